From an optimization exercise on the open Yosys and OpenROAD flow, aimed at small area and few clock cycles; shortcuts taken in it are not production practice.
Only simulation tests tie the RTL to the original design; equivalence was not proved.
Runs are listed by start time; runs that overlapped did not see each other's results, and the first one shown may already differ from the original design.
The series may have gaps, and a smaller design here may also do less where the tests do not look.
Power figures rest on the tool's default switching activity, not on a simulated workload.

==> design.v <==
function integer clogb2;
input [31:0] value;
begin
   for (clogb2 = 0; value > 0; clogb2 = clogb2 + 1)
        value = value >> 1;
end
endfunction 
function integer clogb2_v1;
input [31:0] value;
reg   [31:0] i;
reg   [31:0] temp;
begin
   temp = 0;
   i    = 0;
   for (i = 0; temp < value; i = i + 1)  
	temp = 1<<i;
   clogb2_v1 = i-1;
end
endfunction
module lm32_adder (
    adder_op_x,
    adder_op_x_n,
    operand_0_x,
    operand_1_x,
    adder_result_x,
    adder_carry_n_x,
    adder_overflow_x
    );
input adder_op_x;                                        
input adder_op_x_n;                                      
input [(32-1):0] operand_0_x;                      
input [(32-1):0] operand_1_x;                      
output [(32-1):0] adder_result_x;                  
wire   [(32-1):0] adder_result_x;
output adder_carry_n_x;                                  
wire   adder_carry_n_x;
output adder_overflow_x;                                 
reg    adder_overflow_x;
wire a_sign;                                             
wire b_sign;                                             
wire result_sign;                                        
lm32_addsub addsub (
    .DataA          (operand_0_x), 
    .DataB          (operand_1_x), 
    .Cin            (adder_op_x), 
    .Add_Sub        (adder_op_x_n), 
    .Result         (adder_result_x), 
    .Cout           (adder_carry_n_x)
    );
assign a_sign = operand_0_x[32-1];
assign b_sign = operand_1_x[32-1];
assign result_sign = adder_result_x[32-1];
always @(*)
begin    
    if  (   (!a_sign & b_sign & result_sign)
         || (a_sign & !b_sign & !result_sign)
        )
        adder_overflow_x = 1'b1;
    else
        adder_overflow_x = 1'b0;
end
endmodule
module lm32_addsub (
    DataA, 
    DataB, 
    Cin, 
    Add_Sub, 
    Result, 
    Cout
    );
input [31:0] DataA;
input [31:0] DataB;
input Cin;
input Add_Sub;
output [31:0] Result;
wire   [31:0] Result;
output Cout;
wire   Cout;
	     wire [32:0] tmp_addResult = DataA + DataB + Cin;
	     wire [32:0] tmp_subResult = DataA - DataB - !Cin;   
	     assign  Result = (Add_Sub == 1) ? tmp_addResult[31:0] : tmp_subResult[31:0];
	     assign  Cout = (Add_Sub == 1) ? tmp_addResult[32] : !tmp_subResult[32];
endmodule
module lm32_logic_op (
    logic_op_x,
    operand_0_x,
    operand_1_x,
    logic_result_x
    );
input [3:0] logic_op_x;
input [(32-1):0] operand_0_x;
input [(32-1):0] operand_1_x;
output [(32-1):0] logic_result_x;
reg    [(32-1):0] logic_result_x;
integer logic_idx;
always @(*)
begin
    for(logic_idx = 0; logic_idx < 32; logic_idx = logic_idx + 1)
        logic_result_x[logic_idx] = logic_op_x[{operand_1_x[logic_idx], operand_0_x[logic_idx]}];
end
endmodule
module lm32_decoder (
    instruction,
    d_result_sel_0,
    d_result_sel_1,        
    x_result_sel_csr,
    x_result_sel_shift,
    x_result_sel_logic,
    x_result_sel_add,
    m_result_sel_compare,
    w_result_sel_load,
    x_bypass_enable,
    m_bypass_enable,
    read_enable_0,
    read_idx_0,
    read_enable_1,
    read_idx_1,
    write_enable,
    write_idx,
    immediate,
    branch_offset,
    load,
    store,
    size,
    sign_extend,
    adder_op,
    logic_op,
    branch,
    branch_reg,
    condition,
    bi_conditional,
    bi_unconditional,
    scall,
    eret,
    csr_write_enable
    );
input [(32-1):0] instruction;        
output [0:0] d_result_sel_0;
reg    [0:0] d_result_sel_0;
output [1:0] d_result_sel_1;
reg    [1:0] d_result_sel_1;
output x_result_sel_csr;
reg    x_result_sel_csr;
output x_result_sel_shift;
reg    x_result_sel_shift;
output x_result_sel_logic;
reg    x_result_sel_logic;
output x_result_sel_add;
reg    x_result_sel_add;
output m_result_sel_compare;
reg    m_result_sel_compare;
output w_result_sel_load;
reg    w_result_sel_load;
output x_bypass_enable;
wire   x_bypass_enable;
output m_bypass_enable;
wire   m_bypass_enable;
output read_enable_0;
wire   read_enable_0;
output [(5-1):0] read_idx_0;
wire   [(5-1):0] read_idx_0;
output read_enable_1;
wire   read_enable_1;
output [(5-1):0] read_idx_1;
wire   [(5-1):0] read_idx_1;
output write_enable;
wire   write_enable;
output [(5-1):0] write_idx;
wire   [(5-1):0] write_idx;
output [(32-1):0] immediate;
wire   [(32-1):0] immediate;
output [((32-2)+2-1):2] branch_offset;
wire   [((32-2)+2-1):2] branch_offset;
output load;
wire   load;
output store;
wire   store;
output [1:0] size;
wire   [1:0] size;
output sign_extend;
wire   sign_extend;
output adder_op;
wire   adder_op;
output [3:0] logic_op;
wire   [3:0] logic_op;
output branch;
wire   branch;
output branch_reg;
wire   branch_reg;
output [(3-1):0] condition;
wire   [(3-1):0] condition;
output bi_conditional;
wire bi_conditional;
output bi_unconditional;
wire bi_unconditional;
output scall;
wire   scall;
output eret;
wire   eret;
output csr_write_enable;
wire   csr_write_enable;
wire [(32-1):0] extended_immediate;        
wire [(32-1):0] high_immediate;            
wire [(32-1):0] call_immediate;            
wire [(32-1):0] branch_immediate;          
wire sign_extend_immediate;                      
wire select_high_immediate;                      
wire select_call_immediate;                      
function integer clogb2;
input [31:0] value;
begin
   for (clogb2 = 0; value > 0; clogb2 = clogb2 + 1)
        value = value >> 1;
end
endfunction 
function integer clogb2_v1;
input [31:0] value;
reg   [31:0] i;
reg   [31:0] temp;
begin
   temp = 0;
   i    = 0;
   for (i = 0; temp < value; i = i + 1)  
	temp = 1<<i;
   clogb2_v1 = i-1;
end
endfunction
assign op_add    = instruction[30:26] == 5'b01101;
assign op_and    = instruction[30:26] == 5'b01000;
assign op_andhi  = instruction[31:26] == 6'b011000;
assign op_b      = instruction[31:26] == 6'b110000;
assign op_bi     = instruction[31:26] == 6'b111000;
assign op_be     = instruction[31:26] == 6'b010001;
assign op_bg     = instruction[31:26] == 6'b010010;
assign op_bge    = instruction[31:26] == 6'b010011;
assign op_bgeu   = instruction[31:26] == 6'b010100;
assign op_bgu    = instruction[31:26] == 6'b010101;
assign op_bne    = instruction[31:26] == 6'b010111;
assign op_call   = instruction[31:26] == 6'b110110;
assign op_calli  = instruction[31:26] == 6'b111110;
assign op_cmpe   = instruction[30:26] == 5'b11001;
assign op_cmpg   = instruction[30:26] == 5'b11010;
assign op_cmpge  = instruction[30:26] == 5'b11011;
assign op_cmpgeu = instruction[30:26] == 5'b11100;
assign op_cmpgu  = instruction[30:26] == 5'b11101;
assign op_cmpne  = instruction[30:26] == 5'b11111;
assign op_lb     = instruction[31:26] == 6'b000100;
assign op_lbu    = instruction[31:26] == 6'b010000;
assign op_lh     = instruction[31:26] == 6'b000111;
assign op_lhu    = instruction[31:26] == 6'b001011;
assign op_lw     = instruction[31:26] == 6'b001010;
assign op_nor    = instruction[30:26] == 5'b00001;
assign op_or     = instruction[30:26] == 5'b01110;
assign op_orhi   = instruction[31:26] == 6'b011110;
assign op_raise  = instruction[31:26] == 6'b101011;
assign op_rcsr   = instruction[31:26] == 6'b100100;
assign op_sb     = instruction[31:26] == 6'b001100;
assign op_sh     = instruction[31:26] == 6'b000011;
assign op_sr     = instruction[30:26] == 5'b00101;
assign op_sru    = instruction[30:26] == 5'b00000;
assign op_sub    = instruction[31:26] == 6'b110010;
assign op_sw     = instruction[31:26] == 6'b010110;
assign op_user   = instruction[31:26] == 6'b110011;
assign op_wcsr   = instruction[31:26] == 6'b110100;
assign op_xnor   = instruction[30:26] == 5'b01001;
assign op_xor    = instruction[30:26] == 5'b00110;
assign arith = op_add | op_sub;
assign logical = op_and | op_andhi | op_nor | op_or | op_orhi | op_xor | op_xnor;
assign cmp = op_cmpe | op_cmpg | op_cmpge | op_cmpgeu | op_cmpgu | op_cmpne;
assign bi_conditional = op_be | op_bg | op_bge | op_bgeu  | op_bgu | op_bne;
assign bi_unconditional = op_bi;
assign bra = op_b | bi_unconditional | bi_conditional;
assign call = op_call | op_calli;
assign shift = op_sr | op_sru;
assign load = op_lb | op_lbu | op_lh | op_lhu | op_lw;
assign store = op_sb | op_sh | op_sw;
always @(*)
begin
    if (call) 
        d_result_sel_0 = 1'b1;
    else 
        d_result_sel_0 = 1'b0;
    if (call) 
        d_result_sel_1 = 2'b00;         
    else if ((instruction[31] == 1'b0) && !bra) 
        d_result_sel_1 = 2'b10;
    else
        d_result_sel_1 = 2'b01; 
    x_result_sel_csr = 1'b0;
    x_result_sel_shift = 1'b0;
    x_result_sel_logic = 1'b0;
    x_result_sel_add = 1'b0;
    if (op_rcsr)
        x_result_sel_csr = 1'b1;
    else if (shift)
        x_result_sel_shift = 1'b1;        
    else if (logical) 
        x_result_sel_logic = 1'b1;
    else 
        x_result_sel_add = 1'b1;        
    m_result_sel_compare = cmp;
    w_result_sel_load = load;
end
assign x_bypass_enable =  arith 
                        | logical
                        | shift
                        | op_rcsr
                        ;
assign m_bypass_enable = x_bypass_enable 
                        | cmp
                        ;
assign read_enable_0 = ~(op_bi | op_calli);
assign read_idx_0 = instruction[25:21];
assign read_enable_1 = ~(op_bi | op_calli | load);
assign read_idx_1 = instruction[20:16];
assign write_enable = ~(bra | op_raise | store | op_wcsr);
assign write_idx = call
                    ? 5'd29
                    : instruction[31] == 1'b0 
                        ? instruction[20:16] 
                        : instruction[15:11];
assign size = instruction[27:26];
assign sign_extend = instruction[28];                      
assign adder_op = op_sub | op_cmpe | op_cmpg | op_cmpge | op_cmpgeu | op_cmpgu | op_cmpne | bra;
assign logic_op = instruction[29:26];
assign branch = bra | call;
assign branch_reg = op_call | op_b;
assign condition = instruction[28:26];      
assign scall = op_raise & instruction[2];
assign eret = op_b & (instruction[25:21] == 5'd30);
assign csr_write_enable = op_wcsr;
assign sign_extend_immediate = ~(op_and | op_cmpgeu | op_cmpgu | op_nor | op_or | op_xnor | op_xor);
assign select_high_immediate = op_andhi | op_orhi;
assign select_call_immediate = instruction[31];
assign high_immediate = {instruction[15:0], 16'h0000};
assign extended_immediate = {{16{sign_extend_immediate & instruction[15]}}, instruction[15:0]};
assign call_immediate = {{6{instruction[25]}}, instruction[25:0]};
assign branch_immediate = {{16{instruction[15]}}, instruction[15:0]};
assign immediate = select_high_immediate == 1'b1 
                        ? high_immediate 
                        : extended_immediate;
assign branch_offset = select_call_immediate == 1'b1   
                        ? call_immediate
                        : branch_immediate;
endmodule 
module lm32_interrupt (
    clk_i, 
    rst_i,
    interrupt,
    stall_x,
    exception,
    eret_q_x,
    csr,
    csr_write_data,
    csr_write_enable,
    interrupt_exception,
    csr_read_data
    );
parameter interrupts = 32;          
input clk_i;                                     
input rst_i;                                     
input [interrupts-1:0] interrupt;                
input stall_x;                                   
input exception;                                 
input eret_q_x;                                  
input [(3-1):0] csr;                       
input [(32-1):0] csr_write_data;           
input csr_write_enable;                          
output interrupt_exception;                      
wire   interrupt_exception;
output [(32-1):0] csr_read_data;           
reg    [(32-1):0] csr_read_data;
wire [interrupts-1:0] asserted;                  
wire [interrupts-1:0] interrupt_n_exception;
reg ie;                                          
reg eie;                                         
reg [interrupts-1:0] ip;                         
reg [interrupts-1:0] im;                         
assign interrupt_n_exception = ip & im;
assign interrupt_exception = (|interrupt_n_exception) & ie;
assign asserted = ip | interrupt;
assign ie_csr_read_data = {{32-3{1'b0}}, 
                           1'b0,
                           eie, 
                           ie
                          };
assign ip_csr_read_data = ip;
assign im_csr_read_data = im;
generate
    if (interrupts > 1) 
    begin
always @(*)
begin
    case (csr)
    3'h0:  csr_read_data = {{32-3{1'b0}}, 
                                    1'b0,                                     
                                    eie, 
                                    ie
                                   };
    3'h2:  csr_read_data = ip;
    3'h1:  csr_read_data = im;
    default:       csr_read_data = {32{1'bx}};
    endcase
end
    end
    else
    begin
always @(*)
begin
    case (csr)
    3'h0:  csr_read_data = {{32-3{1'b0}}, 
                                    1'b0,                                    
                                    eie, 
                                    ie
                                   };
    3'h2:  csr_read_data = ip;
    default:       csr_read_data = {32{1'bx}};
    endcase
end
    end
endgenerate
generate
    if (interrupts > 1)
    begin
always @(posedge clk_i )
begin
    if (rst_i == 1'b1)
    begin
        ie <= 1'b0;
        eie <= 1'b0;
        im <= {interrupts{1'b0}};
        ip <= {interrupts{1'b0}};
    end
    else
    begin
        ip <= asserted;
        if (exception == 1'b1)
        begin
            eie <= ie;
            ie <= 1'b0;
        end
        else if (stall_x == 1'b0)
        begin
            if (eret_q_x == 1'b1)
                ie <= eie;          
            else if (csr_write_enable == 1'b1)
            begin
                if (csr == 3'h0)
                begin
                    ie <= csr_write_data[0];
                    eie <= csr_write_data[1];
                end
                if (csr == 3'h1)
                    im <= csr_write_data[interrupts-1:0];
                if (csr == 3'h2)
                    ip <= asserted & ~csr_write_data[interrupts-1:0];
            end
        end
    end
end
    end
else
    begin
always @(posedge clk_i )
begin
    if (rst_i == 1'b1)
    begin
        ie <= 1'b0;
        eie <= 1'b0;
        ip <= {interrupts{1'b0}};
    end
    else
    begin
        ip <= asserted;
        if (exception == 1'b1)
        begin
            eie <= ie;
            ie <= 1'b0;
        end
        else if (stall_x == 1'b0)
        begin
            if (eret_q_x == 1'b1)
                ie <= eie;          
            else if (csr_write_enable == 1'b1)
            begin
                if (csr == 3'h0)
                begin
                    ie <= csr_write_data[0];
                    eie <= csr_write_data[1];
                end
                if (csr == 3'h2)
                    ip <= asserted & ~csr_write_data[interrupts-1:0];
            end
        end
    end
end
    end
endgenerate
endmodule
module lm32_load_store_unit (
    clk_i,
    rst_i,
    stall_a,
    stall_x,
    stall_m,
    kill_x,
    kill_m,
    exception_m,
    store_operand_x,
    load_store_address_x,
    load_store_address_m,
    load_store_address_w,
    load_x,
    store_x,
    load_q_x,
    store_q_x,
    load_q_m,
    store_q_m,
    sign_extend_x,
    size_x,
    d_dat_i,
    d_ack_i,
    d_err_i,
    d_rty_i,
    load_data_w,
    stall_wb_load,
    d_dat_o,
    d_adr_o,
    d_cyc_o,
    d_sel_o,
    d_stb_o,
    d_we_o,
    d_cti_o,
    d_lock_o,
    d_bte_o
    );
parameter associativity = 1;                             
parameter sets = 512;                                    
parameter bytes_per_line = 16;                           
parameter base_address = 0;                              
parameter limit = 0;                                     
localparam addr_offset_width = bytes_per_line == 4 ? 1 : clogb2(bytes_per_line)-1-2;
localparam addr_offset_lsb = 2;
localparam addr_offset_msb = (addr_offset_lsb+addr_offset_width-1);
input clk_i;                                             
input rst_i;                                             
input stall_a;                                           
input stall_x;                                           
input stall_m;                                           
input kill_x;                                            
input kill_m;                                            
input exception_m;                                       
input [(32-1):0] store_operand_x;                  
input [(32-1):0] load_store_address_x;             
input [(32-1):0] load_store_address_m;             
input [1:0] load_store_address_w;                        
input load_x;                                            
input store_x;                                           
input load_q_x;                                          
input store_q_x;                                         
input load_q_m;                                          
input store_q_m;                                         
input sign_extend_x;                                     
input [1:0] size_x;                           
input [(32-1):0] d_dat_i;                          
input d_ack_i;                                           
input d_err_i;                                           
input d_rty_i;                                           
output [(32-1):0] load_data_w;                     
reg    [(32-1):0] load_data_w;
output stall_wb_load;                                    
reg    stall_wb_load;
output [(32-1):0] d_dat_o;                         
reg    [(32-1):0] d_dat_o;
output [(32-1):0] d_adr_o;                         
reg    [(32-1):0] d_adr_o;
output d_cyc_o;                                          
reg    d_cyc_o;
output [(4-1):0] d_sel_o;                  
reg    [(4-1):0] d_sel_o;
output d_stb_o;                                          
reg    d_stb_o; 
output d_we_o;                                           
reg    d_we_o;
output [(3-1):0] d_cti_o;                        
reg    [(3-1):0] d_cti_o;
output d_lock_o;                                         
reg    d_lock_o;
output [(2-1):0] d_bte_o;                        
wire   [(2-1):0] d_bte_o;
reg [1:0] size_m;
reg [1:0] size_w;
reg sign_extend_m;
reg sign_extend_w;
reg [(32-1):0] store_data_x;       
reg [(32-1):0] store_data_m;       
reg [(4-1):0] byte_enable_x;
reg [(4-1):0] byte_enable_m;
wire [(32-1):0] data_m;
reg [(32-1):0] data_w;
wire wb_select_x;                                        
reg wb_select_m;
reg [(32-1):0] wb_data_m;                          
reg wb_load_complete;                                    
function integer clogb2;
input [31:0] value;
begin
   for (clogb2 = 0; value > 0; clogb2 = clogb2 + 1)
        value = value >> 1;
end
endfunction 
function integer clogb2_v1;
input [31:0] value;
reg   [31:0] i;
reg   [31:0] temp;
begin
   temp = 0;
   i    = 0;
   for (i = 0; temp < value; i = i + 1)  
	temp = 1<<i;
   clogb2_v1 = i-1;
end
endfunction
   assign wb_select_x =    1'b1
                     ;
always @(*)
begin
    case (size_x)
    2'b00:  store_data_x = {4{store_operand_x[7:0]}};
    2'b11: store_data_x = {2{store_operand_x[15:0]}};
    2'b10:  store_data_x = store_operand_x;    
    default:          store_data_x = {32{1'bx}};
    endcase
end
always @(*)
begin
    casez ({size_x, load_store_address_x[1:0]})
    {2'b00, 2'b11}:  byte_enable_x = 4'b0001;
    {2'b00, 2'b10}:  byte_enable_x = 4'b0010;
    {2'b00, 2'b01}:  byte_enable_x = 4'b0100;
    {2'b00, 2'b00}:  byte_enable_x = 4'b1000;
    {2'b11, 2'b1?}: byte_enable_x = 4'b0011;
    {2'b11, 2'b0?}: byte_enable_x = 4'b1100;
    {2'b10, 2'b??}:  byte_enable_x = 4'b1111;
    default:                   byte_enable_x = 4'bxxxx;
    endcase
end
   assign data_m = wb_data_m;
always @(*)
begin
    casez ({size_w, load_store_address_w[1:0]})
    {2'b00, 2'b11}:  load_data_w = {{24{sign_extend_w & data_w[7]}}, data_w[7:0]};
    {2'b00, 2'b10}:  load_data_w = {{24{sign_extend_w & data_w[15]}}, data_w[15:8]};
    {2'b00, 2'b01}:  load_data_w = {{24{sign_extend_w & data_w[23]}}, data_w[23:16]};
    {2'b00, 2'b00}:  load_data_w = {{24{sign_extend_w & data_w[31]}}, data_w[31:24]};
    {2'b11, 2'b1?}: load_data_w = {{16{sign_extend_w & data_w[15]}}, data_w[15:0]};
    {2'b11, 2'b0?}: load_data_w = {{16{sign_extend_w & data_w[31]}}, data_w[31:16]};
    {2'b10, 2'b??}:  load_data_w = data_w;
    default:                   load_data_w = {32{1'bx}};
    endcase
end
assign d_bte_o = 2'b00;
always @(posedge clk_i )
begin
    if (rst_i == 1'b1)
    begin
        d_cyc_o <= 1'b0;
        d_stb_o <= 1'b0;
        d_dat_o <= {32{1'b0}};
        d_adr_o <= {32{1'b0}};
        d_sel_o <= {4{1'b0}};
        d_we_o <= 1'b0;
        d_cti_o <= 3'b111;
        d_lock_o <= 1'b0;
        wb_data_m <= {32{1'b0}};
        wb_load_complete <= 1'b0;
        stall_wb_load <= 1'b0;
    end
    else
    begin
        if (d_cyc_o == 1'b1)
        begin
            if ((d_ack_i == 1'b1) || (d_err_i == 1'b1))
            begin
                begin
                    d_cyc_o <= 1'b0;
                    d_stb_o <= 1'b0;
                    d_lock_o <= 1'b0;
                end
                wb_data_m <= d_dat_i;
                wb_load_complete <= !d_we_o;
            end
            if (d_err_i == 1'b1)
                $display ("Data bus error. Address: %x", d_adr_o);
        end
        else
        begin
                 if (   (store_q_m == 1'b1)
                     && (stall_m == 1'b0)
                    )
            begin
                d_dat_o <= store_data_m;
                d_adr_o <= load_store_address_m;
                d_cyc_o <= 1'b1;
                d_sel_o <= byte_enable_m;
                d_stb_o <= 1'b1;
                d_we_o <= 1'b1;
                d_cti_o <= 3'b111;
            end        
            else if (   (load_q_m == 1'b1) 
                     && (wb_select_m == 1'b1) 
                     && (wb_load_complete == 1'b0)
                    )
            begin
                stall_wb_load <= 1'b0;
                d_adr_o <= load_store_address_m;
                d_cyc_o <= 1'b1;
                d_sel_o <= byte_enable_m;
                d_stb_o <= 1'b1;
                d_we_o <= 1'b0;
                d_cti_o <= 3'b111;
            end
        end
        if (stall_m == 1'b0)
            wb_load_complete <= 1'b0;
        if ((load_q_x == 1'b1) && (wb_select_x == 1'b1) && (stall_x == 1'b0))
            stall_wb_load <= 1'b1;
        if ((kill_m == 1'b1) || (exception_m == 1'b1))
            stall_wb_load <= 1'b0;
    end
end
always @(posedge clk_i )
begin
    if (rst_i == 1'b1)
    begin
        sign_extend_m <= 1'b0;
        size_m <= 2'b00;
        byte_enable_m <= 1'b0;
        store_data_m <= {32{1'b0}};
        wb_select_m <= 1'b0;        
    end
    else
    begin
        if (stall_m == 1'b0)
        begin
            sign_extend_m <= sign_extend_x;
            size_m <= size_x;
            byte_enable_m <= byte_enable_x;    
            store_data_m <= store_data_x;
            wb_select_m <= wb_select_x;
        end
    end
end
always @(posedge clk_i )
begin
    if (rst_i == 1'b1)
    begin
        size_w <= 2'b00;
        data_w <= {32{1'b0}};
        sign_extend_w <= 1'b0;
    end
    else
    begin
        size_w <= size_m;
        data_w <= data_m;
        sign_extend_w <= sign_extend_m;
    end
end
always @(posedge clk_i)
begin
    if (((load_q_m == 1'b1) || (store_q_m == 1'b1)) && (stall_m == 1'b0)) 
    begin
        if ((size_m === 2'b11) && (load_store_address_m[0] !== 1'b0))
            $display ("Warning: Non-aligned halfword access. Address: 0x%0x Time: %0t.", load_store_address_m, $time);
        if ((size_m === 2'b10) && (load_store_address_m[1:0] !== 2'b00))
            $display ("Warning: Non-aligned word access. Address: 0x%0x Time: %0t.", load_store_address_m, $time);
    end
end
endmodule
module lm32_instruction_unit (
    clk_i,
    rst_i,
    stall_a,
    stall_f,
    stall_d,
    stall_x,
    stall_m,
    valid_f,
    valid_d,
    kill_f,
    branch_predict_taken_d,
    branch_predict_address_d,
    exception_m,
    branch_taken_m,
    branch_mispredict_taken_m,
    branch_target_m,
    i_dat_i,
    i_ack_i,
    i_err_i,
    i_rty_i,
    pc_f,
    pc_d,
    pc_x,
    pc_m,
    pc_w,
    i_dat_o,
    i_adr_o,
    i_cyc_o,
    i_sel_o,
    i_stb_o,
    i_we_o,
    i_cti_o,
    i_lock_o,
    i_bte_o,
    bus_error_d,
    instruction_d
    );
parameter associativity = 1;                             
parameter sets = 512;                                    
parameter bytes_per_line = 16;                           
parameter base_address = 0;                              
parameter limit = 0;                                     
localparam addr_offset_width = bytes_per_line == 4 ? 1 : clogb2(bytes_per_line)-1-2;
localparam addr_offset_lsb = 2;
localparam addr_offset_msb = (addr_offset_lsb+addr_offset_width-1);
input clk_i;                                             
input rst_i;                                             
input stall_a;                                           
input stall_f;                                           
input stall_d;                                           
input stall_x;                                           
input stall_m;                                           
input valid_f;                                           
input valid_d;                                           
input kill_f;                                            
input branch_predict_taken_d;                            
input [((32-2)+2-1):2] branch_predict_address_d;           
input exception_m;
input branch_taken_m;                                    
input branch_mispredict_taken_m;                         
input [((32-2)+2-1):2] branch_target_m;                    
input [(32-1):0] i_dat_i;                          
input i_ack_i;                                           
input i_err_i;                                           
input i_rty_i;                                           
output [((32-2)+2-1):2] pc_f;                              
reg    [((32-2)+2-1):2] pc_f;
output [((32-2)+2-1):2] pc_d;                              
reg    [((32-2)+2-1):2] pc_d;
output [((32-2)+2-1):2] pc_x;                              
reg    [((32-2)+2-1):2] pc_x;
output [((32-2)+2-1):2] pc_m;                              
reg    [((32-2)+2-1):2] pc_m;
output [((32-2)+2-1):2] pc_w;                              
reg    [((32-2)+2-1):2] pc_w;
output [(32-1):0] i_dat_o;                         
wire   [(32-1):0] i_dat_o;
output [(32-1):0] i_adr_o;                         
reg    [(32-1):0] i_adr_o;
output i_cyc_o;                                          
reg    i_cyc_o; 
output [(4-1):0] i_sel_o;                  
wire   [(4-1):0] i_sel_o;
output i_stb_o;                                          
reg    i_stb_o;
output i_we_o;                                           
wire   i_we_o;
output [(3-1):0] i_cti_o;                        
reg    [(3-1):0] i_cti_o;
output i_lock_o;                                         
reg    i_lock_o;
output [(2-1):0] i_bte_o;                        
wire   [(2-1):0] i_bte_o;
output bus_error_d;                                      
reg    bus_error_d;
output [(32-1):0] instruction_d;            
reg    [(32-1):0] instruction_d;
reg [((32-2)+2-1):2] pc_a;                                 
reg [(32-1):0] wb_data_f;                   
wire [(32-1):0] instruction_f;              
reg bus_error_f;                                         
function integer clogb2;
input [31:0] value;
begin
   for (clogb2 = 0; value > 0; clogb2 = clogb2 + 1)
        value = value >> 1;
end
endfunction 
function integer clogb2_v1;
input [31:0] value;
reg   [31:0] i;
reg   [31:0] temp;
begin
   temp = 0;
   i    = 0;
   for (i = 0; temp < value; i = i + 1)  
	temp = 1<<i;
   clogb2_v1 = i-1;
end
endfunction
always @(*)
begin
      if (branch_taken_m == 1'b1)
	if ((branch_mispredict_taken_m == 1'b1) && (exception_m == 1'b0))
	  pc_a = pc_x;
	else
          pc_a = branch_target_m;
      else
	if ( (valid_d == 1'b1) && (branch_predict_taken_d == 1'b1) )
	  pc_a = branch_predict_address_d;
	else
            pc_a = pc_f + 1'b1;
end
assign instruction_f = wb_data_f;
assign i_dat_o = 32'd0;
assign i_we_o = 1'b0;
assign i_sel_o = 4'b1111;
assign i_bte_o = 2'b00;
always @(posedge clk_i )
begin
    if (rst_i == 1'b1)
    begin
        pc_f <= (32'h0-4)/4;
        pc_d <= {(32-2){1'b0}};
        pc_x <= {(32-2){1'b0}};
        pc_m <= {(32-2){1'b0}};
        pc_w <= {(32-2){1'b0}};
    end
    else
    begin
        if (stall_f == 1'b0)
            pc_f <= pc_a;
        if (stall_d == 1'b0)
            pc_d <= pc_f;
        if (stall_x == 1'b0)
            pc_x <= pc_d;
        if (stall_m == 1'b0)
            pc_m <= pc_x;
        pc_w <= pc_m;
    end
end
always @(posedge clk_i )
begin
    if (rst_i == 1'b1)
    begin
        i_cyc_o <= 1'b0;
        i_stb_o <= 1'b0;
        i_adr_o <= {32{1'b0}};
        i_cti_o <= 3'b111;
        i_lock_o <= 1'b0;
        wb_data_f <= {32{1'b0}};
        bus_error_f <= 1'b0;
    end
    else
    begin   
        if (i_cyc_o == 1'b1)
        begin
            if((i_ack_i == 1'b1) || (i_err_i == 1'b1))
            begin
                i_cyc_o <= 1'b0;
                i_stb_o <= 1'b0;
                wb_data_f <= i_dat_i;
            end
            if (i_err_i == 1'b1)
            begin
                bus_error_f <= 1'b1;
                $display ("Instruction bus error. Address: %x", i_adr_o);
            end
        end
        else
        begin
            if (   (stall_a == 1'b0) 
               )
            begin
                i_adr_o <= {pc_a, 2'b00};
                i_cyc_o <= 1'b1;
                i_stb_o <= 1'b1;
                bus_error_f <= 1'b0;
            end
	    else
	    begin
	        if (   (stall_a == 1'b0) 
	           )
		begin
		    bus_error_f <= 1'b0;
		end
	    end
        end
    end
end
always @(posedge clk_i )
begin
    if (rst_i == 1'b1)
    begin
        instruction_d <= {32{1'b0}};
        bus_error_d <= 1'b0;
    end
    else
    begin
        if (stall_d == 1'b0)
        begin
            instruction_d <= instruction_f;
            bus_error_d <= bus_error_f;
        end
    end
end  
endmodule
module lm32_cpu (
    clk_i,
    rst_i,
    interrupt,
    I_DAT_I,
    I_ACK_I,
    I_ERR_I,
    I_RTY_I,
    D_DAT_I,
    D_ACK_I,
    D_ERR_I,
    D_RTY_I,
    I_DAT_O,
    I_ADR_O,
    I_CYC_O,
    I_SEL_O,
    I_STB_O,
    I_WE_O,
    I_CTI_O,
    I_LOCK_O,
    I_BTE_O,
    D_DAT_O,
    D_ADR_O,
    D_CYC_O,
    D_SEL_O,
    D_STB_O,
    D_WE_O,
    D_CTI_O,
    D_LOCK_O,
    D_BTE_O
    );
parameter eba_reset = 32'h0;                            
parameter icache_associativity = 1;    
parameter icache_sets = 512;                      
parameter icache_bytes_per_line = 16;  
parameter icache_base_address = 0;      
parameter icache_limit = 0;                    
parameter dcache_associativity = 1;    
parameter dcache_sets = 512;                      
parameter dcache_bytes_per_line = 16;  
parameter dcache_base_address = 0;      
parameter dcache_limit = 0;                    
parameter watchpoints = 0;
parameter breakpoints = 0;
parameter interrupts = 32;                          
input clk_i;                                     
input rst_i;                                     
input [(32-1):0] interrupt;           
input [(32-1):0] I_DAT_I;                  
input I_ACK_I;                                   
input I_ERR_I;                                   
input I_RTY_I;                                   
input [(32-1):0] D_DAT_I;                  
input D_ACK_I;                                   
input D_ERR_I;                                   
input D_RTY_I;                                   
output [(32-1):0] I_DAT_O;                 
wire   [(32-1):0] I_DAT_O;
output [(32-1):0] I_ADR_O;                 
wire   [(32-1):0] I_ADR_O;
output I_CYC_O;                                  
wire   I_CYC_O;
output [(4-1):0] I_SEL_O;          
wire   [(4-1):0] I_SEL_O;
output I_STB_O;                                  
wire   I_STB_O;
output I_WE_O;                                   
wire   I_WE_O;
output [(3-1):0] I_CTI_O;                
wire   [(3-1):0] I_CTI_O;
output I_LOCK_O;                                 
wire   I_LOCK_O;
output [(2-1):0] I_BTE_O;                
wire   [(2-1):0] I_BTE_O;
output [(32-1):0] D_DAT_O;                 
wire   [(32-1):0] D_DAT_O;
output [(32-1):0] D_ADR_O;                 
wire   [(32-1):0] D_ADR_O;
output D_CYC_O;                                  
wire   D_CYC_O;
output [(4-1):0] D_SEL_O;          
wire   [(4-1):0] D_SEL_O;
output D_STB_O;                                  
wire   D_STB_O;
output D_WE_O;                                   
wire   D_WE_O;
output [(3-1):0] D_CTI_O;                
wire   [(3-1):0] D_CTI_O;
output D_LOCK_O;                                 
wire   D_LOCK_O;
output [(2-1):0] D_BTE_O;                
wire   [(2-1):0] D_BTE_O;
reg valid_f;                                     
reg valid_d;                                     
reg valid_x;                                     
reg valid_m;                                     
reg valid_w;                                     
wire q_x;
wire [(32-1):0] immediate_d;               
wire load_d;                                     
reg load_x;                                     
reg load_m;
wire load_q_x;
wire store_q_x;
wire store_d;                                    
reg store_x;
reg store_m;
wire [1:0] size_d;                    
reg [1:0] size_x;
wire branch_d;                                   
wire branch_predict_d;                           
wire branch_predict_taken_d;                     
wire [((32-2)+2-1):2] branch_predict_address_d;    
wire [((32-2)+2-1):2] branch_target_d;
wire bi_unconditional;
wire bi_conditional;
reg branch_x;                                   
reg branch_predict_x;
reg branch_predict_taken_x;
reg branch_m;
reg branch_predict_m;
reg branch_predict_taken_m;
wire branch_mispredict_taken_m;                  
wire branch_flushX_m;                            
wire branch_reg_d;                               
wire [((32-2)+2-1):2] branch_offset_d;             
reg [((32-2)+2-1):2] branch_target_x;              
reg [((32-2)+2-1):2] branch_target_m;
wire [0:0] d_result_sel_0_d;  
wire [1:0] d_result_sel_1_d;  
wire x_result_sel_csr_d;                         
reg x_result_sel_csr_x;
wire x_result_sel_shift_d;                       
reg x_result_sel_shift_x;
wire x_result_sel_logic_d;                       
reg x_result_sel_logic_x;
wire x_result_sel_add_d;                         
reg x_result_sel_add_x;
wire m_result_sel_compare_d;                     
reg m_result_sel_compare_x;
reg m_result_sel_compare_m;
wire w_result_sel_load_d;                        
reg w_result_sel_load_x;
reg w_result_sel_load_m;
reg w_result_sel_load_w;
wire x_bypass_enable_d;                          
reg x_bypass_enable_x;                          
wire m_bypass_enable_d;                          
reg m_bypass_enable_x;                          
reg m_bypass_enable_m;
wire sign_extend_d;                              
reg sign_extend_x;
wire write_enable_d;                             
reg write_enable_x;
wire write_enable_q_x;
reg write_enable_m;
wire write_enable_q_m;
reg write_enable_w;
wire write_enable_q_w;
wire read_enable_0_d;                            
wire [(5-1):0] read_idx_0_d;           
wire read_enable_1_d;                            
wire [(5-1):0] read_idx_1_d;           
wire [(5-1):0] write_idx_d;            
reg [(5-1):0] write_idx_x;            
reg [(5-1):0] write_idx_m;
reg [(5-1):0] write_idx_w;
wire [(3-1):0] csr_d;                      
reg  [(3-1):0] csr_x;                  
wire [(3-1):0] condition_d;          
reg [(3-1):0] condition_x;          
wire scall_d;                                    
reg scall_x;    
wire eret_d;                                     
reg eret_x;
wire eret_q_x;
reg eret_m;
wire csr_write_enable_d;                         
reg csr_write_enable_x;
wire csr_write_enable_q_x;
wire bus_error_d;                                
reg bus_error_x;
reg data_bus_error_exception_m;
reg [((32-2)+2-1):2] memop_pc_w;
reg [(32-1):0] d_result_0;                 
reg [(32-1):0] d_result_1;                 
reg [(32-1):0] x_result;                   
reg [(32-1):0] m_result;                   
reg [(32-1):0] w_result;                   
reg [(32-1):0] operand_0_x;                
reg [(32-1):0] operand_1_x;                
reg [(32-1):0] store_operand_x;            
reg [(32-1):0] operand_m;                  
reg [(32-1):0] operand_w;                  
reg [(32-1):0] registers[0:(1<<5)-1];    
wire [(32-1):0] reg_data_0;                
wire [(32-1):0] reg_data_1;                
reg [(32-1):0] bypass_data_0;              
reg [(32-1):0] bypass_data_1;              
wire reg_write_enable_q_w;
reg interlock;                                   
wire stall_a;                                    
wire stall_f;                                    
wire stall_d;                                    
wire stall_x;                                    
wire stall_m;                                    
wire adder_op_d;                                 
reg adder_op_x;                                 
reg adder_op_x_n;                                
wire [(32-1):0] adder_result_x;            
wire adder_overflow_x;                           
wire adder_carry_n_x;                            
wire [3:0] logic_op_d;            
reg [3:0] logic_op_x;            
wire [(32-1):0] logic_result_x;            
wire [(32-1):0] shifter_result_x;          
wire [(32-1):0] interrupt_csr_read_data_x; 
wire [(32-1):0] cfg;                       
wire [(32-1):0] cfg2;                      
reg [(32-1):0] csr_read_data_x;            
wire [((32-2)+2-1):2] pc_f;                        
wire [((32-2)+2-1):2] pc_d;                        
wire [((32-2)+2-1):2] pc_x;                        
wire [((32-2)+2-1):2] pc_m;                        
wire [((32-2)+2-1):2] pc_w;                        
wire [(32-1):0] instruction_d;      
wire [(32-1):0] load_data_w;               
wire stall_wb_load;                              
wire raw_x_0;                                    
wire raw_x_1;                                    
wire raw_m_0;                                    
wire raw_m_1;                                    
wire raw_w_0;                                    
wire raw_w_1;                                    
wire cmp_zero;                                   
wire cmp_negative;                               
wire cmp_overflow;                               
wire cmp_carry_n;                                
reg condition_met_x;                             
reg condition_met_m;
wire branch_taken_m;                             
wire kill_f;                                     
wire kill_d;                                     
wire kill_x;                                     
wire kill_m;                                     
wire kill_w;                                     
reg [(32-2)+2-1:8] eba;                  
reg [(3-1):0] eid_x;                       
wire exception_x;                                
reg exception_m;
reg exception_w;
wire exception_q_w;
wire interrupt_exception;                        
wire instruction_bus_error_exception;            
wire data_bus_error_exception;                   
wire system_call_exception;                      
reg data_bus_error_seen;                         
function integer clogb2;
input [31:0] value;
begin
   for (clogb2 = 0; value > 0; clogb2 = clogb2 + 1)
        value = value >> 1;
end
endfunction 
function integer clogb2_v1;
input [31:0] value;
reg   [31:0] i;
reg   [31:0] temp;
begin
   temp = 0;
   i    = 0;
   for (i = 0; temp < value; i = i + 1)  
	temp = 1<<i;
   clogb2_v1 = i-1;
end
endfunction
lm32_instruction_unit #(
    .associativity          (icache_associativity),
    .sets                   (icache_sets),
    .bytes_per_line         (icache_bytes_per_line),
    .base_address           (icache_base_address),
    .limit                  (icache_limit)
  ) instruction_unit (
    .clk_i                  (clk_i),
    .rst_i                  (rst_i),
    .stall_a                (stall_a),
    .stall_f                (stall_f),
    .stall_d                (stall_d),
    .stall_x                (stall_x),
    .stall_m                (stall_m),
    .valid_f                (valid_f),
    .valid_d                (valid_d),
    .kill_f                 (kill_f),
    .branch_predict_taken_d (branch_predict_taken_d),
    .branch_predict_address_d (branch_predict_address_d),
    .exception_m            (exception_m),
    .branch_taken_m         (branch_taken_m),
    .branch_mispredict_taken_m (branch_mispredict_taken_m),
    .branch_target_m        (branch_target_m),
    .i_dat_i                (I_DAT_I),
    .i_ack_i                (I_ACK_I),
    .i_err_i                (I_ERR_I),
    .i_rty_i                (I_RTY_I),
    .pc_f                   (pc_f),
    .pc_d                   (pc_d),
    .pc_x                   (pc_x),
    .pc_m                   (pc_m),
    .pc_w                   (pc_w),
    .i_dat_o                (I_DAT_O),
    .i_adr_o                (I_ADR_O),
    .i_cyc_o                (I_CYC_O),
    .i_sel_o                (I_SEL_O),
    .i_stb_o                (I_STB_O),
    .i_we_o                 (I_WE_O),
    .i_cti_o                (I_CTI_O),
    .i_lock_o               (I_LOCK_O),
    .i_bte_o                (I_BTE_O),
    .bus_error_d            (bus_error_d),
    .instruction_d          (instruction_d)
    );
lm32_decoder decoder (
    .instruction            (instruction_d),
    .d_result_sel_0         (d_result_sel_0_d),
    .d_result_sel_1         (d_result_sel_1_d),
    .x_result_sel_csr       (x_result_sel_csr_d),
    .x_result_sel_shift     (x_result_sel_shift_d),
    .x_result_sel_logic     (x_result_sel_logic_d),
    .x_result_sel_add       (x_result_sel_add_d),
    .m_result_sel_compare   (m_result_sel_compare_d),
    .w_result_sel_load      (w_result_sel_load_d),
    .x_bypass_enable        (x_bypass_enable_d),
    .m_bypass_enable        (m_bypass_enable_d),
    .read_enable_0          (read_enable_0_d),
    .read_idx_0             (read_idx_0_d),
    .read_enable_1          (read_enable_1_d),
    .read_idx_1             (read_idx_1_d),
    .write_enable           (write_enable_d),
    .write_idx              (write_idx_d),
    .immediate              (immediate_d),
    .branch_offset          (branch_offset_d),
    .load                   (load_d),
    .store                  (store_d),
    .size                   (size_d),
    .sign_extend            (sign_extend_d),
    .adder_op               (adder_op_d),
    .logic_op               (logic_op_d),
    .branch                 (branch_d),
    .bi_unconditional       (bi_unconditional),
    .bi_conditional         (bi_conditional),
    .branch_reg             (branch_reg_d),
    .condition              (condition_d),
    .scall                  (scall_d),
    .eret                   (eret_d),
    .csr_write_enable       (csr_write_enable_d)
    ); 
lm32_load_store_unit #(
    .associativity          (dcache_associativity),
    .sets                   (dcache_sets),
    .bytes_per_line         (dcache_bytes_per_line),
    .base_address           (dcache_base_address),
    .limit                  (dcache_limit)
  ) load_store_unit (
    .clk_i                  (clk_i),
    .rst_i                  (rst_i),
    .stall_a                (stall_a),
    .stall_x                (stall_x),
    .stall_m                (stall_m),
    .kill_x                 (kill_x),
    .kill_m                 (kill_m),
    .exception_m            (exception_m),
    .store_operand_x        (store_operand_x),
    .load_store_address_x   (adder_result_x),
    .load_store_address_m   (operand_m),
    .load_store_address_w   (operand_w[1:0]),
    .load_x                 (load_x),
    .store_x                (store_x),
    .load_q_x               (load_q_x),
    .store_q_x              (store_q_x),
    .load_q_m               (load_q_m),
    .store_q_m              (store_q_m),
    .sign_extend_x          (sign_extend_x),
    .size_x                 (size_x),
    .d_dat_i                (D_DAT_I),
    .d_ack_i                (D_ACK_I),
    .d_err_i                (D_ERR_I),
    .d_rty_i                (D_RTY_I),
    .load_data_w            (load_data_w),
    .stall_wb_load          (stall_wb_load),
    .d_dat_o                (D_DAT_O),
    .d_adr_o                (D_ADR_O),
    .d_cyc_o                (D_CYC_O),
    .d_sel_o                (D_SEL_O),
    .d_stb_o                (D_STB_O),
    .d_we_o                 (D_WE_O),
    .d_cti_o                (D_CTI_O),
    .d_lock_o               (D_LOCK_O),
    .d_bte_o                (D_BTE_O)
    );      
lm32_adder adder (
    .adder_op_x             (adder_op_x),
    .adder_op_x_n           (adder_op_x_n),
    .operand_0_x            (operand_0_x),
    .operand_1_x            (operand_1_x),
    .adder_result_x         (adder_result_x),
    .adder_carry_n_x        (adder_carry_n_x),
    .adder_overflow_x       (adder_overflow_x)
    );
lm32_logic_op logic_op (
    .logic_op_x             (logic_op_x),
    .operand_0_x            (operand_0_x),
    .operand_1_x            (operand_1_x),
    .logic_result_x         (logic_result_x)
    );
lm32_interrupt interrupt_unit (
    .clk_i                  (clk_i), 
    .rst_i                  (rst_i),
    .interrupt              (interrupt),
    .stall_x                (stall_x),
    .exception              (exception_q_w), 
    .eret_q_x               (eret_q_x),
    .csr                    (csr_x),
    .csr_write_data         (operand_1_x),
    .csr_write_enable       (csr_write_enable_q_x),
    .interrupt_exception    (interrupt_exception),
    .csr_read_data          (interrupt_csr_read_data_x)
    );
assign reg_data_0 = registers[read_idx_0_d];
assign reg_data_1 = registers[read_idx_1_d];
assign raw_x_0 = (write_idx_x == read_idx_0_d) && (write_enable_q_x == 1'b1);
assign raw_m_0 = (write_idx_m == read_idx_0_d) && (write_enable_q_m == 1'b1);
assign raw_w_0 = (write_idx_w == read_idx_0_d) && (write_enable_q_w == 1'b1);
assign raw_x_1 = (write_idx_x == read_idx_1_d) && (write_enable_q_x == 1'b1);
assign raw_m_1 = (write_idx_m == read_idx_1_d) && (write_enable_q_m == 1'b1);
assign raw_w_1 = (write_idx_w == read_idx_1_d) && (write_enable_q_w == 1'b1);
always @(*)
begin
    if (   (   (x_bypass_enable_x == 1'b0)
            && (   ((read_enable_0_d == 1'b1) && (raw_x_0 == 1'b1))
                || ((read_enable_1_d == 1'b1) && (raw_x_1 == 1'b1))
               )
           )
        || (   (m_bypass_enable_m == 1'b0)
            && (   ((read_enable_0_d == 1'b1) && (raw_m_0 == 1'b1))
                || ((read_enable_1_d == 1'b1) && (raw_m_1 == 1'b1))
               )
           )
       )
        interlock = 1'b1;
    else
        interlock = 1'b0;
end
always @(*)
begin
    if (raw_x_0 == 1'b1)        
        bypass_data_0 = x_result;
    else if (raw_m_0 == 1'b1)
        bypass_data_0 = m_result;
    else if (raw_w_0 == 1'b1)
        bypass_data_0 = w_result;
    else
        bypass_data_0 = reg_data_0;
end
always @(*)
begin
    if (raw_x_1 == 1'b1)
        bypass_data_1 = x_result;
    else if (raw_m_1 == 1'b1)
        bypass_data_1 = m_result;
    else if (raw_w_1 == 1'b1)
        bypass_data_1 = w_result;
    else
        bypass_data_1 = reg_data_1;
end
   assign branch_predict_d = bi_unconditional | bi_conditional;
   assign branch_predict_taken_d = bi_unconditional ? 1'b1 : (bi_conditional ? instruction_d[15] : 1'b0);
   assign branch_target_d = pc_d + branch_offset_d;
   assign branch_predict_address_d = branch_predict_taken_d ? branch_target_d : pc_f;
always @(*)
begin
    d_result_0 = d_result_sel_0_d[0] ? {pc_f, 2'b00} : bypass_data_0; 
    case (d_result_sel_1_d)
    2'b00:      d_result_1 = {32{1'b0}};
    2'b01:     d_result_1 = bypass_data_1;
    2'b10: d_result_1 = immediate_d;
    default:                        d_result_1 = {32{1'bx}};
    endcase
end
assign shifter_result_x = {operand_0_x[32-1] & sign_extend_x, operand_0_x[32-1:1]};
assign cmp_zero = operand_0_x == operand_1_x;
assign cmp_negative = adder_result_x[32-1];
assign cmp_overflow = adder_overflow_x;
assign cmp_carry_n = adder_carry_n_x;
always @(*)
begin
    case (condition_x)
    3'b000:   condition_met_x = 1'b1;
    3'b110:   condition_met_x = 1'b1;
    3'b001:    condition_met_x = cmp_zero;
    3'b111:   condition_met_x = !cmp_zero;
    3'b010:    condition_met_x = !cmp_zero && (cmp_negative == cmp_overflow);
    3'b101:   condition_met_x = cmp_carry_n && !cmp_zero;
    3'b011:   condition_met_x = cmp_negative == cmp_overflow;
    3'b100:  condition_met_x = cmp_carry_n;
    default:              condition_met_x = 1'bx;
    endcase 
end
always @(*)
begin
    x_result =   x_result_sel_add_x ? adder_result_x 
               : x_result_sel_csr_x ? csr_read_data_x
               : x_result_sel_shift_x ? shifter_result_x
               : logic_result_x;
end
always @(*)
begin
    m_result =   m_result_sel_compare_m ? {{32-1{1'b0}}, condition_met_m}
               : operand_m; 
end
always @(*)
begin
    w_result =    w_result_sel_load_w ? load_data_w
                : operand_w;
end
assign branch_taken_m =      (stall_m == 1'b0) 
                          && (   (   (branch_m == 1'b1) 
                                  && (valid_m == 1'b1)
                                  && (   (   (condition_met_m == 1'b1)
					  && (branch_predict_taken_m == 1'b0)
					 )
				      || (   (condition_met_m == 1'b0)
					  && (branch_predict_m == 1'b1)
					  && (branch_predict_taken_m == 1'b1)
					 )
				     )
                                 ) 
                              || (exception_m == 1'b1)
                             );
assign branch_mispredict_taken_m =    (condition_met_m == 1'b0)
                                   && (branch_predict_m == 1'b1)
	   			   && (branch_predict_taken_m == 1'b1);
assign branch_flushX_m =    (stall_m == 1'b0)
                         && (   (   (branch_m == 1'b1) 
                                 && (valid_m == 1'b1)
			         && (   (condition_met_m == 1'b1)
				     || (   (condition_met_m == 1'b0)
					 && (branch_predict_m == 1'b1)
					 && (branch_predict_taken_m == 1'b1)
					)
				    )
			        )
			     || (exception_m == 1'b1)
			    );
assign kill_f =    (   (valid_d == 1'b1)
                    && (branch_predict_taken_d == 1'b1)
		   )
                || (branch_taken_m == 1'b1) 
                ;
assign kill_d =    (branch_taken_m == 1'b1) 
                ;
assign kill_x =    (branch_flushX_m == 1'b1) 
                ;
assign kill_m =    1'b0
                ;                
assign kill_w =    1'b0
                ;
assign instruction_bus_error_exception = (   (bus_error_x == 1'b1)
                                          && (valid_x == 1'b1)
                                         );
assign data_bus_error_exception = data_bus_error_seen == 1'b1;
assign system_call_exception = (   (scall_x == 1'b1)
                                && (valid_x == 1'b1)
			       );
assign exception_x =           (system_call_exception == 1'b1)
                            || (instruction_bus_error_exception == 1'b1)
                            || (data_bus_error_exception == 1'b1)
                            || (   (interrupt_exception == 1'b1)
 				&& (store_q_m == 1'b0)
				&& (D_CYC_O == 1'b0)
                               )
                            ;
always @(*)
begin
         if (data_bus_error_exception == 1'b1)
        eid_x = 3'h4;
    else
         if (instruction_bus_error_exception == 1'b1)
        eid_x = 3'h2;
    else
         if (   (interrupt_exception == 1'b1)
            )
        eid_x = 3'h6;
    else
        eid_x = 3'h7;
end
assign stall_a = (stall_f == 1'b1);
assign stall_f = (stall_d == 1'b1);
assign stall_d =   (stall_x == 1'b1) 
                || (   (interlock == 1'b1)
                    && (kill_d == 1'b0)
                   ) 
		|| (   (   (eret_d == 1'b1)
			|| (scall_d == 1'b1)
			|| (bus_error_d == 1'b1)
		       )
		    && (   (load_q_x == 1'b1)
			|| (load_q_m == 1'b1)
			|| (store_q_x == 1'b1)
			|| (store_q_m == 1'b1)
			|| (D_CYC_O == 1'b1)
		       )
                    && (kill_d == 1'b0)
		   )
                || (   (csr_write_enable_d == 1'b1)
                    && (load_q_x == 1'b1)
                   )                      
                ;
assign stall_x =    (stall_m == 1'b1)
                 ;
assign stall_m =    (stall_wb_load == 1'b1)
                 || (   (D_CYC_O == 1'b1)
                     && (   (store_m == 1'b1)
		         || ((store_x == 1'b1) && (interrupt_exception == 1'b1))
                         || (load_m == 1'b1)
                         || (load_x == 1'b1)
                        ) 
                    ) 
                 || (I_CYC_O == 1'b1)            
                 ;      
assign q_x = (valid_x == 1'b1) && (kill_x == 1'b0);
assign csr_write_enable_q_x = (csr_write_enable_x == 1'b1) && (q_x == 1'b1);
assign eret_q_x = (eret_x == 1'b1) && (q_x == 1'b1);
assign load_q_x = (load_x == 1'b1) 
               && (q_x == 1'b1)
                  ;
assign store_q_x = (store_x == 1'b1) 
               && (q_x == 1'b1)
                  ;
assign q_m = (valid_m == 1'b1) && (kill_m == 1'b0) && (exception_m == 1'b0);
assign load_q_m = (load_m == 1'b1) && (q_m == 1'b1);
assign store_q_m = (store_m == 1'b1) && (q_m == 1'b1);
assign exception_q_w = ((exception_w == 1'b1) && (valid_w == 1'b1));        
assign write_enable_q_x = (write_enable_x == 1'b1) && (valid_x == 1'b1) && (branch_flushX_m == 1'b0);
assign write_enable_q_m = (write_enable_m == 1'b1) && (valid_m == 1'b1);
assign write_enable_q_w = (write_enable_w == 1'b1) && (valid_w == 1'b1);
assign reg_write_enable_q_w = (write_enable_w == 1'b1) && (kill_w == 1'b0) && (valid_w == 1'b1);
assign cfg = {
              6'h02,
              watchpoints[3:0],
              breakpoints[3:0],
              interrupts[5:0],
              1'b0,
              1'b0,
              1'b0,
              1'b0,
              1'b0,
              1'b0,
              1'b0,
              1'b0,
              1'b0,
              1'b0,
              1'b0,
              1'b0
              };
assign cfg2 = {
		     30'b0,
		     1'b0,
		     1'b0
		     };
assign csr_d = read_idx_0_d[(3-1):0];
always @(*)
begin
    case (csr_x)
    3'h0,
    3'h1,
    3'h2:   csr_read_data_x = interrupt_csr_read_data_x;  
    3'h6:  csr_read_data_x = cfg;
    3'h7:  csr_read_data_x = {eba, 8'h00};
    3'ha: csr_read_data_x = cfg2;
    default:        csr_read_data_x = {32{1'bx}};
    endcase
end
always @(posedge clk_i )
begin
    if (rst_i == 1'b1)
        eba <= eba_reset[(32-2)+2-1:8];
    else
    begin
        if ((csr_write_enable_q_x == 1'b1) && (csr_x == 3'h7) && (stall_x == 1'b0))
            eba <= operand_1_x[(32-2)+2-1:8];
    end
end
always @(posedge clk_i )
begin
    if (rst_i == 1'b1)
        data_bus_error_seen <= 1'b0;
    else
    begin
        if ((D_ERR_I == 1'b1) && (D_CYC_O == 1'b1))
            data_bus_error_seen <= 1'b1;
        if ((exception_m == 1'b1) && (kill_m == 1'b0))
            data_bus_error_seen <= 1'b0;
    end
end
always @(posedge clk_i )
begin
    if (rst_i == 1'b1)
    begin
        valid_f <= 1'b0;
        valid_d <= 1'b0;
        valid_x <= 1'b0;
        valid_m <= 1'b0;
        valid_w <= 1'b0;
    end
    else
    begin    
        if ((kill_f == 1'b1) || (stall_a == 1'b0))
            valid_f <= 1'b1;
        else if (stall_f == 1'b0)
            valid_f <= 1'b0;            
        if (kill_d == 1'b1)
            valid_d <= 1'b0;
        else if (stall_f == 1'b0)
            valid_d <= valid_f & !kill_f;
        else if (stall_d == 1'b0)
            valid_d <= 1'b0;
        if (stall_d == 1'b0)
            valid_x <= valid_d & !kill_d;
        else if (kill_x == 1'b1)
            valid_x <= 1'b0;
        else if (stall_x == 1'b0)
            valid_x <= 1'b0;
        if (kill_m == 1'b1)
            valid_m <= 1'b0;
        else if (stall_x == 1'b0)
            valid_m <= valid_x & !kill_x;
        else if (stall_m == 1'b0)
            valid_m <= 1'b0;
        if (stall_m == 1'b0)
            valid_w <= valid_m & !kill_m;
        else 
            valid_w <= 1'b0;        
    end
end
always @(posedge clk_i )
begin
    if (rst_i == 1'b1)
    begin
        operand_0_x <= {32{1'b0}};
        operand_1_x <= {32{1'b0}};
        store_operand_x <= {32{1'b0}};
        branch_target_x <= {32{1'b0}};        
        x_result_sel_csr_x <= 1'b0;
        x_result_sel_shift_x <= 1'b0;
        x_result_sel_logic_x <= 1'b0;
        x_result_sel_add_x <= 1'b0;
        m_result_sel_compare_x <= 1'b0;
        w_result_sel_load_x <= 1'b0;
        x_bypass_enable_x <= 1'b0;
        m_bypass_enable_x <= 1'b0;
        write_enable_x <= 1'b0;
        write_idx_x <= {5{1'b0}};
        csr_x <= {3{1'b0}};
        load_x <= 1'b0;
        store_x <= 1'b0;
        size_x <= {2{1'b0}};
        sign_extend_x <= 1'b0;
        adder_op_x <= 1'b0;
        adder_op_x_n <= 1'b0;
        logic_op_x <= 4'h0;
        branch_x <= 1'b0;
        branch_predict_x <= 1'b0;
        branch_predict_taken_x <= 1'b0;
        condition_x <= 3'b000;
        scall_x <= 1'b0;
        eret_x <= 1'b0;
        bus_error_x <= 1'b0;
        data_bus_error_exception_m <= 1'b0;
        csr_write_enable_x <= 1'b0;
        operand_m <= {32{1'b0}};
        branch_target_m <= {32{1'b0}};
        m_result_sel_compare_m <= 1'b0;
        w_result_sel_load_m <= 1'b0;
        m_bypass_enable_m <= 1'b0;
        branch_m <= 1'b0;
        branch_predict_m <= 1'b0;
	branch_predict_taken_m <= 1'b0;
        exception_m <= 1'b0;
        load_m <= 1'b0;
        store_m <= 1'b0;
        write_enable_m <= 1'b0;            
        write_idx_m <= {5{1'b0}};
        condition_met_m <= 1'b0;
        operand_w <= {32{1'b0}};        
        w_result_sel_load_w <= 1'b0;
        write_idx_w <= {5{1'b0}};        
        write_enable_w <= 1'b0;
        exception_w <= 1'b0;
        memop_pc_w <= {(32-2){1'b0}};
    end
    else
    begin
        if (stall_x == 1'b0)
        begin
            operand_0_x <= d_result_0;
            operand_1_x <= d_result_1;
            store_operand_x <= bypass_data_1;
            branch_target_x <= branch_reg_d == 1'b1 ? bypass_data_0[((32-2)+2-1):2] : branch_target_d;            
            x_result_sel_csr_x <= x_result_sel_csr_d;
            x_result_sel_shift_x <= x_result_sel_shift_d;
            x_result_sel_logic_x <= x_result_sel_logic_d;
            x_result_sel_add_x <= x_result_sel_add_d;
            m_result_sel_compare_x <= m_result_sel_compare_d;
            w_result_sel_load_x <= w_result_sel_load_d;
            x_bypass_enable_x <= x_bypass_enable_d;
            m_bypass_enable_x <= m_bypass_enable_d;
            load_x <= load_d;
            store_x <= store_d;
            branch_x <= branch_d;
	    branch_predict_x <= branch_predict_d;
	    branch_predict_taken_x <= branch_predict_taken_d;
	    write_idx_x <= write_idx_d;
            csr_x <= csr_d;
            size_x <= size_d;
            sign_extend_x <= sign_extend_d;
            adder_op_x <= adder_op_d;
            adder_op_x_n <= ~adder_op_d;
            logic_op_x <= logic_op_d;
            condition_x <= condition_d;
            csr_write_enable_x <= csr_write_enable_d;
            scall_x <= scall_d;
            bus_error_x <= bus_error_d;
            eret_x <= eret_d;
            write_enable_x <= write_enable_d;
        end
        if (stall_m == 1'b0)
        begin
            operand_m <= x_result;
            m_result_sel_compare_m <= m_result_sel_compare_x;
            if (exception_x == 1'b1)
            begin
                w_result_sel_load_m <= 1'b0;
            end
            else
            begin
                w_result_sel_load_m <= w_result_sel_load_x;
            end
            m_bypass_enable_m <= m_bypass_enable_x;
            load_m <= load_x;
            store_m <= store_x;
            branch_m <= branch_x;
	    branch_predict_m <= branch_predict_x;
	    branch_predict_taken_m <= branch_predict_taken_x;
            if (exception_x == 1'b1)
                write_idx_m <= 5'd30;
            else 
                write_idx_m <= write_idx_x;
            condition_met_m <= condition_met_x;
            branch_target_m <= exception_x == 1'b1 ? {eba, eid_x, {3{1'b0}}} : branch_target_x;
            eret_m <= eret_q_x;
            write_enable_m <= exception_x == 1'b1 ? 1'b1 : write_enable_x;            
        end
        if (stall_m == 1'b0)
        begin
            if ((exception_x == 1'b1) && (q_x == 1'b1) && (stall_x == 1'b0))
                exception_m <= 1'b1;
            else 
                exception_m <= 1'b0;
	   data_bus_error_exception_m <=    (data_bus_error_exception == 1'b1) 
					 ;
	end
        operand_w <= exception_m == 1'b1 ? (data_bus_error_exception_m ? {memop_pc_w, 2'b00} : {pc_m, 2'b00}) : m_result;
        w_result_sel_load_w <= w_result_sel_load_m;
        write_idx_w <= write_idx_m;
        write_enable_w <= write_enable_m;
        exception_w <= exception_m;
        if (   (stall_m == 1'b0)
            && (   (load_q_m == 1'b1) 
                || (store_q_m == 1'b1)
               )
	   )
          memop_pc_w <= pc_m;
    end
end
always @(posedge clk_i )
begin
    if (rst_i == 1'b1) begin
        registers[0] <= {32{1'b0}};
        registers[1] <= {32{1'b0}};
        registers[2] <= {32{1'b0}};
        registers[3] <= {32{1'b0}};
        registers[4] <= {32{1'b0}};
        registers[5] <= {32{1'b0}};
        registers[6] <= {32{1'b0}};
        registers[7] <= {32{1'b0}};
        registers[8] <= {32{1'b0}};
        registers[9] <= {32{1'b0}};
        registers[10] <= {32{1'b0}};
        registers[11] <= {32{1'b0}};
        registers[12] <= {32{1'b0}};
        registers[13] <= {32{1'b0}};
        registers[14] <= {32{1'b0}};
        registers[15] <= {32{1'b0}};
        registers[16] <= {32{1'b0}};
        registers[17] <= {32{1'b0}};
        registers[18] <= {32{1'b0}};
        registers[19] <= {32{1'b0}};
        registers[20] <= {32{1'b0}};
        registers[21] <= {32{1'b0}};
        registers[22] <= {32{1'b0}};
        registers[23] <= {32{1'b0}};
        registers[24] <= {32{1'b0}};
        registers[25] <= {32{1'b0}};
        registers[26] <= {32{1'b0}};
        registers[27] <= {32{1'b0}};
        registers[28] <= {32{1'b0}};
        registers[29] <= {32{1'b0}};
        registers[30] <= {32{1'b0}};
        registers[31] <= {32{1'b0}}; 
        end
    else begin
        if (reg_write_enable_q_w == 1'b1)
          registers[write_idx_w] <= w_result;
        end
end
endmodule 
module lm32_wb (
    input         clk_i,
    input         rst_i,
    input  [31:0] interrupt,
    input  [31:0] I_DAT_I,
    input         I_ACK_I,
    output [31:0] I_ADR_O,
    output        I_CYC_O,
    output        I_STB_O,
    input  [31:0] D_DAT_I,
    input         D_ACK_I,
    output [31:0] D_DAT_O,
    output [31:0] D_ADR_O,
    output        D_CYC_O,
    output [3:0]  D_SEL_O,
    output        D_STB_O,
    output        D_WE_O
);
wire [31:0] i_dat_o_unused;
wire [3:0]  i_sel_o_unused;
wire        i_we_o_unused;
wire [2:0]  i_cti_o_unused;
wire        i_lock_o_unused;
wire [1:0]  i_bte_o_unused;
wire [2:0]  d_cti_o_unused;
wire        d_lock_o_unused;
wire [1:0]  d_bte_o_unused;
lm32_cpu cpu (
    .clk_i     (clk_i),
    .rst_i     (rst_i),
    .interrupt (interrupt),
    .I_DAT_I   (I_DAT_I),
    .I_ACK_I   (I_ACK_I),
    .I_ERR_I   (1'b0),
    .I_RTY_I   (1'b0),
    .D_DAT_I   (D_DAT_I),
    .D_ACK_I   (D_ACK_I),
    .D_ERR_I   (1'b0),
    .D_RTY_I   (1'b0),
    .I_DAT_O   (i_dat_o_unused),
    .I_ADR_O   (I_ADR_O),
    .I_CYC_O   (I_CYC_O),
    .I_SEL_O   (i_sel_o_unused),
    .I_STB_O   (I_STB_O),
    .I_WE_O    (i_we_o_unused),
    .I_CTI_O   (i_cti_o_unused),
    .I_LOCK_O  (i_lock_o_unused),
    .I_BTE_O   (i_bte_o_unused),
    .D_DAT_O   (D_DAT_O),
    .D_ADR_O   (D_ADR_O),
    .D_CYC_O   (D_CYC_O),
    .D_SEL_O   (D_SEL_O),
    .D_STB_O   (D_STB_O),
    .D_WE_O    (D_WE_O),
    .D_CTI_O   (d_cti_o_unused),
    .D_LOCK_O  (d_lock_o_unused),
    .D_BTE_O   (d_bte_o_unused)
);
endmodule
==> run.sh <==
#!/bin/bash
# synth_recipe.tcl (not shown) runs the flow's synth.tcl, then flattens the netlist and writes it again
# the make line also repeats each setting of config.mk as NAME=value (left out here)
make -C /OpenROAD-flow-scripts/flow DESIGN_CONFIG=/design/flow/config.mk WORK_HOME=/design/flow/orfs CLKGATE_MAP_FILE= SYNTH_SCRIPT=/design/flow/synth_recipe.tcl finish
==> config.mk <==
export PLATFORM = sky130hd
export DESIGN_NAME = lm32_wb
export DESIGN_NICKNAME = lm32_wb
export VERILOG_FILES = /design/flow/design.v
export SDC_FILE = /design/flow/constraint.sdc
export NUM_CORES = 4
export LEC_CHECK = 0
export CAP_MARGIN = 20
export CORE_MARGIN = 2
export CORE_UTILIZATION = 45
export PLACE_DENSITY = 0.6
export SLEW_MARGIN = 20
==> constraint.sdc <==
create_clock -name core_clock -period 10.0 [get_ports {clk_i}]
set_input_delay 2.0000 -clock core_clock [delete_from_list [all_inputs] [get_ports {clk_i}]]
set_output_delay 2.0000 -clock core_clock [all_outputs]
set_load 0.01 [all_outputs]
==> metrics.md, run 1 <==
| Metric | Value |
|---|---|
| Max Cap Viol | 0 |
| Most frequent cells in the layout | nor2_1, nand2_1, edfxtp_1 |
| Hold Path End | cpu.valid_d$_SDFFE_PP0N_ |
| Die Span Y | 458 um |
| Post-Syn Area | 92600 um^2 |
| RSZ-0062 raised after global routing | false |
| Hold WC Path Type | flip-flop to flip-flop |
| Hold Crit Start | cpu.valid_f$_SDFFE_PP0P_ |
| Comb power frac | 12.8% |
| Total overflow reported by the global router | 0 |
| Register area share after synthesis | 49.9% |
| Die area | 209000 um^2 |
| Leakage | 34.3 nW |
| R2r endpoint | cpu.operand_1_x[14]$_SDFFE_PP0N_ |
| Die W | 458 um |
| Final GP Congestion | 1.03 |
| H-tree depth | 4 |
| Fillers | 18166 |
| Min cycle time layout | 5410 ps |
| CP arrival | 6130 ps |
| Routed len/inst | 31.5 um |
| Pwr per Cell Area | 175 nW/um^2 |
| Router iterations before antenna repair | 8 |
| Pin count of the biggest net entering global routing | 222 |
| CP Data Required Time | 10730 ps |
| Synth unique cells | 92 |
| Placed Area | 96900 um^2 |
| Commonest register cell after synthesis | edfxtp_1 |
| Final Instance Area | 104000 um^2 |
| Sequential power share | 46.5% |
| Post-CTS resize count | 0 |
| Worst Setup End Kind | flip-flop |
| Rows | 166 |
| Worst vdd ir | 0.188 mV |
| Worst skew pair latency | 870 ps |
| Max Slew Vio Count | 0 |
| Core area | 205000 um^2 |
| Setup crit start kind | flip-flop |
| Drt drc | 0 |
| Clock-pin slew of the registers on the worst-case setup and hold paths | 60 ps |
| Reg2reg start | cpu.interrupt_unit.ip[0]$_SDFF_PP0_ |
| Worst-Margin Slew | 1230 ps |
| DRT iter0 DRCs | 9341 |
| Final hold violations | 0 |
| Clk_skew | 72.6 ps |
| Hold buffers post-CTS | 0 |
| CP max FO | 74 |
| R2R Setup Slk | 4590 ps |
| Final worst-path cycle share | 54.1% |
| Final setup fails | 0 |
| Fmax | 185 MHz |
| #FFs+latches synth | 1798 |
| Final core utilization | 50.6% |
| Vias per cell | 6.40 |
| DP Worst Slack | 4500 ps |
| Most common cell after layout, fill and taps aside | nor2_1 |
| WS Path Type | flip-flop to flip-flop |
| Post-Route Setup TNS | 0 ps |
| Top Ports | 205 |
| Async S/R FF share, synth | 0% |
| Area share of the leading cell type in the synthesized netlist | 33.2% |
| Largest cells by area after synthesis | edfxtp_1, dfxtp_1, mux4_2 |
| Bufs on Longest Clock Path | 3 |
| Synth area leader | edfxtp_1 |
| Setup Fix Bufs, Post-CTS | 0 |
| Warnings, synthesis | 69 |
| CTS tree | done |
| Vias in the first global route | 70262 |
| Multi-input gate area | 43100 um^2 |
| Initial Util | 45.3% |
| Detail Route Antenna Nets | 0 |
| Root Buffer | clkbuf_16 |
| Post-Syn Instances | 8531 |
| Post-synth EDFFs | 1024 |
| Synthesis-to-layout area growth | 11.8% |
| Switching Fraction | 27.3% |
| Initial antenna violation count | 13 |
| Total track usage | 33.2% |
| Reg2reg path depth | 11 |
| Internal power | 13.2 mW |
| Syn_area_per_cell | 10.9 um^2 |
| Num CTS Buffers | 191 |
| Via count | 71737 |
| Status | timing/DRC/antenna clean |
| First-pass GRT wire length | 504 mm |
| Setup slack after layout | 4590 ps |
| Drt total wl | 353 mm |
| Clock share of power | 40.7% |
| Rel. slew slack | 17.3% |
| Layout cell share with drive strength beyond 1 | 15.9% |
| I/O Buffers | 202 |
| Nets | 8584 |
| Hold path depth | 2 |
| Hpwl dp | 241 mm |
| Storage element area | 46300 um^2 |
| CTS sink cnt | 1798 |
| Switching power | 4.96 mW |
metal layers:
metal / wire (um) / part of all wire [%] / GRT usage, % / vias to the layer above
li1: - / - / - / 30743
met1: 127000 / 36 / 40.6 / 36136
met2: 167000 / 47 / 53.8 / 3929
met3: 31900 / 9.0 / 6.57 / 915
met4: 26400 / 7.5 / 21.5 / 14
met5: 89 / 0.025 / 0 / -
worst max-delay path by stage:
stage | start | to | cells past startpoint
2_1_floorplan | rst_i | cpu.registers[13][0]$_SDFFCE_PN0P_ | 5
3_3_place_gp | rst_i | cpu.registers[11][0]$_SDFFCE_PN0P_ | 4
3_5_place_dp | rst_i | cpu.registers[11][21]$_SDFFCE_PN0P_ | 4
4_1_cts | cpu.interrupt_unit.ip[0]$_SDFF_PP0_ | cpu.operand_1_x[14]$_SDFFE_PP0N_ | 11
5_1_grt | cpu.interrupt_unit.ip[0]$_SDFF_PP0_ | cpu.operand_1_x[14]$_SDFFE_PP0N_ | 11
6_report | cpu.interrupt_unit.ip[0]$_SDFF_PP0_ | cpu.operand_1_x[14]$_SDFFE_PP0N_ | 11
area by class of cell:
class | instances | area share (%)
antenna | 4 | 0.00967
clock buffer | 248 | 5.07
clock inverter | 104 | 1.20
inverter | 165 | 0.601
multi-input combinational | 5801 | 41.6
sequential | 1798 | 44.7
tap | 2688 | 3.25
timing repair buffer | 396 | 3.52
power groups by stage:
stage / sequential (mW) / clock [mW] / combinational (mW)
2_1_floorplan: 8.43 / 0 / 1.44
3_3_place_gp: 8.57 / 0 / 2.23
3_5_place_dp: 8.59 / 0 / 2.25
4_1_cts: 8.43 / 7.43 / 2.26
5_1_grt: 8.47 / 7.73 / 2.44
6_report: 8.44 / 7.37 / 2.32
critical path, stage by stage (launching register included):
cell and delay, ps:
dfxtp_1 330, a22oi_1 310, nand4_1 160, o41ai_2 330
buf_4 250, o211a_4 770, buf_4 750, nand2_1 690
nor2_1 690, o21a_1 520, a222oi_1 180, inv_1 170
sequential cells by signal (all words and copies together) (netlist names), 32 cells and up, named ones only:
register	flops
cpu.instruction_unit.instruction_d	32
cpu.instruction_unit.wb_data_f	32
cpu.interrupt_unit.im	32
cpu.interrupt_unit.ip	32
cpu.load_store_unit.d_adr_o	32
cpu.load_store_unit.d_dat_o	32
cpu.load_store_unit.data_w	32
cpu.load_store_unit.store_data_m	32
cpu.load_store_unit.wb_data_m	32
cpu.operand_0_x	32
cpu.operand_1_x	32
cpu.operand_m	32
cpu.operand_w	32
cpu.registers	1024
cpu.store_operand_x	32
Yosys cell counts (all sizes together) (40+ instances only):
library cell / instances
nand3: 71
nor2b: 82
clkbuf: 616
nor3: 63
a211oi: 149
ha: 126
edfxtp: 1024
dfxtp: 774
a21oi: 699
o21ai: 239
o221ai: 40
a22oi: 60
buf: 152
mux4: 671
o211ai: 78
xor2: 55
xnor2: 68
nor2: 1502
nand2: 1135
mux2i: 216
inv: 163
cell families (layout without fill, tap and decap cells):
kind of cell             after synthesis  after routing  share of synthesized area, %
AND/OR/NAND/NOR                     3043           3043                          13.4
flip-flops                          1798           1798                          49.9
AO/OA/AOI/OAI                       1579           1579                          10.6
buffers and inverters                933            913                          4.01
multiplexers                         923            923                          19.1
adder cells (fa/ha/maj)              131            131                          1.81
XOR/XNOR                             123            123                          1.16
other                                  1              6                       0.00405
metrics by stage:
step	cells	total power, mW	hold WS [ps]
2_1_floorplan	8532	9.88	429
3_3_place_gp	10844	10.8	441
3_5_place_dp	10844	10.8	441
4_1_cts	11196	18.1	445
5_1_grt	11202	18.6	468
6_report	11204	18.1	448
==> run 2: changes to the inputs <==
==> design.v (replaced) <==
module lm32_wb (
    input         clk_i,
    input         rst_i,
    input  [31:0] interrupt,
    input  [31:0] I_DAT_I,
    input         I_ACK_I,
    output [31:0] I_ADR_O,
    output        I_CYC_O,
    output        I_STB_O,
    input  [31:0] D_DAT_I,
    input         D_ACK_I,
    output [31:0] D_DAT_O,
    output [31:0] D_ADR_O,
    output        D_CYC_O,
    output [3:0]  D_SEL_O,
    output        D_STB_O,
    output        D_WE_O
);
reg         e1;          
reg         e2;          
reg         d_pend;      
reg  [31:2] pc;          
reg  [31:0] ir;
reg  [31:0] opa;         
reg  [31:2] adr_h;       
reg  [3:0]  sel_h;
reg         ie, eie;
reg  [31:0] im, ip;
reg  [31:8] eba;
reg  [31:0] rf [1:31];
wire [5:0] op  = ir[31:26];
wire [4:0] op5 = ir[30:26];
wire op_b      = op == 6'b110000;
wire op_bi     = op == 6'b111000;
wire op_call   = op == 6'b110110;
wire op_calli  = op == 6'b111110;
wire op_bcond  = (op[5:3] == 3'b010) && (op[2:0] != 3'b000) && (op[2:0] != 3'b110);
wire op_scall  = (op == 6'b101011) && ir[2];
wire op_rcsr   = op == 6'b100100;
wire op_wcsr   = op == 6'b110100;
wire op_sub    = op == 6'b110010;
wire op_andhi  = op == 6'b011000;
wire op_orhi   = op == 6'b011110;
wire op_and    = op5 == 5'b01000;
wire op_nor    = op5 == 5'b00001;
wire op_or     = op5 == 5'b01110;
wire op_xor    = op5 == 5'b00110;
wire op_xnor   = op5 == 5'b01001;
wire op_cmpgeu = op5 == 5'b11100;
wire op_cmpgu  = op5 == 5'b11101;
wire op_shift  = (op5 == 5'b00101) || (op5 == 5'b00000);
wire op_cmp    = (op5 == 5'b11001) || (op5 == 5'b11010) || (op5 == 5'b11011) ||
                 op_cmpgeu || op_cmpgu || (op5 == 5'b11111);
wire op_logic  = op_and || op_nor || op_or || op_xor || op_xnor || op_andhi || op_orhi;
wire op_load   = (op == 6'b000100) || (op == 6'b010000) || (op == 6'b000111) ||
                 (op == 6'b001011) || (op == 6'b001010);
wire op_store  = (op == 6'b001100) || (op == 6'b000011) || (op == 6'b010110);
wire call      = op_call || op_calli;
wire reg_tgt   = op_b || op_call;           
wire eret      = op_b && (ir[25:21] == 5'd30);
wire rb_zero   = ir[20:16] == 5'd0;
wire bc_rr     = op_bcond && !rb_zero;      
wire [1:0] size = ir[27:26];                
wire [5:0]  iop    = I_DAT_I[31:26];
wire        i_rd_a = (iop == 6'b000100) || (iop == 6'b010000) || (iop == 6'b000111) ||
                     (iop == 6'b001011) || (iop == 6'b001010) ||
                     (iop == 6'b110000) || (iop == 6'b110110) ||
                     ((iop[5:3] == 3'b010) && (iop[2:0] != 3'b000) && (iop[2:0] != 3'b110) &&
                      (I_DAT_I[20:16] == 5'd0));
wire [4:0]  i_ra   = i_rd_a ? I_DAT_I[25:21] : I_DAT_I[20:16];
reg  [31:1] rsel;
integer q;
always @(posedge clk_i)
    for (q = 1; q < 32; q = q + 1)
        if (acc)
            rsel[q] <= i_ra == q;
        else if (e1 && e1_go)
            rsel[q] <= ir[25:21] == q;
reg  [31:0] rfq;
always @(*) begin
    rfq = 32'd0;
    for (q = 1; q < 32; q = q + 1)
        rfq = rfq | ({32{rsel[q]}} & rf[q]);
end
wire int_take = e1 && ie && (|(ip & im));
wire exc      = int_take || op_scall;       
wire        sext_imm = !(op_and || op_cmpgeu || op_cmpgu || op_nor || op_or || op_xnor || op_xor);
wire [31:0] imm      = (op_andhi || op_orhi) ? {ir[15:0], 16'h0000}
                                             : {{16{sext_imm & ir[15]}}, ir[15:0]};
wire        use_imm  = !ir[31] && !op_bcond;
wire [31:0] opb      = use_imm ? imm : opa;
wire [31:0] sum      = rfq + (op_sub ? ~opb : opb) + {31'd0, op_sub};
wire        eq       = rfq == opb;
wire        ge_lo    = rfq[30:0] >= opb[30:0];
wire        same_msb = rfq[31] == opb[31];
wire        ge_u     = (rfq[31] && !opb[31]) || (same_msb && ge_lo);
wire        ge_s     = (!rfq[31] && opb[31]) || (same_msb && ge_lo);
reg cond;
always @(*) begin
    case (ir[28:26])
    3'b001:  cond = eq;
    3'b111:  cond = !eq;
    3'b010:  cond = ge_s && !eq;
    3'b011:  cond = ge_s;
    3'b101:  cond = ge_u && !eq;
    3'b100:  cond = ge_u;
    default: cond = 1'b1;
    endcase
end
wire rz = rfq == 32'd0;
reg cond_z;
always @(*) begin
    case (ir[28:26])
    3'b001:  cond_z = rz;
    3'b111:  cond_z = !rz;
    3'b010:  cond_z = !rz && !rfq[31];
    3'b011:  cond_z = !rfq[31];
    3'b101:  cond_z = !rz;
    default: cond_z = 1'b1;
    endcase
end
reg [31:0] logic_r;
integer k;
always @(*)
    for (k = 0; k < 32; k = k + 1)
        logic_r[k] = ir[26 + {opb[k], rfq[k]}];
wire [31:0] shr = {rfq[31] & ir[28], rfq[31:1]};
reg [31:0] csr;
always @(*) begin
    case (ir[23:21])
    3'd0:    csr = {30'd0, eie, ie};
    3'd1:    csr = im;
    3'd2:    csr = ip;
    3'd6:    csr = 32'h0802_0000;
    default: csr = {eba, 8'h00};
    endcase
end
wire [31:0] result = op_rcsr  ? csr :
                     op_shift ? shr :
                     op_logic ? logic_r :
                     op_cmp   ? {31'd0, cond} :
                                sum;
wire [31:2] seq  = pc + 30'd1;
wire [31:2] boff = ir[31] ? {{4{ir[25]}}, ir[25:0]} : {{14{ir[15]}}, ir[15:0]};
wire [31:2] btgt = pc + boff;
reg [31:2] npc1;                              
always @(*) begin
    if (int_take)
        npc1 = {eba, 6'b110000};
    else if (op_scall)
        npc1 = {eba, 6'b111000};
    else if (reg_tgt)
        npc1 = rfq[31:2];
    else if (op_bi || op_calli || (op_bcond && cond_z))
        npc1 = btgt;
    else
        npc1 = seq;
end
wire [31:2] npc2 = cond ? btgt : seq;         
wire [1:0] boff2 = sum[1:0];
reg  [3:0] sel;
always @(*) begin
    case (size)
    2'b10:   sel = 4'b1111;
    2'b11:   sel = boff2[1] ? 4'b0011 : 4'b1100;
    default: sel = 4'b1000 >> boff2;
    endcase
end
wire [31:0] st_data = (size == 2'b00) ? {4{rfq[7:0]}} :
                      (size == 2'b11) ? {2{rfq[15:0]}} : rfq;
wire        ld_word = size == 2'b10;
wire        ld_half = size == 2'b11;
wire [15:0] ld_h    = boff2[1] ? D_DAT_I[15:0] : D_DAT_I[31:16];
wire [7:0]  ld_b    = boff2[0] ? ld_h[7:0] : ld_h[15:8];
wire        ld_sign = ir[28] & (ld_half ? ld_h[15] : ld_b[7]);
wire [31:0] ld_data;
assign ld_data[7:0]   = (ld_word || ld_half) ? D_DAT_I[7:0] & {8{ld_word}} | ld_h[7:0] & {8{ld_half}} : ld_b;
assign ld_data[15:8]  = ld_word ? D_DAT_I[15:8] : ld_half ? ld_h[15:8] : {8{ld_sign}};
assign ld_data[31:16] = ld_word ? D_DAT_I[31:16] : {16{ld_sign}};
wire e1_go  = !(d_pend && (!D_ACK_I || (op_load && !int_take)));
wire ld_req = op_load && ((e1 && !int_take && !d_pend) || e2);
wire st_req = op_store && e2;
wire e2_go  = !(op_load && !D_ACK_I);
assign D_CYC_O = d_pend || ld_req || st_req;
assign D_STB_O = D_CYC_O;
assign D_WE_O  = d_pend || st_req;
assign D_SEL_O = d_pend ? sel_h : sel;
assign D_ADR_O = {d_pend ? adr_h : sum[31:2], 2'b00};
assign D_DAT_O = opa;
wire wait_f = !e1 && !e2;
wire acc    = I_ACK_I && (wait_f || (e2 && e2_go));
assign I_CYC_O = e1 ? (e1_go && !(bc_rr && !int_take)) : 1'b1;
assign I_STB_O = I_CYC_O;
assign I_ADR_O = {e1 ? npc1 : (e2 && bc_rr) ? npc2 : pc, 2'b00};
wire        we1   = e1 && e1_go && (exc || call);
wire        we2   = e2 && (op_load ? D_ACK_I :
                          !(op_bcond || op_b || op_bi || call || op_scall || op_store || op_wcsr));
wire [4:0]  widx  = e1 ? (exc ? 5'd30 : 5'd29) : (ir[31] ? ir[15:11] : ir[20:16]);
wire [31:0] wdata = e1 ? {exc ? pc : seq, 2'b00} : op_load ? ld_data : result;
integer r;
always @(posedge clk_i)
    for (r = 1; r < 32; r = r + 1)
        if ((we1 || we2) && widx == r)
            rf[r] <= wdata;
always @(posedge clk_i) begin
    if (acc)
        ir <= I_DAT_I;
    if (e1 && e1_go)
        opa <= op_store ? st_data : rfq;
    if (st_req) begin
        adr_h <= sum[31:2];
        sel_h <= sel;
    end
end
always @(posedge clk_i) begin
    if (rst_i) begin
        e1     <= 1'b0;
        e2     <= 1'b0;
        d_pend <= 1'b0;
        pc     <= 30'd0;
    end else begin
        if (e1) begin
            if (e1_go) begin
                e1 <= 1'b0;
                e2 <= !int_take;
                if (!(bc_rr && !int_take))
                    pc <= npc1;
            end
        end else begin
            if (e2 && e2_go) begin
                e2 <= 1'b0;
                if (bc_rr)
                    pc <= npc2;
            end
            e1 <= acc;
        end
        if (st_req)
            d_pend <= 1'b1;
        else if (D_ACK_I)
            d_pend <= 1'b0;
    end
end
wire csr_we = e2 && op_wcsr;
wire [2:0] csr_idx = ir[23:21];
always @(posedge clk_i) begin
    if (rst_i) begin
        ie  <= 1'b0;
        eie <= 1'b0;
        im  <= 32'd0;
        ip  <= 32'd0;
        eba <= 24'd0;
    end else begin
        if (csr_we && csr_idx == 3'd2)
            ip <= (ip | interrupt) & ~opa;
        else
            ip <= ip | interrupt;
        if (e1 && e1_go && exc) begin
            eie <= ie;
            ie  <= 1'b0;
        end else if (e1 && e1_go && eret)
            ie <= eie;
        else if (csr_we && csr_idx == 3'd0) begin
            ie  <= opa[0];
            eie <= opa[1];
        end
        if (csr_we && csr_idx == 3'd1)
            im <= opa;
        if (csr_we && csr_idx == 3'd7)
            eba <= opa[31:8];
    end
end
endmodule
--- a/config.mk
+++ b/config.mk
@@ -7,6 +7,7 @@
 export LEC_CHECK = 0
 export CAP_MARGIN = 20
 export CORE_MARGIN = 2
-export CORE_UTILIZATION = 45
-export PLACE_DENSITY = 0.6
+export CORE_UTILIZATION = 60
+export CTS_BUF_LIST = sky130_fd_sc_hd__clkbuf_8
+export PLACE_DENSITY = 0.7
 export SLEW_MARGIN = 20
==> run 2 against run 1 <==
  * Synthesized area down 39%
  * Clock-buffer cell count down 52
  * Die area down 54%
  * Via count down 38%
  * Still clean on timing, DRC and antenna
  * Total power down 29%
  * First-iteration DRC count down 5.5%
  * Worst setup slack worse by 4400 ps
  * Critical path type is now flip-flop to output pin
  * Combinational power up 16%
  * Critical path depth up 8
  * Register-to-register slack worse by 1800 ps
==> metrics.md, run 2 <==
| Metric | Value |
|---|---|
| Status | timing/DRC/antenna clean |
| Hold buffers post-CTS | 0 |
| R2R Setup Slk | 2820 ps |
| Post-synth EDFFs | 1121 |
| Max Cap Viol | 0 |
| Commonest register cell after synthesis | edfxtp_1 |
| H-tree depth | 4 |
| Top Ports | 205 |
| Critical Path Source | rsel[3]$_DFFE_PP_ |
| Final hold violations | 0 |
| CTS sink cnt | 1244 |
| Most frequent cell after synthesis | edfxtp_1 |
| Hold Crit Start | im[2]$_SDFFE_PP0P_ |
| Largest register FFs | 992 |
| Bufs on Longest Clock Path | 3 |
| Worst-Margin Slew | 1260 ps |
| Worst vdd ir | 0.193 mV |
| Hold path depth | 2 |
| Vias per cell | 7.31 |
| Nets | 4912 |
| Via count | 44742 |
| I/O Buffers | 200 |
| WS Path Type | flip-flop to output pin |
| Final core utilization | 68.9% |
| Leakage | 21.5 nW |
| Fillers | 6654 |
| Most instantiated cells after synthesis | edfxtp_1, a22oi_1, nand2_1 |
| CP arrival | 7760 ps |
| Final cell count without fillers | 6123 |
| Fmax | 102 MHz |
| Hold WC Path Type | flip-flop to flip-flop |
| Post-Syn Area | 56400 um^2 |
| Total track usage | 46.2% |
| R2r endpoint | rf[19][30]$_DFFE_PP_ |
| Dpl cells | 5778 |
| Worst skew pair latency | 930 ps |
| Core area | 93200 um^2 |
| CTS tree | done |
| Total overflow reported by the global router | 0 |
| Initial antenna violation count | 13 |
| Layout cell share with drive strength beyond 1 | 12.8% |
| Router iterations before antenna repair | 8 |
| Area share of the leading cell type in the synthesized netlist | 59.7% |
| Final worst-path cycle share | 97.6% |
| DRT iter0 DRCs | 8828 |
| Reg2reg path depth | 19 |
| Largest cells by area after synthesis | edfxtp_1, a22oi_1, dfxtp_1 |
| Total power | 12.9 mW |
| Final GP Congestion | 1.11 |
| Die W | 311 um |
| Pwr per Cell Area | 201 nW/um^2 |
| Num CTS Buffers | 189 |
| Post-Route Setup TNS | 0 ps |
| Reg2reg start | rsel[3]$_DFFE_PP_ |
| Most frequent cells in the layout | edfxtp_1, a22oi_1, nand2_1 |
| Die area | 96500 um^2 |
| Pin count of the biggest net entering global routing | 77 |
| First-pass GRT wire length | 314 mm |
| Detail Route Antenna Nets | 0 |
| Post-Syn Instances | 4441 |
| Vias in the first global route | 41211 |
| #FFs+latches synth | 1244 |
| Max Slew Vio Count | 0 |
| Rows | 112 |
| Die Span Y | 311 um |
| Synth area leader | edfxtp_1 |
| Worst Setup End Kind | output pin |
| Root Buffer | clkbuf_8 |
| Most common cell after layout, fill and taps aside | edfxtp_1 |
| Largest Register | rf |
| Async S/R FF share, synth | 0% |
| Warnings, synthesis | 2 |
| Register area share after synthesis | 64.0% |
| Syn_area_per_cell | 12.7 um^2 |
| Clock-pin slew of the registers on the worst-case setup and hold paths | 60 ps |
| Hpwl dp | 148 mm |
| Clk_skew | 52.8 ps |
| Min cycle time layout | 9760 ps |
| Drt total wl | 227 mm |
| Synthesis-to-layout area growth | 13.9% |
| Setup slack after layout | 242 ps |
| Rel. slew slack | 15.8% |
| Drt drc | 0 |
| Initial Util | 60.5% |
| Setup crit start kind | flip-flop |
| Hold Path End | im[2]$_SDFFE_PP0P_ |
| CP max FO | 19 |
| Final setup fails | 0 |
| Routed len/inst | 37.1 um |
| CP Data Required Time | 8000 ps |
| Synth unique cells | 97 |
| DP Worst Slack | 1150 ps |
==> run 2: power breakdown <==
| group | switching [mW] | internal, mW | total (mW) |
|---|---|---|---|
| Combinational | 1.83 | 0.848 | 2.68 |
| Sequential | 0.145 | 6.15 | 6.29 |
| Clock | 2.01 | 1.90 | 3.91 |
| Total | 3.99 | 8.89 | 12.9 |
==> run 2: cell families after synthesis <==
family | after synthesis | synth area share (%)
adders and majority gates | 97 | 2.17
and+or+nand+nor | 1087 | 8.91
muxes | 145 | 3.20
buffers and inverters | 374 | 2.82
AOI/OAI and AO/OA | 1358 | 16.7
other | 1 | 0.00665
xor gates and xnor gates | 135 | 2.14
DFF | 1244 | 64.0
==> run 2: layout make-up <==
class                           count  area, um^2  area share, %
Antenna cell                        6        15.0         0.0234
Clock buffer                      196        2700           4.20
Clock inverter                    140         714           1.11
Inverter                           57         214          0.333
Multi-Input combinational cell   2826       19200           29.9
Sequential cell                  1244       36100           56.2
Tap cell                         1254        1570           2.44
Timing Repair Buffer              400        3680           5.73
==> run 2: how the worst max path moves through the flow <==
stage / depth (start not counted) / end / slack (ps)
2_1_floorplan: 20 / I_ADR_O[12] / 2530
3_3_place_gp: 18 / I_ADR_O[26] / 1330
3_5_place_dp: 18 / I_ADR_O[26] / 1150
4_1_cts: 18 / I_ADR_O[26] / 160
5_1_grt: 18 / I_ADR_O[26] / -7
6_report: 19 / D_ADR_O[28] / 240
==> run 2: critical path: stages (launching register included) <==
cell             delay (ps)
edfxtp_1                800
buf_12                  380
a22o_1                  240
a221oi_1                260
nand3_1                 130
or4_1                   940
ha_1                    540
nand3_1                 110
o21bai_1                190
nand3_1                 110
a41oi_1                 220
maj3_2                  400
o2111ai_1               310
a41oi_1                 270
or3_1                   400
o21ai_0                 210
a21oi_1                 110
xnor2_1                 400
mux2_2                  240
clkdlybuf4s50_1         530
==> run 2: timing repair <==
action / in CTS / in global routing
resized for setup: 0 / 2
endpoints found under the setup margin: 0 / 16
setup buffers: 0 / 0
==> run 2: per-stage QoR <==
stage          cell area (um^2)  hold slack, ps
6_report                  64300             471
3_5_place_dp              60800             464
5_1_grt                   64200             488
2_1_floorplan             56400             446
3_3_place_gp              60700             456
4_1_cts                   64200             473
==> run 2: per-layer routing <==
| metal | vias to the layer above | share of wire [%] | global-route usage (%) | wire (um) |
|---|---|---|---|---|
| li1 | 18039 | - | - | - |
| met2 | 4177 | 42 | 67.0 | 95900 |
| met4 | 10 | 7.2 | 25.8 | 16300 |
| met5 | - | 0.030 | 0 | 69 |
| met1 | 21602 | 35 | 62.4 | 80400 |
| met3 | 914 | 15 | 14.2 | 34500 |
Testbench counts for the RTL of run 2, summed over its fixed seeds: cycles 120,775.
==> run 3: changes to the inputs <==
--- a/design.v
+++ b/design.v
@@ -89,21 +89,25 @@
                                              : {{16{sext_imm & ir[15]}}, ir[15:0]};
 wire        use_imm  = !ir[31] && !op_bcond;
 wire [31:0] opb      = use_imm ? imm : opa;
-wire [31:0] sum      = rfq + (op_sub ? ~opb : opb) + {31'd0, op_sub};
-wire        eq       = rfq == opb;
-wire        ge_lo    = rfq[30:0] >= opb[30:0];
-wire        same_msb = rfq[31] == opb[31];
-wire        ge_u     = (rfq[31] && !opb[31]) || (same_msb && ge_lo);
-wire        ge_s     = (!rfq[31] && opb[31]) || (same_msb && ge_lo);
+wire        use_br   = op_bi || op_calli || (op_bcond && e1);
+wire        sub      = !use_br && (op_sub || op_cmp || op_bcond);
+wire [31:2] boff     = ir[31] ? {{4{ir[25]}}, ir[25:0]} : {{14{ir[15]}}, ir[15:0]};
+wire [31:0] add_a    = use_br ? {pc, 2'b00} : rfq;
+wire [31:0] add_b    = use_br ? {boff, 2'b00} : sub ? ~opb : opb;
+wire [32:0] sum33    = {1'b0, add_a} + {1'b0, add_b} + {32'd0, sub};
+wire [31:0] sum      = sum33[31:0];
+wire        carry    = sum33[32];
+wire        zero     = sum == 32'd0;
+wire        ovf      = (rfq[31] ^ opb[31]) && (sum[31] ^ rfq[31]);
 reg cond;
 always @(*) begin
     case (ir[28:26])
-    3'b001:  cond = eq;
-    3'b111:  cond = !eq;
-    3'b010:  cond = ge_s && !eq;
-    3'b011:  cond = ge_s;
-    3'b101:  cond = ge_u && !eq;
-    3'b100:  cond = ge_u;
+    3'b001:  cond = zero;
+    3'b111:  cond = !zero;
+    3'b010:  cond = !zero && (sum[31] == ovf);
+    3'b011:  cond = sum[31] == ovf;
+    3'b101:  cond = carry && !zero;
+    3'b100:  cond = carry;
     default: cond = 1'b1;
     endcase
 end
@@ -141,8 +145,7 @@
                      op_cmp   ? {31'd0, cond} :
                                 sum;
 wire [31:2] seq  = pc + 30'd1;
-wire [31:2] boff = ir[31] ? {{4{ir[25]}}, ir[25:0]} : {{14{ir[15]}}, ir[15:0]};
-wire [31:2] btgt = pc + boff;
+wire [31:2] btgt = sum[31:2];
 reg [31:2] npc1;                              
 always @(*) begin
     if (int_take)
@@ -156,7 +159,7 @@
     else
         npc1 = seq;
 end
-wire [31:2] npc2 = cond ? btgt : seq;         
+wire [31:2] npc2 = cond ? adr_h : seq;        
 wire [1:0] boff2 = sum[1:0];
 reg  [3:0] sel;
 always @(*) begin
@@ -207,10 +210,10 @@
         ir <= I_DAT_I;
     if (e1 && e1_go)
         opa <= op_store ? st_data : rfq;
-    if (st_req) begin
+    if (st_req || (e1 && e1_go && bc_rr))
         adr_h <= sum[31:2];
+    if (st_req)
         sel_h <= sel;
-    end
 end
 always @(posedge clk_i) begin
     if (rst_i) begin
==> flow/run.sh (new file) <==
#!/bin/bash
# The standard layout (standard.sh, from synthesis to the routed layout),
# with one change: buffer_ports gives every input and output port a
# sky130_fd_sc_hd__buf_2 instead of the cell it picks by default
# (clkdlybuf4s50_1, a larger and slower delay buffer).
# make's full output goes to standard_flow.log here; ORFS keeps each tool's
# own log under orfs/logs/.
set -euo pipefail
export BUFFER_PORTS_ARGS="-buffer_cell sky130_fd_sc_hd__buf_2"
bash standard.sh finish > standard_flow.log 2>&1
==> standard.sh (new file) <==
#!/bin/bash
# synth_recipe.tcl (not shown) runs the flow's synth.tcl, then flattens the netlist and writes it again
# the make line also repeats each setting of config.mk as NAME=value (left out here)
make -C /OpenROAD-flow-scripts/flow DESIGN_CONFIG=/design/flow/config.mk WORK_HOME=/design/flow/orfs CLKGATE_MAP_FILE= SYNTH_SCRIPT=/design/flow/synth_recipe.tcl "${@:-finish}"
--- a/config.mk
+++ b/config.mk
@@ -8,6 +8,8 @@
 export CAP_MARGIN = 20
 export CORE_MARGIN = 2
 export CORE_UTILIZATION = 60
-export CTS_BUF_LIST = sky130_fd_sc_hd__clkbuf_8
+export CTS_BUF_LIST = sky130_fd_sc_hd__clkbuf_16
+export CTS_CLUSTER_DIAMETER = 100
+export CTS_CLUSTER_SIZE = 25
 export PLACE_DENSITY = 0.7
 export SLEW_MARGIN = 20
removed: run.sh
==> run 3 against run 2 <==
  * Still clean
  * Critical path depth grew 2
  * Clock skew shrank 15 ps
  * Synthesized area shrank 2.6%
  * Cell count shrank 7.4%
  * Design area shrank 6.6%
  * Register-to-register slack lost 250 ps
  * Clock-buffer cell count shrank 139
  * Global-route usage grew 1.8 points
  * Combinational power shrank 5%
  * First-iteration DRC count shrank 2.7%
  * Clock power shrank 32%
  * Sequential share of layout area grew 4.0 points
==> metrics.md, run 3 <==
| Metric | Value |
|---|---|
| Register area share after synthesis | 65.8% |
| Hold WC Path Type | flip-flop to flip-flop |
| Largest Register | rf |
| DRT iter0 DRCs | 8589 |
| Root Buffer | clkbuf_16 |
| Final worst-path cycle share | 97.8% |
| Num CTS Buffers | 57 |
| Die Span Y | 307 um |
| Setup crit start kind | flip-flop |
| Final setup fails | 0 |
| Async S/R FF share, synth | 0% |
| Synth unique cells | 86 |
| Fmax | 102 MHz |
| CP arrival | 7780 ps |
| Post-Syn Instances | 4309 |
| Largest register FFs | 992 |
| Bufs on Longest Clock Path | 3 |
| Layout cell share with drive strength beyond 1 | 14.2% |
| Synthesis-to-layout area growth | 9.23% |
| Synth area leader | edfxtp_1 |
| Min cycle time layout | 9780 ps |
| H-tree depth | 2 |
| Mux contribution to synthesized area | 3.58% |
| Largest cells by area after synthesis | edfxtp_1, a22oi_1, dfxtp_1 |
| Pin count of the biggest net entering global routing | 101 |
| Total overflow reported by the global router | 0 |
| Max Cap Viol | 0 |
| Clock-pin slew of the registers on the worst-case setup and hold paths | 100 ps |
| Area share of the leading cell type in the synthesized netlist | 61.3% |
| Rel. slew slack | 16.7% |
| Worst vdd ir | 0.157 mV |
| Post-Syn Area | 54900 um^2 |
| CTS sink cnt | 1244 |
| Commonest register cell after synthesis | edfxtp_1 |
| Router iterations before antenna repair | 10 |
| Most instantiated cells after synthesis | edfxtp_1, a22oi_1, nand2_1 |
| Rows | 110 |
| Initial Util | 60.7% |
| Setup slack after layout | 219 ps |
| Initial antenna violation count | 12 |
| Max Slew Vio Count | 0 |
| Synth Area in Adders | 0.820% |
| Detail Route Antenna Nets | 0 |
| Post-Route Setup TNS | 0 ps |
| Pwr per Cell Area | 190 nW/um^2 |
| Die W | 307 um |
| #FFs+latches synth | 1244 |
| Multi-input gate area | 17800 um^2 |
| Warnings, synthesis | 2 |
| Most frequent cell after synthesis | edfxtp_1 |
| Synth Area in Simple Gates | 9.28% |
| Final GP Congestion | 1.08 |
| I/O Buffers | 200 |
| DP Worst Slack | 961 ps |
| Clk_skew | 37.7 ps |
| Post-synth EDFFs | 1121 |
| Total track usage | 48.1% |
| Worst Setup End Kind | output pin |
| Routed len/inst | 40.2 um |
| Core area | 90400 um^2 |
| CP Data Required Time | 8000 ps |
| WS Path Type | flip-flop to output pin |
| Most common cell after layout, fill and taps aside | edfxtp_1 |
| Syn_area_per_cell | 12.7 um^2 |
| Vias in the first global route | 39922 |
| CTS tree | done |
| Worst skew pair latency | 740 ps |
| Worst-Margin Slew | 1250 ps |
| Die area | 94000 um^2 |
| CP max FO | 31 |
| Nets | 4599 |
| Hold buffers post-CTS | 0 |
| Drt total wl | 228 mm |
| RSZ-0062 raised after global routing | false |
| First-pass GRT wire length | 312 mm |
| Via count | 43293 |
| Status | timing/DRC/antenna clean |
| Most frequent cells in the layout | edfxtp_1, a22oi_1, nand2_1 |
| Final hold violations | 0 |
| Hpwl dp | 146 mm |
| Top Ports | 205 |
| Compound-Gate Fraction of Synth Area | 16.9% |
| Vias per cell | 7.64 |
| Fillers | 6501 |
| Leakage | 19.9 nW |
| Largest family of logic cells by synthesized area | compound AO/OA/AOI/OAI gates |
| Storage element area | 36100 um^2 |
| Drt drc | 0 |
| XOR/XNOR Fraction of Synth Area | 1.02% |
## run 3: logic make-up after synthesis
logic type	after synthesis
mux	179
compound gates	1325
buf+inv	355
flops	1244
simple gates	1106
other cells	1
fa+ha+maj	35
xor+xnor	64
## run 3: routing by layer
layer  track usage, %  wire length, um  up-vias
met1             60.4            75200    20895
met5                0               46        -
met4             35.4            20400        6
met3             13.7            33000     1026
met2             71.6            99400     4121
li1                 -                -    17245
## run 3: critical path: stages, from the launching register on
cell and delay [ps]:
edfxtp_1 760, buf_4 370, a222oi_1 430, nand3_1 110, or4_1 810, nor2_1 190
nor2_1 60, ha_1 440, o21a_1 220, a21oi_1 100, a21oi_1 400, o22ai_2 190
o211ai_2 310, a221o_1 310, nand2_1 280, a32oi_1 540, nand2_1 180, a311oi_4 280
buf_12 300, mux2i_1 150, a221oi_1 350, buf_2 200
## run 3: power breakdown
group	leakage (nW)	switching, mW	internal, mW
registers	11.1	0.104	6.11
clock network	0.826	1.60	1.05
logic	7.91	1.85	0.700
## run 3: final timing paths
kind	from	end	slack (ps)	depth (start not counted)
max	rsel[17]$_DFFE_PP_	I_ADR_O[7]	220	21
min	im[23]$_SDFFE_PP0P_	im[23]$_SDFFE_PP0P_	470	2
max reg2reg	rsel[17]$_DFFE_PP_	rf[16][0]$_DFFE_PP_	2570	21
min reg2reg	im[23]$_SDFFE_PP0P_	im[23]$_SDFFE_PP0P_	470	2
## run 3: what timing repair did
action / in CTS / in global routing
setup endpoints to repair: 0 / 30
gates resized for setup: 0 / 7
endpoints found under the hold margin: 0 / 0
buffers inserted: 0 / 2
## run 3: final cells by class
class,count,area share (%)
Inverter,39,0.244
Antenna cell,11,0.0459
Clock inverter,20,0.311
Clock buffer,57,2.38
Multi-Input combinational cell,2713,29.7
Sequential cell,1244,60.2
Tap cell,1176,2.45
Timing Repair Buffer,410,4.61
## run 3: stage by stage
step	power [mW]	area (um^2)	utilization, %	hold slack [ps]	instances
after detailed placement	8.69	58300	64.4	461	5578
final	11.4	60000	66.4	475	5670
after global placement	8.68	58200	64.4	456	5575
after global routing	11.6	60000	66.3	493	5659
after floorplan	7.53	54900	-	449	4312
after CTS	11.2	59900	66.2	476	5655
Testbench counts for the RTL of run 3, summed over its fixed seeds: cycles 120,775.
==> run 4: changes to the inputs <==
--- a/design.v
+++ b/design.v
@@ -68,14 +68,13 @@
                      ((iop[5:3] == 3'b010) && (iop[2:0] != 3'b000) && (iop[2:0] != 3'b110) &&
                       (I_DAT_I[20:16] == 5'd0));
 wire [4:0]  i_ra   = i_rd_a ? I_DAT_I[25:21] : I_DAT_I[20:16];
+wire        rd_a1  = op_load || reg_tgt || (op_bcond && rb_zero);
+wire [4:0]  ra_nx  = acc ? i_ra : (e1 && !e1_go && !rd_a1) ? ir[20:16] : ir[25:21];
 reg  [31:1] rsel;
 integer q;
 always @(posedge clk_i)
     for (q = 1; q < 32; q = q + 1)
-        if (acc)
-            rsel[q] <= i_ra == q;
-        else if (e1 && e1_go)
-            rsel[q] <= ir[25:21] == q;
+        rsel[q] <= ra_nx == q;
 reg  [31:0] rfq;
 always @(*) begin
     rfq = 32'd0;
==> flow/run.sh (replaced) <==
#!/bin/bash
# The standard layout (standard.sh, from synthesis to the routed layout),
# with one change: buffer_ports gives every input and output port a
# sky130_fd_sc_hd__buf_1 instead of the cell it picks by default
# (clkdlybuf4s50_1, a larger and slower delay buffer).
# make's full output goes to standard_flow.log here; ORFS keeps each tool's
# own log under orfs/logs/.
set -euo pipefail
export BUFFER_PORTS_ARGS="-buffer_cell sky130_fd_sc_hd__buf_1"
bash standard.sh finish > standard_flow.log 2>&1
--- a/config.mk
+++ b/config.mk
@@ -7,9 +7,9 @@
 export LEC_CHECK = 0
 export CAP_MARGIN = 20
 export CORE_MARGIN = 2
-export CORE_UTILIZATION = 60
+export CORE_UTILIZATION = 65
 export CTS_BUF_LIST = sky130_fd_sc_hd__clkbuf_16
 export CTS_CLUSTER_DIAMETER = 100
 export CTS_CLUSTER_SIZE = 25
-export PLACE_DENSITY = 0.7
+export PLACE_DENSITY = 0.75
 export SLEW_MARGIN = 20
==> run 4 against run 3 <==
  * Sequential power rose by 6.9%
  * Synthesized area is 0.44% lower
  * Flip-flop and latch count stayed put
  * Still clean on timing, DRC and antenna
  * Combinational power grew 91%
  * Hold slack better by 6.0 ps
  * Critical path type unchanged
  * Routed wire length increased by 9.1%
  * Critical path depth up 2
==> metrics.md, run 4 <==
| Metric | Value |
|---|---|
| Worst-Margin Slew | 1280 ps |
| Num CTS Buffers | 61 |
| Post-Syn Area | 54700 um^2 |
| Nets | 4815 |
| Final hold violations | 0 |
| Final worst-path cycle share | 97.4% |
| Dpl cells | 5686 |
| Routed len/inst | 42.8 um |
| Layout cell share with drive strength beyond 1 | 11.6% |
| Die W | 294 um |
| Core area | 83400 um^2 |
| Status | timing/DRC/antenna clean |
| #FFs+latches synth | 1244 |
| H-tree depth | 2 |
| WS Path Type | flip-flop to output pin |
| DRT iter0 DRCs | 10076 |
| Root Buffer | clkbuf_16 |
| Most frequent cell after synthesis | edfxtp_1 |
| Hold Crit Start | im[28]$_SDFFE_PP0P_ |
| R2R Setup Slk | 2510 ps |
| Detail Route Antenna Nets | 0 |
| Largest Register | rf |
| Worst skew pair latency | 750 ps |
| R2r endpoint | rf[21][0]$_DFFE_PP_ |
| Register area share after synthesis | 65.5% |
| Async S/R FF share, synth | 0% |
| Hold Path End | im[28]$_SDFFE_PP0P_ |
| Router iterations before antenna repair | 10 |
| Max Cap Viol | 0 |
| CTS tree | done |
| Die area | 86500 um^2 |
| Synth area leader | edfxtp_1 |
| I/O Buffers | 200 |
| Bufs on Longest Clock Path | 3 |
| Leakage | 19.9 nW |
| Hpwl dp | 159 mm |
| Syn_area_per_cell | 12.3 um^2 |
| Clk_skew | 42.0 ps |
| DP Worst Slack | 1030 ps |
| Reg2reg path depth | 23 |
| Total overflow reported by the global router | 0 |
| Max Used Layer | met5 |
| Reg2reg start | rsel[7]$_DFF_P_ |
| Pwr per Cell Area | 239 nW/um^2 |
| Initial Util | 65.6% |
| Worst Setup End Kind | output pin |
| Most instantiated cells after synthesis | edfxtp_1, nand2_1, a22oi_1 |
| Via count | 47069 |
| Area share of the leading cell type in the synthesized netlist | 59.9% |
| Largest cells by area after synthesis | edfxtp_1, a22oi_1, dfxtp_1 |
| Fmax | 103 MHz |
| Post-Syn Instances | 4450 |
| Drt drc | 0 |
| Setup slack after layout | 261 ps |
| Top Ports | 205 |
| CP max FO | 22 |
| Post-Route Setup TNS | 0 ps |
| Final GP Congestion | 1.15 |
| Pin count of the biggest net entering global routing | 99 |
| Initial antenna violation count | 24 |
| Synthesis-to-layout area growth | 10.3% |
| First-pass GRT wire length | 338 mm |
| Worst vdd ir | 0.209 mV |
| Max Slew Vio Count | 0 |
| Most common cell after layout, fill and taps aside | edfxtp_1 |
| Synth unique cells | 84 |
| Drt total wl | 249 mm |
| Rows | 106 |
| Met3 Wirelength | 46.2 mm |
| Final core utilization | 72.3% |
| Commonest register cell after synthesis | edfxtp_1 |
| Hold WC Path Type | flip-flop to flip-flop |
| Rel. slew slack | 13.8% |
| Warnings, synthesis | 2 |
| Post-synth EDFFs | 1090 |
| Vias per cell | 8.10 |
| Vias in the first global route | 43382 |
| Hold path depth | 2 |
| Met2 Routed Length | 101 mm |
| CP Data Required Time | 8000 ps |
| Setup crit start kind | flip-flop |
| Most frequent cells in the layout | edfxtp_1, nand2_1, a22oi_1 |
| RSZ-0062 raised after global routing | false |
| Largest register FFs | 992 |
| Final cell count without fillers | 5812 |
| Final setup fails | 0 |
| WL met1 | 73.0 mm |
| Hold buffers post-CTS | 0 |
| Die Span Y | 294 um |
| Min cycle time layout | 9740 ps |
| Clock-pin slew of the registers on the worst-case setup and hold paths | 100 ps |
| Total track usage | 57.3% |
| CP arrival | 7740 ps |
| CTS sink cnt | 1244 |
==> run 4: cell type report <==
class	instances	area, um^2
fillers	5352	23100
clock buffers	61	1530
inverters	51	191
clock inverters	37	389
multi-input cells	2850	18000
flip-flops and latches	1244	35900
well taps	1080	1350
diodes	16	40.0
repair buffers	473	2910
==> run 4: worst max path at each step <==
stage                      from          end  slack (ps)  cells past startpoint
2_1_floorplan  ir[27]$_DFFE_PP_  I_ADR_O[10]        1960                     28
3_3_place_gp   ir[31]$_DFFE_PP_   I_ADR_O[5]        1080                     25
3_5_place_dp    rsel[7]$_DFF_P_   I_ADR_O[5]        1030                     22
4_1_cts         rsel[7]$_DFF_P_   I_ADR_O[5]         240                     22
5_1_grt        ir[28]$_DFFE_PP_   I_ADR_O[5]          90                     27
6_report        rsel[7]$_DFF_P_   I_ADR_O[5]         260                     23
==> run 4: logic make-up after synthesis <==
family / after synthesis / share of synthesized area [%]
buffers and inverters: 359 / 2.60
flip-flops: 1244 / 65.5
adder cells (fa/ha/maj): 35 / 0.824
other: 1 / 0.00686
AND/OR/NAND/NOR: 1246 / 10.0
AO/OA/AOI/OAI: 1388 / 17.9
XOR/XNOR: 71 / 1.14
multiplexers: 106 / 2.04
==> run 4: routing by layer <==
metal	GRT usage, %	vias to the layer above
met5	0.454	-
met2	80.0	5676
met1	66.1	21810
met3	27.4	1710
met4	48.9	22
li1	-	17851
==> run 4: metrics by stage <==
stage	hold slack (ps)	power (mW)	area [um^2]
2_1_floorplan	449	8.91	54700
3_3_place_gp	456	11.0	58100
3_5_place_dp	462	11.1	58200
4_1_cts	476	13.8	60100
5_1_grt	506	14.6	60300
6_report	481	14.4	60300
==> run 4: critical path: stages, from the launching register on <==
cell and delay, ps:
dfxtp_2 620, a222oi_1 600, nand3_1 150, nor2_1 380
nand2_2 290, nand2_1 170, fa_1 220, inv_1 70
fa_1 500, a211oi_1 420, o21ai_2 190, a21o_1 240
o211a_1 240, or3_1 360, a21oi_1 190, xor2_1 350
inv_2 190, nor4_4 350, a31o_4 300, or2_1 150
buf_4 310, mux2i_1 320, o211ai_1 180, buf_1 200
==> run 4: power by group <==
group          leakage [nW]  switching (mW)  internal [mW]
clock                  1.01            1.75           1.17
combinational          7.73            3.62           1.26
sequential             11.2           0.165           6.48
total                  19.9            5.53           8.90
==> run 4: what timing repair did <==
item,in CTS,in global routing
endpoints found under the setup margin,0,29
buffers inserted,0,8
resized for setup,0,9
Testbench counts for the RTL of run 4, summed over its fixed seeds: cycles 120,775.
==> run 5: changes to the inputs <==
==> flow/run.sh (replaced) <==
#!/bin/bash
# The standard layout (standard.sh, from synthesis to the routed layout),
# with one change: buffer_ports gives every input and output port a
# sky130_fd_sc_hd__buf_2 instead of the cell it picks by default
# (clkdlybuf4s50_1, a larger and slower delay buffer).
# make's full output goes to standard_flow.log here; ORFS keeps each tool's
# own log under orfs/logs/.
set -euo pipefail
export BUFFER_PORTS_ARGS="-buffer_cell sky130_fd_sc_hd__buf_2"
bash standard.sh finish > standard_flow.log 2>&1
--- a/config.mk
+++ b/config.mk
@@ -7,9 +7,9 @@
 export LEC_CHECK = 0
 export CAP_MARGIN = 20
 export CORE_MARGIN = 2
-export CORE_UTILIZATION = 65
+export CORE_UTILIZATION = 60
 export CTS_BUF_LIST = sky130_fd_sc_hd__clkbuf_16
 export CTS_CLUSTER_DIAMETER = 100
 export CTS_CLUSTER_SIZE = 25
-export PLACE_DENSITY = 0.75
+export PLACE_DENSITY = 0.7
 export SLEW_MARGIN = 20
==> run 5 against run 4 <==
  * Still clean
  * Global-route usage shrank 4.9 points
  * Critical path depth stayed put
  * Clock skew up 28 ps
  * Non-clock buffer count fell by 16
  * Maximum frequency decreased by 0.44%
  * Routed wire length down 0.44%
  * Cell count increased by 1.2%
  * Synthesized cell count is the same
  * Clock-buffer cell count is 1 higher
==> metrics.md, run 5 <==
| Metric | Value |
|---|---|
| RSZ-0062 raised after global routing | false |
| Largest family of logic cells by synthesized area | compound AO/OA/AOI/OAI gates |
| Leakage | 20.4 nW |
| Hold path depth | 2 |
| Worst Setup End Kind | output pin |
| Num CTS Buffers | 61 |
| Most frequent cells in the layout | edfxtp_1, nand2_1, a22oi_1 |
| Nets | 4800 |
| Status | timing/DRC/antenna clean |
| Vias in the first global route | 42666 |
| Compound-Gate Fraction of Synth Area | 17.9% |
| Fmax | 102 MHz |
| Synthesis-to-layout area growth | 10.7% |
| Max Slew Vio Count | 0 |
| Clk_skew | 69.6 ps |
| DP Worst Slack | 683 ps |
| Largest Register | rf |
| Max Cap Viol | 0 |
| Post-Syn Instances | 4450 |
| Worst vdd ir | 0.330 mV |
| Rel. slew slack | 17.7% |
| Worst skew pair latency | 760 ps |
| Rows | 110 |
| Post-synth EDFFs | 1090 |
| Min cycle time layout | 9780 ps |
| Most common cell after layout, fill and taps aside | edfxtp_1 |
| Drt total wl | 248 mm |
| Pwr per Cell Area | 239 nW/um^2 |
| Largest register FFs | 992 |
| Die Span Y | 306 um |
| Mux contribution to synthesized area | 2.04% |
| CP Data Required Time | 8000 ps |
| Async S/R FF share, synth | 0% |
| Hpwl dp | 163 mm |
| Post-Route Setup TNS | 0 ps |
| Routed len/inst | 42.1 um |
| Multi-input gate area | 18100 um^2 |
| Core area | 90100 um^2 |
| Synth area leader | edfxtp_1 |
| Final worst-path cycle share | 97.8% |
| Commonest register cell after synthesis | edfxtp_1 |
| Setup slack after layout | 218 ps |
| Layout cell share with drive strength beyond 1 | 15.8% |
| Initial Util | 60.7% |
| Router iterations before antenna repair | 10 |
| Post-Syn Area | 54700 um^2 |
| Reg2reg path depth | 22 |
| Vias per cell | 7.79 |
| CTS sink cnt | 1244 |
| Worst-Margin Slew | 1220 ps |
| Hold WC Path Type | flip-flop to flip-flop |
| Bufs on Longest Clock Path | 3 |
| R2r endpoint | rf[16][0]$_DFFE_PP_ |
| CP max FO | 20 |
| Final setup fails | 0 |
| Detail Route Antenna Nets | 0 |
| Total track usage | 52.4% |
| Most frequent cell after synthesis | edfxtp_1 |
| I/O Buffers | 200 |
| Setup crit start kind | flip-flop |
| Via count | 45856 |
| Die W | 306 um |
| WS Path Type | flip-flop to output pin |
| Drt drc | 0 |
| Largest cells by area after synthesis | edfxtp_1, a22oi_1, dfxtp_1 |
| Area share of the leading cell type in the synthesized netlist | 59.9% |
| XOR/XNOR Fraction of Synth Area | 1.14% |
| First-pass GRT wire length | 337 mm |
| H-tree depth | 2 |
| Most instantiated cells after synthesis | edfxtp_1, nand2_1, a22oi_1 |
| Synth Area in Adders | 0.824% |
| Clock-pin slew of the registers on the worst-case setup and hold paths | 100 ps |
| Synth Area in Simple Gates | 10.0% |
| DRT iter0 DRCs | 9076 |
| Worst setup endpoint | I_ADR_O[15] |
| Syn_area_per_cell | 12.3 um^2 |
| Synth unique cells | 84 |
| Total overflow reported by the global router | 0 |
| Root Buffer | clkbuf_16 |
| Final hold violations | 0 |
| CP arrival | 7780 ps |
| Pin count of the biggest net entering global routing | 94 |
| CTS tree | done |
| Register area share after synthesis | 65.5% |
| Initial antenna violation count | 21 |
| Storage element area | 35900 um^2 |
| Final GP Congestion | 1.06 |
| Fillers | 6390 |
| Critical Path Source | rsel[11]$_DFF_P_ |
| Die area | 93600 um^2 |
| R2R Setup Slk | 2600 ps |
| Warnings, synthesis | 2 |
| #FFs+latches synth | 1244 |
| Final core utilization | 67.2% |
| Reg2reg start | rsel[11]$_DFF_P_ |
| Top Ports | 205 |
run 5: cell count changes in the layout (fill, tap and decap cells not counted), sizes merged:
cell	previous run	this run
buf	472	457
diode	16	7
clkinv	10	3
inv	77	82
clkinvlp	0	1
o31ai	20	21
run 5: cell type report:
cell class	instances	share of cell area, %
repair buffers	457	4.95
clock inverters	36	0.568
well taps	1176	2.43
diodes	7	0.0289
clock buffers	62	2.56
multi-input cells	2851	29.9
flip-flops and latches	1244	59.2
inverters	51	0.316
run 5: report_power, final:
part	total [mW]	switching, mW	internal (mW)
clock	2.90	1.71	1.19
sequential	6.63	0.153	6.48
combinational	4.92	3.60	1.31
run 5: per-stage QoR:
| stage | hold WS, ps | total power, mW | std cells | instance area, um^2 |
|---|---|---|---|---|
| after floorplan | 449 | 8.91 | 4453 | 54700 |
| after global placement | 456 | 11.2 | 5765 | 58300 |
| after detailed placement | 462 | 11.3 | 5767 | 58400 |
| after CTS | 477 | 14.0 | 5866 | 60300 |
| after global routing | 492 | 14.6 | 5878 | 60500 |
| final | 475 | 14.4 | 5884 | 60500 |
run 5: metal layers:
| layer | share of wire, % | track usage (%) | vias to the layer above |
|---|---|---|---|
| met3 | 16 | 16.7 | 1291 |
| met2 | 42 | 76.5 | 4935 |
| met4 | 10 | 43.0 | 30 |
| met5 | 0.083 | 0.310 | - |
| met1 | 32 | 63.9 | 21788 |
| li1 | - | - | 17812 |
run 5: how the worst min path moves through the flow:
stage                             start             endpoint  slack, ps
floorplan           im[10]$_SDFFE_PP0P_  im[10]$_SDFFE_PP0P_        450
global placement    im[22]$_SDFFE_PP0P_  im[22]$_SDFFE_PP0P_        460
detailed placement  im[31]$_SDFFE_PP0P_  im[31]$_SDFFE_PP0P_        460
CTS                 im[10]$_SDFFE_PP0P_  im[10]$_SDFFE_PP0P_        480
global route         im[5]$_SDFFE_PP0P_   im[5]$_SDFFE_PP0P_        490
finish               im[3]$_SDFFE_PP0P_   im[3]$_SDFFE_PP0P_        470
run 5: worst max-delay path, stage by stage (launching register included):
cell and delay (ps):
dfxtp_2 660, a22oi_1 470, nand4_1 190, nor2_1 390, nand2_2 260, nand2_1 150
fa_1 240, inv_1 80, fa_1 520, a211oi_1 430, o21ai_2 200, a21o_1 280
o211a_1 280, or3_1 370, a21oi_1 190, xor2_1 240, inv_2 140, nor4_4 320
mux2i_1 280, or2_2 350, buf_4 340, mux2i_1 340, o211ai_1 110, buf_2 180
run 5: kinds of logic after synthesis:
| family | after synthesis |
|---|---|
| adders and majority gates | 35 |
| DFF | 1244 |
| AOI/OAI and AO/OA | 1388 |
| and+or+nand+nor | 1246 |
| buffers and inverters | 359 |
| other | 1 |
| muxes | 106 |
| xor gates and xnor gates | 71 |
run 5: what timing repair did:
action	4_1_cts	5_1_grt
setup buffers	0	4
pin swaps	1	1
endpoints found under the setup margin	12	30
resized for setup	2	29
hold buffers	0	0
endpoints found under the hold margin	0	0
gates cloned	1	0

separate check: timing with driven ports:
In the flow no input, the clock included, has a driving cell. The finished layouts below were timed again as built, in two steps. Step 1 assumes that a clkbuf_16 drives the clock port and a buf_2 every other input. Step 2 times the ports against the registers' clock, not the clock port: input delays grow and output delays shrink by t, the midpoint of the rising clock arrivals with the driver on. a / b / c = ideal / step 1 / step 2; a / b = the first two.
| run | t (ns) | slack for setup (ns) | worst hold slack (ns) | worst register clock-pin slew, ns | pins driven straight from the clock port |
|---|---|---|---|---|---|
| run 1 | 0.922 | 4.594 / 4.594 / 4.555 | 0.448 / 0.448 / 0.448 | 0.07 / 0.07 | 1 |
| run 2 | 0.976 | 0.242 / 0.170 / 1.145 | 0.471 / 0.471 / 0.471 | 0.07 / 0.07 | 1 |
| run 3 | 0.791 | 0.219 / 0.145 / 0.936 | 0.475 / 0.475 / 0.475 | 0.11 / 0.11 | 1 |
| run 4 | 0.806 | 0.261 / 0.184 / 0.990 | 0.481 / 0.481 / 0.481 | 0.11 / 0.11 | 1 |
| run 5 | 0.801 | 0.218 / 0.141 / 0.943 | 0.475 / 0.475 / 0.475 | 0.11 / 0.11 | 1 |
After both steps setup and hold are still met in every run listed. The setup slack of run 1, which loses most, moves by 0.000 ns with the drivers and by -0.039 ns with both steps.
